What follows belongs to an exercise in optimizing a design on an open flow for small area; a production flow would make more cautious choices. Where RTL was checked, it was by simulation tests only, not by an equivalence proof against the original. The runs stand in the order in which they began. Some may have run side by side, so a run need not build on the results above it, and the first need not be the original design. Some runs may be left out. An edit can pass the tests and still lose a function that they never use. Only the layout flow was run in runs 3 to 6; the RTL was not checked for function there.

--- flow/design.v ---
`default_nettype none
module wb_slave #(
	parameter ADDR_WIDTH = 16,
	parameter DATA_WIDTH = 32,
	parameter GRANULE = 8,
	parameter REGISTER_NUM = 16,
	localparam SEL_WIDTH = DATA_WIDTH / GRANULE
	) (
	input  wire rst_i,
	input  wire clk_i,
	input  wire [ADDR_WIDTH-1:0] adr_i,
	input  wire [DATA_WIDTH-1:0] dat_i,
	output reg  [DATA_WIDTH-1:0] dat_o,
	input  wire [SEL_WIDTH-1:0]  sel_i,
	input  wire we_i,
	input  wire stb_i,
	output wire ack_o,
	output wire err_o,
	output wire stall_o,
	input  wire cyc_i
	);
	localparam [1:0] STATE_IDLE = 2'd0;
	localparam [1:0] STATE_PROCESS = 2'd1;
	localparam [1:0] STATE_STALL = 2'd2;
	localparam [1:0] STATE_WAIT_FOR_PHASE_END = 2'd3;
	reg [DATA_WIDTH-1:0] register_value [0:REGISTER_NUM-1];
	reg [ADDR_WIDTH-1:0] r_adr_i;
	reg [DATA_WIDTH-1:0] r_dat_i;
	reg [SEL_WIDTH-1:0]  r_sel_i;
	reg r_we_i;
	reg ack;
	reg err;
	reg stall;
	reg [1:0] state;
	integer i;
	always @(posedge clk_i) begin
		if (rst_i) begin
			state <= STATE_IDLE;
			ack <= 1'h0;
			err <= 1'h0;
			stall <= 1'h0;
			for (i = 0; i < REGISTER_NUM; i = i + 1) begin
				register_value[i] <= {DATA_WIDTH{1'h0}};
			end
		end
		else begin
			case (state)
				STATE_IDLE: begin
					if (stb_i) begin
						state <= STATE_PROCESS;
						r_sel_i <= sel_i;
						r_adr_i <= adr_i;
						r_we_i <= we_i;
						ack <= 1'h0;
						err <= 1'h0;
						stall <= 1'h0;
						if (we_i) begin
							r_dat_i <= dat_i;
						end
					end
				end
				STATE_PROCESS: begin
					if (r_adr_i >= REGISTER_NUM) begin
						err <= 1'h1;
						ack <= 1'h0;
						stall <= 1'h0;
					end else begin
						for (i = 0; i < SEL_WIDTH; i = i + 1) begin
							if (r_sel_i[i]) begin
								if (r_we_i && r_adr_i != 16'h0008) begin
									register_value[r_adr_i][i*GRANULE+:GRANULE] <= r_dat_i[i*GRANULE+:GRANULE];
								end else if (!r_we_i && r_adr_i != 16'h0009) begin
									dat_o[i*GRANULE+:GRANULE] <= register_value[r_adr_i][i*GRANULE+:GRANULE];
								end
							end
						end
						ack <= 1'h1;
						err <= 1'h0;
					end
					if (stb_i) begin
						stall <= 1'h1;
						state <= STATE_STALL;
					end else begin
						state <= STATE_WAIT_FOR_PHASE_END;
					end
				end
				STATE_STALL: begin 
					stall <= 1'h0;
					ack   <= 1'h0;
					err   <= 1'h0;
					state <= STATE_PROCESS;
				end
				STATE_WAIT_FOR_PHASE_END: begin
					if (~stb_i) begin
						state <= STATE_IDLE;
						ack <= 1'h0;
						err <= 1'h0;
					end
				end
			endcase
		end
	end
	assign   ack_o = ack;
	assign   err_o = err;
	assign stall_o = stall;
endmodule
`default_nettype wire
--- flow/run.sh ---
#!/bin/bash
# synth_recipe.tcl (not shown) runs the flow's synth.tcl, then flattens the netlist and writes it again
# the make line also repeats each setting of config.mk as NAME=value (left out here)
make -C /OpenROAD-flow-scripts/flow DESIGN_CONFIG=/design/flow/config.mk WORK_HOME=/design/flow/orfs CLKGATE_MAP_FILE= SYNTH_SCRIPT=/design/flow/synth_recipe.tcl finish
--- flow/config.mk ---
export PLATFORM = sky130hd
export DESIGN_NAME = wb_slave
export DESIGN_NICKNAME = wb_slave
export VERILOG_FILES = /design/flow/design.v
export SDC_FILE = /design/flow/constraint.sdc
export NUM_CORES = 4
export LEC_CHECK = 0
export CAP_MARGIN = 20
export CORE_MARGIN = 2
export CORE_UTILIZATION = 40
export SLEW_MARGIN = 20
--- flow/constraint.sdc ---
create_clock -name core_clock -period 5.0 [get_ports {clk_i}]
set_input_delay 1.0000 -clock core_clock [delete_from_list [all_inputs] [get_ports {clk_i}]]
set_output_delay 1.0000 -clock core_clock [all_outputs]
set_load 0.01 [all_outputs]
==> results.cfg, run 1 <==
[sta]
post-route-period-util_pct = 69.4
maxSlewHeadroom_pct = 23.3
worst_clock_skew_ns = 0.0238
clock.fmax_mhz = 288
setup_viol = 0
period_needed_ns = 3.47
rsz0062_at_grt = false
finalHoldViolations = 0
tns_ns = 0
maxSlewViolCount = 0
worst_pin_slew_ns = 1.15

[global_route]
gr-total-overflow = 0
antenna_found_initial = 0
grt_pass1_wl_um = 112000
grt_usage_pct = 20.4
grt_max_degree = 104
grt_pass1_vias = 17600

[floorplan]
die_x_um = 270
design.die.area_um2 = 73000
start_util_pct = 40.5
die_h_um = 270
io_pins = 92
num_rows = 97
coreArea_um2 = 70000

[worst_setup_path]
crit_start = r_adr_i[14]
worstPathRequired_ns = 5.30
path_delay_family = buffers and inverters
crit_type = flop to flop
path_cells = nor4_2 > buf_4 > nand2_4 > buf_4 > buf_4 > buf_4 > nor4_1
worstPathMaxFanout = 54
worst-path-buf-inv = 4
endpoint_kind = flop
cp.arrival_ns = 3.77
slowest_stage = buf_4
critical-path-max-stage-delay_ns = 0.67
critPathLaunchType = flop
reg2reg_depth = 7
r2r_start = r_adr_i[14]
r2r_slack_ns = 1.53
r2r-end = register_value[0][13]
crit_top_cell = buf_4

[clock_network]
cts_tree = done
cts_root_buf = clkbuf_16
clk_pin_slew_ns = 0.06
postCtsHoldBufs = 0
htreeDepth = 3
clock_latency_ns = 0.61
cts_inserted_buffers = 66
cts_setup_buffers = 0
clock_sinks = 606
cts_buffer_depth = 3
cts.repair.resized = 0

[run_status]
status = no timing/DRC/antenna violations

[synth]
synth_ff_type = edfxtp_1
yosysSeqAreaShare_pct = 63.9
syn_area_um2 = 28300
ys_ff_latch = 606
syn_inst = 1744
synthArstFlopShare_pct = 0
syn_avg_cell_area_um2 = 16.2
synth_area_leader_cell = edfxtp_1
ys_types = 37
synth_edf_count = 597
synth.area.top_cells = edfxtp_1 (63%), mux4_2 (10%), nor4_2 (8.9%)
synth_common_cells = edfxtp_1 (597), nor4_1 (248), nor4_2 (202)
synth_top_area_share_pct = 63.3
yosysMostFrequentCell = edfxtp_1
yosys_warnings = 1

[drt]
drt_iter0_drc = 1856
drtAntennaViolNets = 0
drc = 0
wirelength_um = 75000
viasPerCell = 6.18
vias = 17100
firstDrtPassIters = 5
post_drt_wl_per_cell_um = 27.2

[min_path]
whs_endpoint = ack
hold_depth = 2
hp-class = flop to flop
hold_start = ack

[place]
gp_routability_congestion = 0.779
place_hpwl_um = 44000
io_buffers = 90
place_inst = 2645

[final_layout]
seq_area_um2 = 18100
diodes = 0
n_fill_cell = 6058
multi_input_area_um2 = 9490
final_nets = 1831
drive_gt1_share_pct = 32.4
synthToLayoutAreaGrowth_pct = 15.1
stdcell_count = 2760

[flow_run]
drv_cap = 0
## how the worst max path moves through the flow
stage	endpoint	cells after the start	slack, ns
after floorplan	r_dat_i[0]	3	0.93
after global placement	register_value[15][12]	4	1.53
after detailed placement	register_value[14][16]	4	1.43
after CTS	register_value[0][13]	7	1.60
after global routing	register_value[0][14]	7	1.41
final	register_value[0][13]	7	1.53
## cells in the final DEF, fill, tap and decap left out, types with 3 or more instances in the layout
cell type        netlist  routed
edfxtp_1             597     597
nor4_1               248     248
nor4_2               202     202
mux4_2               128     128
buf_4                  0      96
clkdlybuf4s50_1        0      89
nand2_1               78      71
clkbuf_16              0      69
a22oi_1               64      64
nor3_1                34      34
conb_1                 1      32
o41ai_2                0      21
o41ai_1               56      21
clkbuf_1             158      15
o41ai_4                0      14
clkinv_1               1      12
nor2b_1               12      10
clkinv_2               0      10
dfxtp_1                9       7
nand4_1                6       6
nand3_2                0       6
nand2_2                0       6
buf_12                 0       6
inv_1                  5       5
bufinv_16              0       5
mux2_2                 4       4
nor4b_2                1       3
## final cells by class
type	instances	share of cell area, %
clock buffer	84	5.47
clock inverter	30	0.829
inverter	6	0.0691
multi-input combinational	901	29.1
sequential	606	55.6
tap	940	3.61
timing repair buffer	193	5.37
## tightest hold or removal path: stages (launching register included)
cell	delay [ns]
dfxtp_1	0.31
o21ai_0	0.07
a21oi_1	0.06
## per-stage QoR
stage / util (%) / setup slack (ns) / cell area, µm² / hold slack, ns
floorplan: - / 0.935 / 28500 / 0.498
global placement: 43.3 / 1.53 / 30300 / 0.485
detailed placement: 43.5 / 1.43 / 30500 / 0.482
CTS: 46.4 / 1.60 / 32500 / 0.490
global route: 46.6 / 1.41 / 32600 / 0.519
finish: 46.6 / 1.53 / 32600 / 0.486
## layer usage
metal,part of all wire (%),global-route usage (%),up-vias
li1,-,-,7414
met1,40,26.2,8837
met2,51,35.3,676
met3,6.1,3.33,131
met4,3.1,7.05,0
met5,0,0,-
## logic make-up (layout without fill, tap and decap cells)
| kind of cell | count (synthesis) | in the layout | synth area share (%) |
|---|---|---|---|
| DFF | 606 | 606 | 63.9 |
| and+or+nand+nor | 604 | 604 | 17.1 |
| buffers and inverters | 268 | 313 | 4.96 |
| AOI/OAI and AO/OA | 132 | 132 | 3.71 |
| muxes | 132 | 132 | 10.3 |
| other | 1 | 32 | 0.0132 |
| xor gates and xnor gates | 1 | 1 | 0.0309 |
## flip-flops by register name (all words and copies together) (netlist names), named ones only
signal	flops
dat_o	32
register_value	512
r_adr_i	16
stall	1
err	1
r_dat_i	32
r_we_i	1
state	2
r_sel_i	4
ack	1
Power of run 1 is not shown: the default activity estimate is doubtful for this run.
==> inputs of run 2 (changes only) <==
==> flow/design.v (replaced) <==
`default_nettype none
module wb_slave #(
	parameter ADDR_WIDTH = 16,
	parameter DATA_WIDTH = 32,
	parameter GRANULE = 8,
	parameter REGISTER_NUM = 16,
	localparam SEL_WIDTH = DATA_WIDTH / GRANULE
	) (
	input  wire rst_i,
	input  wire clk_i,
	input  wire [ADDR_WIDTH-1:0] adr_i,
	input  wire [DATA_WIDTH-1:0] dat_i,
	output reg  [DATA_WIDTH-1:0] dat_o,
	input  wire [SEL_WIDTH-1:0]  sel_i,
	input  wire we_i,
	input  wire stb_i,
	output wire ack_o,
	output wire err_o,
	output wire stall_o,
	input  wire cyc_i
	);
	localparam [1:0] STATE_IDLE = 2'd0;
	localparam [1:0] STATE_PROCESS = 2'd1;
	localparam [1:0] STATE_WAIT_FOR_PHASE_END = 2'd2;
	localparam [1:0] STATE_STALL = 2'd3;
	reg [DATA_WIDTH-1:0] register_value [0:REGISTER_NUM-1];
	reg [3:0] r_adr;
	reg r_oor;
	reg [1:0] state;
	integer i, b;
	wire idle = (state == STATE_IDLE);
	wire capture = idle & stb_i;
	wire in_range = (adr_i[ADDR_WIDTH-1:4] == 0);
	always @(posedge clk_i) begin
		if (idle) begin
			r_adr <= adr_i[3:0];
			r_oor <= ~in_range;
		end
	end
	always @(posedge clk_i) begin
		if (rst_i) begin
			state <= STATE_IDLE;
		end else begin
			case (state)
				STATE_IDLE:               if (stb_i) state <= STATE_PROCESS;
				STATE_PROCESS:            state <= stb_i ? STATE_STALL : STATE_WAIT_FOR_PHASE_END;
				STATE_STALL:              state <= STATE_PROCESS;
				STATE_WAIT_FOR_PHASE_END: if (~stb_i) state <= STATE_IDLE;
			endcase
		end
	end
	wire [DATA_WIDTH-1:0] wdata = dat_i & {DATA_WIDTH{~rst_i}};
	wire wr = capture & we_i & in_range;
	always @(posedge clk_i) begin
		for (i = 0; i < REGISTER_NUM; i = i + 1) begin
			if (i != 8 && i != 9) begin
				for (b = 0; b < SEL_WIDTH; b = b + 1) begin
					if (rst_i | (wr & (adr_i[3:0] == i) & sel_i[b]))
						register_value[i][b*GRANULE+:GRANULE] <= wdata[b*GRANULE+:GRANULE];
				end
			end
		end
	end
	always @(*) begin
		dat_o = {DATA_WIDTH{1'b0}};
		for (i = 0; i < REGISTER_NUM; i = i + 1)
			if (i != 8 && i != 9 && r_adr == i)
				dat_o = dat_o | register_value[i];
	end
	wire phase = state[1];
	assign   ack_o = phase & ~r_oor;
	assign   err_o = phase & r_oor;
	assign stall_o = (state == STATE_STALL);
endmodule
`default_nettype wire
==> results.cfg, run 2 <==
[place]
gp_routability_congestion = 0.768
io_buffers = 90
place_hpwl_um = 26800

[sta]
worst_pin_slew_ns = 1.13
maxSlewViolCount = 0
finalHoldViolations = 0
period_needed_ns = 4.56
clock.fmax_mhz = 219
maxSlewHeadroom_pct = 24.3
worst_clock_skew_ns = 0.0120
rsz0062_at_grt = false
post-route-period-util_pct = 91.2
setup_viol = 0
tns_ns = 0

[synth]
syn_inst = 1075
synth_common_cells = edfxtp_1 (453), a22oi_1 (160), nor2b_1 (70)
synth_area_leader_cell = edfxtp_1
yosys_warnings = 2
synth.area.top_cells = edfxtp_1 (76%), a22oi_1 (6.7%), nor2b_1 (2.5%)
yosysMostFrequentCell = edfxtp_1
ys_ff_latch = 455
synth_top_area_share_pct = 76.3
ys_types = 33
syn_avg_cell_area_um2 = 16.6
synth_ff_type = edfxtp_1
yosysSeqAreaShare_pct = 76.6
syn_area_um2 = 17800
synth_edf_count = 453
synthArstFlopShare_pct = 0

[final_layout]
final_common_cell = edfxtp_1
n_fill_cell = 3807
multi_input_area_um2 = 3860
drive_gt1_share_pct = 10.2
largest_reg_flops = 448
final_nets = 1232
diodes = 0
seq_area_um2 = 13600
final_cell_mix = edfxtp_1 (453), a22oi_1 (160), clkdlybuf4s50_1 (89)
largestRegisters = register_value: 448 flops, r_adr: 4 flops, state: 2 flops
top_register = register_value
synthToLayoutAreaGrowth_pct = 17.2

[drt]
viasPerCell = 5.59
wirelength_um = 43000
drt_iter0_drc = 930
post_drt_wl_per_cell_um = 23.9
drc = 0
firstDrtPassIters = 5
drtAntennaViolNets = 0
vias = 10000

[worst_setup_path]
worstPathRequired_ns = 4.00
cp.arrival_ns = 3.56
worstPathMaxFanout = 17
critPathLaunchType = flop
slowest_stage = or4_1
critical-path-max-stage-delay_ns = 0.55
crit_type = flop to output pin
endpoint_kind = output pin
path_cells = nor2b_4 > and3b_1 > buf_4 > a221o_1 > or4_1 > clkdlybuf4s50_1

[global_route]
gr-total-overflow = 0
use_met2_pct = 29.5
antenna_found_initial = 0
grt_util_met3_pct = 3.61
grt_usage_pct = 18.3
grt_pass1_wl_um = 63700
top_usage_layer = met2
grt.met1_usage_pct = 25.7
grt_max_degree = 65
grt_pass1_vias = 10000

[run_status]
status = no timing/DRC/antenna violations

[floorplan]
coreArea_um2 = 44100
start_util_pct = 40.4
die_h_um = 215
num_rows = 77
design.die.area_um2 = 46300
die_x_um = 215
io_pins = 92

[clock_network]
cts_tree = done
cts_buffer_depth = 3
clock_latency_ns = 0.55
clock_sinks = 455
htreeDepth = 2
postCtsHoldBufs = 0
cts_setup_buffers = 0
cts_inserted_buffers = 46
cts.repair.resized = 0
cts_root_buf = clkbuf_16
clk_pin_slew_ns = 0.06

[flow_run]
drv_cap = 0

[min_path]
hp-class = flop to flop
run 2: cell count changes after synthesis, moves of 92 or more:
cell      change
edfxtp_1    -144
clkbuf_1     -92
nor4_2      -201
mux4_2      -128
a22oi_1      +96
nor4_1      -248
run 2: path summary, 6_finish.rpt:
path	from	endpoint	slack, ns	cells past startpoint
max	r_adr[1]	dat_o[2]	0.44	6
max reg2reg	state[1]	register_value[12][28]	1.96	7
min	state[0]	state[0]	0.54	2
min reg2reg	state[0]	state[0]	0.54	2
run 2: kinds of logic after synthesis:
kind of cell / after synthesis / synth area share (%)
AOI/OAI and AO/OA: 316 / 13.3
adders and majority gates: 4 / 0.281
buffers and inverters: 87 / 2.02
DFF: 455 / 76.6
muxes: 33 / 1.85
and+or+nand+nor: 180 / 6.02
run 2: cell type report:
cell class / count / area share [%]
Multi-Input combinational cell: 533 / 18.5
Tap cell: 592 / 3.55
Clock inverter: 15 / 0.371
Timing Repair Buffer: 132 / 5.86
Clock buffer: 67 / 6.34
Inverter: 3 / 0.0539
Sequential cell: 455 / 65.3
run 2: worst max-delay path, delay by kind of cell, from the launching register on:
family	cells	cell delay, ns
AND/OR/NAND/NOR	3	1.21
buffers and inverters	2	0.89
flip-flops	1	0.53
AO/OA/AOI/OAI	1	0.36
run 2: metrics by stage:
| stage | area, µm² | hold slack [ns] | setup slack (ns) | instances | utilization [%] |
|---|---|---|---|---|---|
| after detailed placement | 19500 | 0.528 | 0.894 | 1715 | 44.1 |
| final | 20900 | 0.544 | 0.441 | 1797 | 47.3 |
| after CTS | 20900 | 0.545 | 0.418 | 1797 | 47.3 |
| after global placement | 19500 | 0.520 | 1.02 | 1715 | 44.1 |
| after global routing | 20900 | 0.562 | 0.333 | 1797 | 47.3 |
| after floorplan | 17800 | 0.488 | 1.91 | 1075 | - |
run 2: layer usage:
metal | vias up | routed length [µm]
li1 | 4570 | -
met1 | 5069 | 18900
met2 | 353 | 20500
met3 | 54 | 2920
met4 | 0 | 722
met5 | - | 0
Power of run 2 is not shown: the default activity estimate is doubtful for this run.
==> inputs of run 3 (changes only) <==
==> flow/design.v (replaced) <==
`default_nettype none
module wb_slave #(
	parameter ADDR_WIDTH = 16,
	parameter DATA_WIDTH = 32,
	parameter GRANULE = 8,
	parameter REGISTER_NUM = 16,
	localparam SEL_WIDTH = DATA_WIDTH / GRANULE
	) (
	input  wire rst_i,
	input  wire clk_i,
	input  wire [ADDR_WIDTH-1:0] adr_i,
	input  wire [DATA_WIDTH-1:0] dat_i,
	output reg  [DATA_WIDTH-1:0] dat_o,
	input  wire [SEL_WIDTH-1:0]  sel_i,
	input  wire we_i,
	input  wire stb_i,
	output wire ack_o,
	output wire err_o,
	output wire stall_o,
	input  wire cyc_i
	);
	reg [1:0] state;
	reg [3:0] r_adr;
	reg r_oor;
	wire idle = ~state[1] & ~state[0];
	wire in_range = ~|adr_i[ADDR_WIDTH-1:4];
	always @(posedge clk_i) begin
		if (idle) begin
			r_adr <= adr_i[3:0];
			r_oor <= ~in_range;
		end
	end
	always @(posedge clk_i) begin
		state[1] <= ~rst_i & ((state[0] & ~state[1]) | (state[1] & ~state[0] & stb_i));
		state[0] <= ~rst_i & ((~state[1] & stb_i) | (state[1] & state[0]));
	end
	assign   ack_o = state[1] & ~r_oor;
	assign   err_o = state[1] & r_oor;
	assign stall_o = state[1] & state[0];
	wire wr = ~rst_i & idle & stb_i & we_i & in_range;
	wire [REGISTER_NUM-1:0] wdec, rdec, wrk;
	genvar gi, gb, gk;
	generate
		for (gi = 0; gi < REGISTER_NUM; gi = gi + 1) begin : g_dec
			assign wdec[gi] = (adr_i[3:0] == gi);
			assign rdec[gi] = (r_adr == gi);
			assign wrk[gi] = wr & wdec[gi];
		end
	endgenerate
	reg [DATA_WIDTH-1:0] register_value [0:REGISTER_NUM-1];
	wire [DATA_WIDTH-1:0] rd_v [0:13];
	wire [13:0] rd_s;
	generate
		for (gi = 0; gi < REGISTER_NUM; gi = gi + 1) begin : g_reg
			if (gi != 8 && gi != 9) begin : g_st
				localparam integer RI = (gi < 8) ? gi : gi - 2;
				assign rd_v[RI] = register_value[gi];
				assign rd_s[RI] = rdec[gi];
				for (gb = 0; gb < SEL_WIDTH; gb = gb + 1) begin : g_byte
					wire w, h;
					wb_byte_en u_en (.wrk(wrk[gi]), .sel(sel_i[gb]), .rst(rst_i), .w(w), .h(h));
					for (gk = 0; gk < GRANULE; gk = gk + 1) begin : g_bit
						wire nxt;
						wb_hold u_hold (
							.q(register_value[gi][gb*GRANULE+gk]),
							.d(dat_i[gb*GRANULE+gk]),
							.w(w), .h(h), .nxt(nxt));
						always @(posedge clk_i)
							register_value[gi][gb*GRANULE+gk] <= nxt;
					end
				end
			end
		end
		for (gk = 0; gk < DATA_WIDTH; gk = gk + 1) begin : g_rd
			wire o;
			wb_rdmux u_rd (
				.v({rd_v[13][gk], rd_v[12][gk], rd_v[11][gk], rd_v[10][gk],
				    rd_v[9][gk], rd_v[8][gk], rd_v[7][gk], rd_v[6][gk],
				    rd_v[5][gk], rd_v[4][gk], rd_v[3][gk], rd_v[2][gk],
				    rd_v[1][gk], rd_v[0][gk]}),
				.s(rd_s), .o(o));
			always @(*) dat_o[gk] = o;
		end
	endgenerate
endmodule
module wb_hold (
	input  wire q,
	input  wire d,
	input  wire w,
	input  wire h,
	output wire nxt
	);
	assign nxt = (q & h) | (d & w);
endmodule
module wb_byte_en (
	input  wire wrk,
	input  wire sel,
	input  wire rst,
	output wire w,
	output wire h
	);
	assign w = wrk & sel;
	assign h = ~(rst | w);
endmodule
module wb_rdmux (
	input  wire [13:0] v,
	input  wire [13:0] s,
	output wire o
	);
	wire [3:0] y;
	genvar g;
	generate
		for (g = 0; g < 4; g = g + 1) begin : g_aoi
			wb_aoi222 u_aoi (
				.a1(v[3*g]), .a2(s[3*g]), .b1(v[3*g+1]), .b2(s[3*g+1]),
				.c1(v[3*g+2]), .c2(s[3*g+2]), .y(y[g]));
		end
	endgenerate
	wb_rdout u_out (.y(y), .a1(v[12]), .a2(s[12]), .b1(v[13]), .b2(s[13]), .o(o));
endmodule
module wb_aoi222 (
	input  wire a1, a2, b1, b2, c1, c2,
	output wire y
	);
	assign y = ~((a1 & a2) | (b1 & b2) | (c1 & c2));
endmodule
module wb_rdout (
	input  wire [3:0] y,
	input  wire a1, a2, b1, b2,
	output wire o
	);
	assign o = ~&y | (a1 & a2) | (b1 & b2);
endmodule
`default_nettype wire
--- a/flow/config.mk
+++ b/flow/config.mk
@@ -8,4 +8,7 @@
 export CAP_MARGIN = 20
 export CORE_MARGIN = 2
 export CORE_UTILIZATION = 40
+export CTS_BUF_LIST = sky130_fd_sc_hd__clkbuf_4
+export CTS_CLUSTER_SIZE = 50
 export SLEW_MARGIN = 20
+export SYNTH_HIERARCHICAL = 1
==> results.cfg, run 3 <==
[floorplan]
num_rows = 73
die_h_um = 205
die_x_um = 205
design.die.area_um2 = 41900
coreArea_um2 = 39700
start_util_pct = 40.6
io_pins = 92

[clock_network]
cts_buffer_depth = 3
postCtsHoldBufs = 0
clock_latency_ns = 0.79
htreeDepth = 3
clock_sinks = 455
cts_inserted_buffers = 113
clk_pin_slew_ns = 0.06
cts_tree = done
cts_root_buf = clkbuf_4

[sta]
setup_viol = 0
tns_ns = 0
finalHoldViolations = 0
rsz0062_at_grt = false
worst_clock_skew_ns = 0.0209
post-route-period-util_pct = 96.6
maxSlewHeadroom_pct = 23.9
worst_pin_slew_ns = 1.14
period_needed_ns = 4.83
maxSlewViolCount = 0
clock.fmax_mhz = 207

[global_route]
antenna_found_initial = 2
grt_max_degree = 59
grt_pass1_vias = 13200
gr-total-overflow = 0
grt_usage_pct = 25.1
grt_pass1_wl_um = 80300

[worst_setup_path]
worstPathRequired_ns = 4.00
reg2reg_depth = 6
cp.arrival_ns = 3.83
r2r_start = state[0]
r2r-end = register_value[15][19]
critPathLaunchType = flop
crit_type = flop to output pin
worstPathMaxFanout = 19
r2r_slack_ns = 2.20
endpoint_kind = output pin

[flow_run]
drv_cap = 0

[drt]
wirelength_um = 53400
drtAntennaViolNets = 0
drc = 0
viasPerCell = 6.42
post_drt_wl_per_cell_um = 25.1
drt_iter0_drc = 1836
vias = 13700
firstDrtPassIters = 9

[synth]
synth-simple-area-share_pct = 5.48
yosysMostFrequentCell = dfxtp_1
ys_types = 23
synthArstFlopShare_pct = 0
synth.area.mux_share_pct = 0
synth_fa_ha_area_share_pct = 0
synth_common_cells = dfxtp_1 (450), a22o_1 (448), a222oi_1 (128)
synth_top_area_share_pct = 55.9
synth_ff_type = dfxtp_1
syn_avg_cell_area_um2 = 12.4
syn_inst = 1300
synthXorXnorAreaFrac_pct = 0
syn_area_um2 = 16100
ys_ff_latch = 455
synth_edf_count = 5
synth.area.top_cells = dfxtp_1 (56%), a22o_1 (24%), a222oi_1 (7.9%)
yosysSeqAreaShare_pct = 56.8
yosys_warnings = 9
synth_compound_area_share_pct = 36.1
synth_top_family_by_area = compound AO/OA/AOI/OAI gates
synth_area_leader_cell = dfxtp_1

[final_layout]
final_nets = 1576
largest_reg_flops = 448
final_cell_mix = dfxtp_1 (450), a22o_1 (448), clkbuf_4 (155)
synthToLayoutAreaGrowth_pct = 19.2
top_register = register_value
final_common_cell = dfxtp_1
largestRegisters = register_value: 448 flops, r_adr: 4 flops, state: 2 flops
drive_gt1_share_pct = 14.6

[min_path]
hp-class = flop to flop
hold_start = register_value[1][14]
hold_depth = 1
whs_endpoint = register_value[1][14]

[place]
place_hpwl_um = 34000
io_buffers = 90
gp_routability_congestion = 0.833

[run_status]
status = no timing/DRC/antenna violations
==> run 3: cell count changes after synthesis, sizes merged, moves of 33 or more <==
cell | previous run | this run
a21oi | 2 | 58
a222oi | 0 | 128
a22o | 0 | 448
a22oi | 160 | 0
and2 | 2 | 58
clkbuf | 66 | 1
dfxtp | 2 | 450
edfxtp | 453 | 5
mux2i | 33 | 0
nor2b | 70 | 0
o21bai | 49 | 0
o22ai | 64 | 0
or4 | 36 | 1
==> run 3: what timing repair did <==
item,in CTS,in global routing
buffers inserted,0,0
gates resized for setup,0,1
setup endpoints to repair,0,1
==> run 3: per-module statistics from Yosys (local to each module, per instance), excerpt <==
module,copies in the design,cells inside,flops+latches,cell area [µm²]
wb_aoi222,128,1,0,10.0
wb_byte_en,56,2,0,11.3
wb_hold,448,1,0,8.76
wb_rdout,32,2,0,16.3
wb_slave,1,548,455,9760
==> run 3: area by class of cell <==
| class | instances | area [µm²] |
|---|---|---|
| multi-input cells | 810 | 6780 |
| flip-flops and latches | 455 | 9160 |
| clock buffers | 155 | 1160 |
| fillers | 3694 | 20500 |
| well taps | 525 | 657 |
| repair buffers | 138 | 1250 |
| clock inverters | 43 | 196 |
| diodes | 3 | 7.51 |
| inverters | 1 | 3.75 |
==> run 3: cells by family (layout without fill, tap and decap cells) <==
logic type / after synthesis / after routing
buf+inv: 35 / 337
simple gates: 144 / 144
flops: 455 / 455
compound gates: 666 / 666
other cells: 0 / 3
==> run 3: per-stage QoR <==
step | util [%] | std cells | hold slack [ns] | area [µm²] | setup slack [ns]
after floorplan | - | 1300 | 0.455 | 16100 | 0.581
after global placement | 44.9 | 1928 | 0.466 | 17800 | 0.747
after detailed placement | 44.9 | 1929 | 0.470 | 17800 | 0.753
after CTS | 48.3 | 2127 | 0.488 | 19200 | 0.129
after global routing | 48.4 | 2129 | 0.495 | 19200 | 0.0276
final | 48.4 | 2130 | 0.484 | 19200 | 0.172
==> run 3: per-layer routing <==
| layer | share of wire (%) | track usage [%] |
|---|---|---|
| met4 | 2.1 | 9.29 |
| met2 | 46 | 38.0 |
| met3 | 8.3 | 5.42 |
| met5 | 0 | 0 |
| met1 | 44 | 35.0 |
==> run 3: how the worst max path moves through the flow <==
stage / startpoint / endpoint / slack (ns) / cells after the start
finish: r_adr[3] / dat_o[29] / 0.17 / 7
global route: r_adr[0] / dat_o[29] / 0.03 / 7
floorplan: r_adr[0] / dat_o[0] / 0.58 / 5
detailed placement: adr_i[10] / register_value[15][28] / 0.75 / 7
CTS: r_adr[0] / dat_o[24] / 0.13 / 7
global placement: adr_i[10] / register_value[15][24] / 0.75 / 7
==> run 3: worst max-delay path, cell delays in order (launching register included) <==
cell and delay (ns):
edfxtp_1 0.51, nand2b_1 0.32, nor2_2 0.91, buf_4 0.30, a222oi_1 0.11, nand4_1 0.14, a221o_1 0.19, clkdlybuf4s50_1 0.56
Power of run 3 is not shown: the default activity estimate is doubtful for this run.
==> inputs of run 4 (changes only) <==
--- a/flow/config.mk
+++ b/flow/config.mk
@@ -8,7 +8,5 @@
 export CAP_MARGIN = 20
 export CORE_MARGIN = 2
 export CORE_UTILIZATION = 40
-export CTS_BUF_LIST = sky130_fd_sc_hd__clkbuf_4
-export CTS_CLUSTER_SIZE = 50
 export SLEW_MARGIN = 20
 export SYNTH_HIERARCHICAL = 1
==> results.cfg, run 4 <==
[final_layout]
final_cell_mix = dfxtp_1 (450), a22o_1 (448), a222oi_1 (128)
synthToLayoutAreaGrowth_pct = 20.3
top_register = register_value
largest_reg_flops = 448
largestRegisters = register_value: 448 flops, r_adr: 4 flops, state: 2 flops
utilization_pct = 48.8
diodes = 0
n_fill_cell = 3559
drive_gt1_share_pct = 9.87
final_common_cell = dfxtp_1
final_nets = 1510

[clock_network]
cts_inserted_buffers = 47
clock_latency_ns = 0.58
htreeDepth = 2
cts_root_buf = clkbuf_16
clock_sinks = 455
cts.repair.resized = 0
clk_pin_slew_ns = 0.06
cts_tree = done
cts_buffer_depth = 3
cts_setup_buffers = 0
postCtsHoldBufs = 0

[synth]
synthArstFlopShare_pct = 0
synth.area.top_cells = dfxtp_1 (56%), a22o_1 (24%), a222oi_1 (7.9%)
synth_top_area_share_pct = 55.9
ys_ff_latch = 455
syn_area_um2 = 16100
synth_area_leader_cell = dfxtp_1
yosys_warnings = 9
yosysMostFrequentCell = dfxtp_1
synth_ff_type = dfxtp_1
synth_common_cells = dfxtp_1 (450), a22o_1 (448), a222oi_1 (128)
yosysSeqAreaShare_pct = 56.8
synth_edf_count = 5
ys_types = 23
syn_avg_cell_area_um2 = 12.4
syn_inst = 1300

[worst_setup_path]
worstPathMaxFanout = 18
path_cells = nand2b_1 > nor2_2 > buf_4 > a222oi_1 > nand4_1 > a221o_1 > clkdlybuf4s50_1
cp.arrival_ns = 3.66
worstPathRequired_ns = 4.00
crit_type = flop to output pin
endpoint_kind = output pin
critPathLaunchType = flop
critical-path-max-stage-delay_ns = 0.83
slowest_stage = nor2_2

[floorplan]
num_rows = 73
design.die.area_um2 = 41900
coreArea_um2 = 39700
start_util_pct = 40.6
die_h_um = 205
io_pins = 92
die_x_um = 205

[place]
io_buffers = 90
gp_routability_congestion = 0.833
place_hpwl_um = 34000

[sta]
tns_ns = 0
period_needed_ns = 4.66
worst_pin_slew_ns = 1.11
rsz0062_at_grt = false
worst_clock_skew_ns = 0.00564
clock.fmax_mhz = 215
maxSlewViolCount = 0
maxSlewHeadroom_pct = 25.6
whs_ns = 0.485
finalHoldViolations = 0
post-route-period-util_pct = 93.1
setup_viol = 0

[drt]
drtAntennaViolNets = 0
viasPerCell = 6.61
drt_iter0_drc = 1967
wirelength_um = 52800
firstDrtPassIters = 9
vias = 13300
drc = 0
post_drt_wl_per_cell_um = 26.2

[global_route]
grt_pass1_vias = 12600
grt_max_degree = 59
antenna_found_initial = 1
grt_usage_pct = 24.8
gr-total-overflow = 0
grt_pass1_wl_um = 79300

[min_path]
hp-class = flop to flop

[run_status]
status = no timing/DRC/antenna violations

[flow_run]
drv_cap = 0
==> run 4: cell counts after synthesis <==
Identical to the previous run, type by type.
==> run 4: per-module statistics from Yosys (local to each module, per instance), a selection <==
module	copies in the design	flops+latches	area [µm²]	cells
wb_slave	1	455	9760	548
wb_rdout	32	0	16.3	2
wb_byte_en	56	0	11.3	2
wb_aoi222	128	0	10.0	1
wb_hold	448	0	8.76	1
==> run 4: worst paths after layout <==
kind / to / startpoint / depth (start not counted) / slack, ns
worst max-delay path: dat_o[24] / r_adr[0] / 7 / 0.34
worst min-delay path: register_value[1][15] / register_value[1][15] / 1 / 0.48
worst max register to register: register_value[15][28] / state[0] / 6 / 2.16
worst min register to register: register_value[1][15] / register_value[1][15] / 1 / 0.48
==> run 4: worst max-delay path: cells and delay by family (launching register included) <==
| family | cells | cell delay [ns] |
|---|---|---|
| DFF | 1 | 0.49 |
| and+or+nand+nor | 3 | 1.37 |
| buffers and inverters | 2 | 0.87 |
| AOI/OAI and AO/OA | 2 | 0.32 |
==> run 4: logic make-up (layout without fill, tap and decap cells) <==
kind of cell    after synthesis  after routing  synth area share, %
compound gates              666            666                 36.1
buf+inv                      35            225                 1.61
flops                       455            455                 56.8
simple gates                144            144                 5.48
==> run 4: routing by layer <==
metal  GRT usage [%]  up-vias  wire (µm)
li1                -     5933          -
met1            35.8     6745      23700
met2            38.1      550      24100
met3            3.83       82       3780
met4            7.17        2       1130
met5               0        -         17
==> run 4: final cells by class <==
type / count / area, µm² / share of cell area [%]
Multi-Input combinational cell: 810 / 6770 / 34.9
Tap cell: 525 / 657 / 3.39
Inverter: 1 / 3.75 / 0.0194
Timing Repair Buffer: 138 / 1250 / 6.47
Clock inverter: 18 / 146 / 0.755
Clock buffer: 68 / 1400 / 7.21
Sequential cell: 455 / 9160 / 47.2
==> run 4: metrics by stage <==
step           std cells  setup WS (ns)  cell area [µm²]
2_1_floorplan       1300          0.581            16100
3_3_place_gp        1928          0.747            17800
3_5_place_dp        1929          0.753            17800
4_1_cts             2015          0.357            19400
5_1_grt             2015          0.197            19400
6_report            2015          0.345            19400
Power of run 4 is not shown: the default activity estimate is doubtful for this run.
==> inputs of run 5 (changes only) <==
--- a/flow/config.mk
+++ b/flow/config.mk
@@ -8,5 +8,8 @@
 export CAP_MARGIN = 20
 export CORE_MARGIN = 2
 export CORE_UTILIZATION = 40
+export CTS_BUF_LIST = sky130_fd_sc_hd__clkbuf_16
+export CTS_CLUSTER_DIAMETER = 100
+export CTS_CLUSTER_SIZE = 30
 export SLEW_MARGIN = 20
 export SYNTH_HIERARCHICAL = 1
==> results.cfg, run 5 <==
[synth]
yosys_warnings = 9
synth_top_area_share_pct = 55.9
synth_ff_type = dfxtp_1
synth_common_cells = dfxtp_1 (450), a22o_1 (448), a222oi_1 (128)
synth_edf_count = 5
synth.area.top_cells = dfxtp_1 (56%), a22o_1 (24%), a222oi_1 (7.9%)
yosysMostFrequentCell = dfxtp_1
synth_area_leader_cell = dfxtp_1
syn_avg_cell_area_um2 = 12.4
ys_types = 23
ys_ff_latch = 455
syn_inst = 1300
syn_area_um2 = 16100
synthArstFlopShare_pct = 0
yosysSeqAreaShare_pct = 56.8

[clock_network]
cts_buffer_depth = 3
clock_latency_ns = 0.54
htreeDepth = 1
cts_tree = done
cts_root_buf = clkbuf_16
cts.repair.resized = 0
clk_pin_slew_ns = 0.11
clock_sinks = 455
cts_inserted_buffers = 19
cts_setup_buffers = 0
postCtsHoldBufs = 0

[final_layout]
final_common_cell = dfxtp_1
largest_reg_flops = 448
final_cell_mix = dfxtp_1 (450), a22o_1 (448), a222oi_1 (128)
diodes = 0
largestRegisters = register_value: 448 flops, r_adr: 4 flops, state: 2 flops
top_register = register_value
synthToLayoutAreaGrowth_pct = 14.2
utilization_pct = 46.3
final_nets = 1482
drive_gt1_share_pct = 6.44

[sta]
maxSlewHeadroom_pct = 25.3
finalHoldViolations = 0
worst_clock_skew_ns = 0.0131
setup_viol = 0
period_needed_ns = 4.66
maxSlewViolCount = 0
worst_pin_slew_ns = 1.12
tns_ns = 0
rsz0062_at_grt = false
post-route-period-util_pct = 93.2
clock.fmax_mhz = 215

[global_route]
grt_pass1_wl_um = 77700
grt_max_degree = 59
grt_pass1_vias = 12300
gr-total-overflow = 0
antenna_found_initial = 1
grt_usage_pct = 24.0

[floorplan]
die_x_um = 205
num_rows = 73
die_h_um = 205
io_pins = 92
design.die.area_um2 = 41900
coreArea_um2 = 39700
start_util_pct = 40.6

[run_status]
status = no timing/DRC/antenna violations

[drt]
post_drt_wl_per_cell_um = 26.6
wirelength_um = 52000
viasPerCell = 6.66
drtAntennaViolNets = 0
vias = 13000
firstDrtPassIters = 7
drc = 0
drt_iter0_drc = 1888

[worst_setup_path]
r2r_start = state[0]
endpoint_kind = output pin
worstPathRequired_ns = 4.00
worstPathMaxFanout = 18
critPathLaunchType = flop
crit_type = flop to output pin
crit_start = r_adr[0]
cp.arrival_ns = 3.66

[min_path]
hold_start = register_value[15][25]
hp-class = flop to flop

[flow_run]
drv_cap = 0

[place]
gp_routability_congestion = 0.833
place_hpwl_um = 34000
io_buffers = 90
[run 5: worst max-delay path: stages (launching register included)]
cell,delay (ns)
edfxtp_1,0.51
nand2b_1,0.31
nor2_2,0.85
buf_4,0.30
a222oi_1,0.14
nand4_1,0.24
a221o_1,0.19
clkdlybuf4s50_1,0.57
[run 5: layout make-up]
type                            count  area (µm²)
Clock buffer                       19         475
Clock inverter                      5        87.6
Fill cell                        3644       21300
Inverter                            1        3.75
Multi-Input combinational cell    810        6770
Sequential cell                   455        9160
Tap cell                          525         657
Timing Repair Buffer              138        1250
[run 5: metal layers]
metal | GRT usage [%] | routed length [µm] | vias up
met4 | 3.34 | 557 | 2
met2 | 37.9 | 24100 | 527
met1 | 35.8 | 23500 | 6594
li1 | - | - | 5842
met5 | 0 | 13 | -
met3 | 2.82 | 3740 | 44
[run 5: worst paths after layout]
check / slack (ns) / end / depth (start not counted)
setup / recovery: 0.34 / dat_o[24] / 7
hold reg to reg: 0.50 / register_value[15][25] / 1
setup reg to reg: 2.20 / register_value[15][22] / 6
hold / removal: 0.50 / register_value[15][25] / 1
[run 5: modules after synthesis (local to each module, per instance), excerpt]
module,flops+latches,area (µm²),copies in the design
wb_byte_en,0,11.3,56
wb_hold,0,8.76,448
wb_aoi222,0,10.0,128
wb_rdout,0,16.3,32
wb_slave,455,9760,1
[run 5: logic make-up (layout without fill, tap and decap cells)]
group | count (synthesis) | after routing | synth area share, %
buffers and inverters | 35 | 163 | 1.61
and+or+nand+nor | 144 | 144 | 5.48
AOI/OAI and AO/OA | 666 | 666 | 36.1
DFF | 455 | 455 | 56.8
[run 5: metrics by stage]
step           cell area, µm²  worst slack (ns)  instances  hold slack, ns
2_1_floorplan           16100             0.581       1300           0.455
6_report                18400             0.342       1953           0.497
3_3_place_gp            17800             0.747       1928           0.466
4_1_cts                 18400             0.377       1953           0.496
3_5_place_dp            17800             0.753       1929           0.470
5_1_grt                 18400             0.190       1953           0.507
Power of run 5 is not shown: the default activity estimate is doubtful for this run.
==> inputs of run 6 (changes only) <==
==> flow/flow/run.sh (new file) <==
#!/bin/bash
# The standard layout (standard.sh, with its standard synthesis), with two
# changes passed to ORFS through its own variables:
#  - port buffers use the smallest buffer cell instead of the resizer's pick;
#  - clock tree: larger sink clusters of clkbuf_16 and no dummy loads.
# The full output of the run goes to layout.log in this folder; ORFS's per-step
# logs stay under orfs/logs/.
set -euo pipefail
export BUFFER_PORTS_ARGS="-buffer_cell sky130_fd_sc_hd__buf_1"
export CTS_ARGS="-sink_clustering_enable -repair_clock_nets -sink_clustering_size 30 -sink_clustering_max_diameter 100 -buf_list sky130_fd_sc_hd__clkbuf_16 -dont_use_dummy_load"
bash standard.sh > layout.log 2>&1
==> flow/standard.sh (new file) <==
#!/bin/bash
# synth_recipe.tcl (not shown) runs the flow's synth.tcl, then flattens the netlist and writes it again
# the make line also repeats each setting of config.mk as NAME=value (left out here)
make -C /OpenROAD-flow-scripts/flow DESIGN_CONFIG=/design/flow/config.mk WORK_HOME=/design/flow/orfs CLKGATE_MAP_FILE= SYNTH_SCRIPT=/design/flow/synth_recipe.tcl "${@:-finish}"
removed: flow/run.sh
==> results.cfg, run 6 <==
[global_route]
antenna_found_initial = 3
gr-total-overflow = 0
grt_pass1_vias = 12300
grt_max_degree = 59
grt_pass1_wl_um = 77500
grt_usage_pct = 24.1

[synth]
yosys_warnings = 9
synth_top_area_share_pct = 55.9
ys_ff_latch = 455
syn_inst = 1300
synth_edf_count = 5
yosysSeqAreaShare_pct = 56.8
synthArstFlopShare_pct = 0
synth.area.top_cells = dfxtp_1 (56%), a22o_1 (24%), a222oi_1 (7.9%)
syn_area_um2 = 16100
synth_area_leader_cell = dfxtp_1
ys_types = 23
synth_ff_type = dfxtp_1
syn_avg_cell_area_um2 = 12.4
yosysMostFrequentCell = dfxtp_1
synth_common_cells = dfxtp_1 (450), a22o_1 (448), a222oi_1 (128)

[place]
place_hpwl_um = 33500
gp_routability_congestion = 0.817
io_buffers = 90

[run_status]
status = no timing/DRC/antenna violations

[drt]
viasPerCell = 6.72
drc = 0
wirelength_um = 52100
drtAntennaViolNets = 0
vias = 13000
firstDrtPassIters = 10
post_drt_wl_per_cell_um = 26.9
drt_iter0_drc = 1828

[sta]
maxSlewHeadroom_pct = 21.6
maxSlewViolCount = 0
worst_pin_slew_ns = 1.17
finalHoldViolations = 0
setup_viol = 0
rsz0062_at_grt = false
period_needed_ns = 4.25
tns_ns = 0
post-route-period-util_pct = 85.0
clock.fmax_mhz = 235
worst_clock_skew_ns = 0.0635

[final_layout]
top_register = register_value
n_fill_cell = 3675
largestRegisters = register_value: 448 flops, r_adr: 4 flops, state: 2 flops
final_cell_mix = dfxtp_1 (450), a22o_1 (448), a222oi_1 (128)
final_common_cell = dfxtp_1
largest_reg_flops = 448
synthToLayoutAreaGrowth_pct = 10.0
final_nets = 1473
seq_area_um2 = 9160
diodes = 0
drive_gt1_share_pct = 6.01
multi_input_area_um2 = 6790

[flow_run]
drv_cap = 0

[floorplan]
num_rows = 73
start_util_pct = 40.6
die_h_um = 205
io_pins = 92
coreArea_um2 = 39700
design.die.area_um2 = 41900
die_x_um = 205

[worst_setup_path]
critical-path-max-stage-delay_ns = 0.76
slowest_stage = nor2_2
critPathLaunchType = flop
worstPathRequired_ns = 4.00
path_delay_family = simple AND/OR/NAND/NOR gates
cp.arrival_ns = 3.25
worst-path-buf-inv = 2
path_cells = nand2_1 > nor2_2 > buf_4 > a222oi_1 > nand4_1 > a221o_1 > buf_1
crit_type = flop to output pin
endpoint_kind = output pin
worstPathMaxFanout = 17

[clock_network]
postCtsHoldBufs = 0
cts_setup_buffers = 0
clock_latency_ns = 0.54
htreeDepth = 1
clk_pin_slew_ns = 0.11
cts_inserted_buffers = 19
clock_sinks = 455
cts.repair.resized = 0
cts_tree = done
cts_buffer_depth = 3
cts_root_buf = clkbuf_16

[min_path]
hp-class = flop to flop
-- run 6: layout make-up --
| cell class | count | share of cell area [%] |
|---|---|---|
| flip-flops and latches | 455 | 51.6 |
| multi-input cells | 810 | 38.3 |
| well taps | 525 | 3.70 |
| repair buffers | 129 | 3.65 |
| clock buffers | 19 | 2.68 |
| inverters | 1 | 0.0212 |
-- run 6: path summary, 6_finish.rpt --
kind                            end                    from  slack (ns)  cells after the start
max                        dat_o[2]                r_adr[2]        0.75                      7
min          register_value[12][21]  register_value[12][21]        0.48                      1
max reg2reg   register_value[5][25]                state[0]        2.24                      6
min reg2reg  register_value[12][21]  register_value[12][21]        0.48                      1
-- run 6: layer usage --
metal | vias up | wire [µm] | share of wire, % | track usage [%]
met5 | - | 34 | 0.065 | 0
met4 | 6 | 1150 | 2.2 | 6.26
met3 | 75 | 4130 | 7.9 | 4.09
met2 | 515 | 23300 | 45 | 36.1
met1 | 6620 | 23500 | 45 | 35.6
li1 | 5813 | - | - | -
-- run 6: cell families (layout without fill, tap and decap cells) --
| kind of cell | after synthesis | after routing | share of synthesized area, % |
|---|---|---|---|
| and+or+nand+nor | 144 | 144 | 5.48 |
| AOI/OAI and AO/OA | 666 | 666 | 36.1 |
| DFF | 455 | 455 | 56.8 |
| buffers and inverters | 35 | 149 | 1.61 |
-- run 6: per-module statistics from Yosys (local to each module, per instance), a selection --
module      cells  times used  area (µm²)  flip-flops and latches
wb_aoi222       1         128        10.0                       0
wb_byte_en      2          56        11.3                       0
wb_hold         1         448        8.76                       0
wb_rdout        2          32        16.3                       0
wb_slave      548           1        9760                     455
-- run 6: through the flow --
| stage | hold WS (ns) | setup WS, ns | cell area, µm² | utilization [%] | cells |
|---|---|---|---|---|---|
| after global routing | 0.505 | 0.591 | 17700 | 44.6 | 1939 |
| after global placement | 0.465 | 1.04 | 17200 | 43.3 | 1919 |
| after detailed placement | 0.470 | 1.10 | 17200 | 43.4 | 1919 |
| after floorplan | 0.455 | 0.581 | 16100 | - | 1300 |
| final | 0.481 | 0.751 | 17700 | 44.6 | 1939 |
| after CTS | 0.482 | 0.778 | 17700 | 44.6 | 1938 |
Power of run 6 is not shown: the default activity estimate is doubtful for this run.
==> inputs of run 7 (changes only) <==
--- a/flow/design.v
+++ b/flow/design.v
@@ -38,13 +38,14 @@
 	assign   err_o = state[1] & r_oor;
 	assign stall_o = state[1] & state[0];
 	wire wr = ~rst_i & idle & stb_i & we_i & in_range;
-	wire [REGISTER_NUM-1:0] wdec, rdec, wrk;
+	wire [REGISTER_NUM-1:0] wdec, rdec, wrk_n;
+	wire [SEL_WIDTH-1:0] sel_n = ~sel_i;
 	genvar gi, gb, gk;
 	generate
 		for (gi = 0; gi < REGISTER_NUM; gi = gi + 1) begin : g_dec
 			assign wdec[gi] = (adr_i[3:0] == gi);
 			assign rdec[gi] = (r_adr == gi);
-			assign wrk[gi] = wr & wdec[gi];
+			assign wrk_n[gi] = ~(wr & wdec[gi]);
 		end
 	endgenerate
 	reg [DATA_WIDTH-1:0] register_value [0:REGISTER_NUM-1];
@@ -58,7 +59,7 @@
 				assign rd_s[RI] = rdec[gi];
 				for (gb = 0; gb < SEL_WIDTH; gb = gb + 1) begin : g_byte
 					wire w, h;
-					wb_byte_en u_en (.wrk(wrk[gi]), .sel(sel_i[gb]), .rst(rst_i), .w(w), .h(h));
+					wb_byte_en u_en (.wrk_n(wrk_n[gi]), .sel_n(sel_n[gb]), .rst(rst_i), .w(w), .h(h));
 					for (gk = 0; gk < GRANULE; gk = gk + 1) begin : g_bit
 						wire nxt;
 						wb_hold u_hold (
@@ -93,14 +94,21 @@
 	assign nxt = (q & h) | (d & w);
 endmodule
 module wb_byte_en (
-	input  wire wrk,
-	input  wire sel,
+	input  wire wrk_n,
+	input  wire sel_n,
 	input  wire rst,
 	output wire w,
 	output wire h
 	);
-	assign w = wrk & sel;
-	assign h = ~(rst | w);
+	wb_nor2 u_w (.a(wrk_n), .b(sel_n), .y(w));
+	wb_nor2 u_h (.a(rst), .b(w), .y(h));
+endmodule
+module wb_nor2 (
+	input  wire a,
+	input  wire b,
+	output wire y
+	);
+	assign y = ~(a | b);
 endmodule
 module wb_rdmux (
 	input  wire [13:0] v,
==> results.cfg, run 7 <==
[worst_setup_path]
endpoint_kind = output pin
critical-path-max-stage-delay_ns = 0.76
worstPathRequired_ns = 4.00
cp.arrival_ns = 3.20
worst-path-buf-inv = 2
path_delay_family = simple AND/OR/NAND/NOR gates
crit_type = flop to output pin
critPathLaunchType = flop
path_cells = nand2b_1 > nor2_2 > buf_4 > a222oi_1 > nand4_1 > a221o_1 > buf_1
slowest_stage = nor2_2
worstPathMaxFanout = 17

[global_route]
antenna_found_initial = 3
grt_max_degree = 59
gr-total-overflow = 0
grt_usage_pct = 23.7
grt_pass1_vias = 12400
grt_pass1_wl_um = 76200

[clock_network]
htreeDepth = 1
cts_buffer_depth = 3
postCtsHoldBufs = 0
cts_setup_buffers = 0
clock_sinks = 455
cts_inserted_buffers = 19
clk_pin_slew_ns = 0.11
cts_tree = done
cts_root_buf = clkbuf_16
cts.repair.resized = 0
clock_latency_ns = 0.55

[floorplan]
start_util_pct = 40.2
die_x_um = 203
coreArea_um2 = 39500
io_pins = 92
die_h_um = 203
num_rows = 73
design.die.area_um2 = 41400

[final_layout]
final_nets = 1515
drive_gt1_share_pct = 7.83
largest_reg_flops = 448
synthToLayoutAreaGrowth_pct = 11.6
top_register = register_value
final_cell_mix = dfxtp_1 (450), a22o_1 (448), a222oi_1 (128)
largestRegisters = register_value: 448 flops, r_adr: 4 flops, state: 2 flops
final_common_cell = dfxtp_1

[drt]
drc = 0
post_drt_wl_per_cell_um = 25.6
drtAntennaViolNets = 0
firstDrtPassIters = 9
drt_iter0_drc = 1639
wirelength_um = 50800
vias = 12900
viasPerCell = 6.53

[sta]
setup_viol = 0
clock.fmax_mhz = 238
period_needed_ns = 4.20
worst_pin_slew_ns = 1.00
maxSlewHeadroom_pct = 32.9
tns_ns = 0
post-route-period-util_pct = 84.0
worst_clock_skew_ns = 0.0588
maxSlewViolCount = 0
finalHoldViolations = 0
rsz0062_at_grt = false

[synth]
synth_common_cells = dfxtp_1 (450), a22o_1 (448), a222oi_1 (128)
yosysMostFrequentCell = dfxtp_1
syn_inst = 1305
synth_area_leader_cell = dfxtp_1
ys_ff_latch = 455
ys_types = 23
synthArstFlopShare_pct = 0
syn_area_um2 = 15900
synth_top_area_share_pct = 56.6
synth.area.top_cells = dfxtp_1 (57%), a22o_1 (25%), a222oi_1 (8.0%)
synth_edf_count = 5
syn_avg_cell_area_um2 = 12.2
yosysSeqAreaShare_pct = 57.5
synth_ff_type = dfxtp_1
yosys_warnings = 9

[min_path]
hp-class = flop to flop

[place]
place_hpwl_um = 32800
io_buffers = 90
gp_routability_congestion = 0.802

[flow_run]
drv_cap = 0

[run_status]
status = no timing/DRC/antenna violations
[run 7: logic make-up after synthesis]
kind of cell	Yosys count	share of synthesized area [%]
flops	455	57.5
buf+inv	40	1.78
simple gates	200	5.91
compound gates	610	34.8
[run 7: final cells by class]
cell class,instances,area [µm²]
clock buffers,19,475
repair buffers,167,917
diodes,3,7.51
multi-input cells,810,6530
well taps,525,657
inverters,5,18.8
flip-flops and latches,455,9160
fillers,3657,21800
[run 7: per-module statistics from Yosys (local to each module, per instance), excerpt]
module | flip-flops and latches | area (µm²) | cells inside | copies in the design
wb_aoi222 | 0 | 10.0 | 1 | 128
wb_hold | 0 | 8.76 | 1 | 448
wb_nor2 | 0 | 3.75 | 1 | 112
wb_slave | 455 | 9770 | 553 | 1
wb_rdout | 0 | 16.3 | 2 | 32
[run 7: layer usage]
metal  track usage [%]  share of wire (%)
met5                 0                  0
met4              6.20                2.5
met3              2.48                6.5
met2              37.9                 46
met1              34.1                 45
[run 7: path summary, 6_finish.rpt]
check,slack [ns],to,from,depth (start not counted)
hold / removal,0.49,register_value[12][27],register_value[12][27],1
setup reg to reg,2.00,register_value[1][23],state[1],6
setup / recovery,0.80,dat_o[18],r_adr[3],7
hold reg to reg,0.49,register_value[12][27],register_value[12][27],1
[run 7: through the flow]
step / cell area, µm² / worst slack, ns / hold slack (ns) / util (%) / instances
2_1_floorplan: 15900 / 0.581 / 0.455 / - / 1305
3_3_place_gp: 17300 / 1.23 / 0.465 / 43.7 / 1962
3_5_place_dp: 17300 / 1.20 / 0.470 / 43.7 / 1962
4_1_cts: 17800 / 0.800 / 0.483 / 44.9 / 1981
5_1_grt: 17800 / 0.667 / 0.506 / 44.9 / 1983
6_report: 17800 / 0.802 / 0.486 / 44.9 / 1984
Power of run 7 is not shown: the default activity estimate is doubtful for this run.
==> inputs of run 8 (changes only) <==
--- a/flow/flow/run.sh
+++ b/flow/flow/run.sh
@@ -7,5 +7,5 @@
 # logs stay under orfs/logs/.
 set -euo pipefail
 export BUFFER_PORTS_ARGS="-buffer_cell sky130_fd_sc_hd__buf_1"
-export CTS_ARGS="-sink_clustering_enable -repair_clock_nets -sink_clustering_size 30 -sink_clustering_max_diameter 100 -buf_list sky130_fd_sc_hd__clkbuf_16 -dont_use_dummy_load"
+export CTS_ARGS="-sink_clustering_enable -repair_clock_nets -sink_clustering_size 25 -sink_clustering_max_diameter 150 -buf_list sky130_fd_sc_hd__clkbuf_16 -dont_use_dummy_load"
 bash standard.sh > layout.log 2>&1
==> results.cfg, run 8 <==
[run_status]
status = no timing/DRC/antenna violations

[worst_setup_path]
critical-path-max-stage-delay_ns = 0.75
crit_type = flop to output pin
worstPathMaxFanout = 17
critPathLaunchType = flop
slowest_stage = nor2_2
endpoint_kind = output pin
reg2reg_depth = 6
r2r_start = state[1]
worstPathRequired_ns = 4.00
r2r-end = register_value[1][22]
path_cells = nand2_1 > nor2_2 > buf_4 > a222oi_1 > nand4_1 > a221o_1 > buf_1
r2r_slack_ns = 2.02
cp.arrival_ns = 3.22

[global_route]
grt_max_degree = 59
gr-total-overflow = 0
antenna_found_initial = 3
grt_pass1_vias = 12400
grt_usage_pct = 23.7
grt_pass1_wl_um = 76100

[place]
io_buffers = 90
dpl_worst_slack_ns = 1.20
place_hpwl_um = 32800
place_inst = 1962
gp_routability_congestion = 0.802

[drt]
post_drt_wl_per_cell_um = 25.6
drt_iter0_drc = 1611
drc = 0
wirelength_um = 50900
vias = 12900
viasPerCell = 6.51
firstDrtPassIters = 10
drtAntennaViolNets = 0

[synth]
synth_common_cells = dfxtp_1 (450), a22o_1 (448), a222oi_1 (128)
syn_avg_cell_area_um2 = 12.2
ys_types = 23
yosys_warnings = 9
synth_ff_type = dfxtp_1
synth.area.top_cells = dfxtp_1 (57%), a22o_1 (25%), a222oi_1 (8.0%)
synthArstFlopShare_pct = 0
yosysSeqAreaShare_pct = 57.5
synth_edf_count = 5
yosysMostFrequentCell = dfxtp_1
synth_top_area_share_pct = 56.6
syn_area_um2 = 15900
syn_inst = 1305
synth_area_leader_cell = dfxtp_1
ys_ff_latch = 455

[floorplan]
die_h_um = 203
die_x_um = 203
io_pins = 92
start_util_pct = 40.2
design.die.area_um2 = 41400
coreArea_um2 = 39500
num_rows = 73

[flow_run]
drv_cap = 0

[final_layout]
final_common_cell = dfxtp_1
utilization_pct = 45.1
stdcell_count = 1987
synthToLayoutAreaGrowth_pct = 12.1
final_cell_mix = dfxtp_1 (450), a22o_1 (448), a222oi_1 (128)
multi_input_area_um2 = 6530
largest_reg_flops = 448
largestRegisters = register_value: 448 flops, r_adr: 4 flops, state: 2 flops
drive_gt1_share_pct = 8.02
n_fill_cell = 3662
top_register = register_value
seq_area_um2 = 9160
final_nets = 1518

[sta]
rsz0062_at_grt = false
finalHoldViolations = 0
period_needed_ns = 4.22
post-route-period-util_pct = 84.4
worst_clock_skew_ns = 0.0501
setup_viol = 0
worst_pin_slew_ns = 1.01
clock.fmax_mhz = 237
tns_ns = 0
setup_slack_ns = 0.780
maxSlewViolCount = 0
maxSlewHeadroom_pct = 32.2

[clock_network]
postCtsHoldBufs = 0
cts_setup_buffers = 0
clk_pin_slew_ns = 0.10
cts_inserted_buffers = 22
htreeDepth = 1
cts.repair.resized = 0
cts_tree = done
clock_latency_ns = 0.54
clock_sinks = 455
cts_root_buf = clkbuf_16
cts_buffer_depth = 3

[min_path]
hold_depth = 1
whs_endpoint = register_value[13][26]
hp-class = flop to flop
hold_start = register_value[13][26]
run 8: cell types whose count changed in the layout (fill, tap and decap cells not counted):
cell	before	now
clkbuf_16	19	22
run 8: worst max-delay path by stage:
stage	end	slack, ns	from
global placement	register_value[1][21]	1.23	adr_i[10]
finish	dat_o[25]	0.78	r_adr[0]
detailed placement	register_value[1][18]	1.20	adr_i[10]
global route	dat_o[19]	0.65	r_adr[3]
CTS	dat_o[25]	0.80	r_adr[0]
floorplan	dat_o[0]	0.58	r_adr[0]
run 8: cell type report:
| cell class | count | area share (%) |
|---|---|---|
| sequential | 455 | 51.3 |
| multi-input combinational | 810 | 36.6 |
| timing repair buffer | 167 | 5.14 |
| tap | 525 | 3.68 |
| clock buffer | 22 | 3.09 |
| inverter | 5 | 0.105 |
| antenna | 3 | 0.0421 |
run 8: kinds of logic after synthesis:
family	count (synthesis)	synth area share (%)
flops	455	57.5
buf+inv	40	1.78
compound gates	610	34.8
simple gates	200	5.91
run 8: stage by stage:
stage	hold WS, ns	cell area [µm²]
after floorplan	0.455	15900
after global placement	0.465	17300
after detailed placement	0.470	17300
after CTS	0.483	17800
after global routing	0.504	17800
final	0.483	17800
run 8: Yosys stat by module, one instance, submodules excluded, excerpt:
module | cells inside | times used | cell area [µm²] | flip-flops and latches
wb_hold | 1 | 448 | 8.76 | 0
wb_aoi222 | 1 | 128 | 10.0 | 0
wb_rdout | 2 | 32 | 16.3 | 0
wb_nor2 | 1 | 112 | 3.75 | 0
wb_slave | 553 | 1 | 9770 | 455
run 8: layer usage:
metal | GRT usage, % | wire length (µm) | vias to the layer above | share of wire (%)
met5 | 0 | 0 | - | 0
met4 | 5.63 | 1110 | 0 | 2.2
met3 | 2.81 | 3540 | 65 | 7.0
met2 | 38.0 | 23300 | 489 | 46
met1 | 34.1 | 22900 | 6522 | 45
li1 | - | - | 5866 | -
run 8: worst max-delay path: cells and delay by family (launching register included):
family                 cells  cell delay (ns)
AOI/OAI and AO/OA          2             0.45
buffers and inverters      2             0.58
DFF                        1             0.50
and+or+nand+nor            3             1.14
Power of run 8 is not shown: the default activity estimate is doubtful for this run.
==> inputs of run 9 (changes only) <==
--- a/flow/flow/run.sh
+++ b/flow/flow/run.sh
@@ -7,5 +7,6 @@
 # logs stay under orfs/logs/.
 set -euo pipefail
 export BUFFER_PORTS_ARGS="-buffer_cell sky130_fd_sc_hd__buf_1"
-export CTS_ARGS="-sink_clustering_enable -repair_clock_nets -sink_clustering_size 25 -sink_clustering_max_diameter 150 -buf_list sky130_fd_sc_hd__clkbuf_16 -dont_use_dummy_load"
+export GPL_KEEP_OVERFLOW=0
+export CTS_ARGS="-sink_clustering_enable -repair_clock_nets -sink_clustering_size 30 -sink_clustering_max_diameter 100 -buf_list sky130_fd_sc_hd__clkbuf_16 -dont_use_dummy_load"
 bash standard.sh > layout.log 2>&1
--- a/flow/config.mk
+++ b/flow/config.mk
@@ -7,7 +7,7 @@
 export LEC_CHECK = 0
 export CAP_MARGIN = 20
 export CORE_MARGIN = 2
-export CORE_UTILIZATION = 40
+export CORE_UTILIZATION = 65
 export CTS_BUF_LIST = sky130_fd_sc_hd__clkbuf_16
 export CTS_CLUSTER_DIAMETER = 100
 export CTS_CLUSTER_SIZE = 30
==> results.cfg, run 9 <==
[floorplan]
coreArea_um2 = 24200
design.die.area_um2 = 25800
die_h_um = 160
num_rows = 57
die_x_um = 160
io_pins = 92
start_util_pct = 65.8

[place]
place_hpwl_um = 30900
io_buffers = 90
gp_routability_congestion = 0.825

[drt]
post_drt_wl_per_cell_um = 27.4
drtAntennaViolNets = 0
wirelength_um = 47500
viasPerCell = 7.49
firstDrtPassIters = 10
vias = 13000
drc = 0
drt_iter0_drc = 2187

[global_route]
grt_pass1_wl_um = 72000
gr-total-overflow = 0
antenna_found_initial = 2
grt_max_degree = 32
grt_usage_pct = 35.3
grt_pass1_vias = 12400

[clock_network]
cts_buffer_depth = 3
clock_sinks = 455
cts.repair.resized = 0
cts_setup_buffers = 0
cts_tree = done
cts_root_buf = clkbuf_16
postCtsHoldBufs = 0
htreeDepth = 1
clk_pin_slew_ns = 0.11
cts_inserted_buffers = 19
clock_latency_ns = 0.53

[sta]
maxSlewHeadroom_pct = 39.5
worst_clock_skew_ns = 0.0614
setup_viol = 0
worst_pin_slew_ns = 0.907
finalHoldViolations = 0
maxSlewViolCount = 0
whs_ns = 0.482
clock.fmax_mhz = 238
post-route-period-util_pct = 84.2
period_needed_ns = 4.21
rsz0062_at_grt = false

[final_layout]
final_cell_mix = dfxtp_1 (450), a22o_1 (448), a222oi_1 (128)
synthToLayoutAreaGrowth_pct = 9.24
largest_reg_flops = 448
drive_gt1_share_pct = 4.62
utilization_pct = 71.9
n_fill_cell = 1828
largestRegisters = register_value: 448 flops, r_adr: 4 flops, state: 2 flops
final_common_cell = dfxtp_1
final_nets = 1466
seq_area_um2 = 9160
multi_input_area_um2 = 6570
top_register = register_value

[min_path]
hold_depth = 1
hp-class = flop to flop

[synth]
ys_ff_latch = 455
syn_avg_cell_area_um2 = 12.2
yosysSeqAreaShare_pct = 57.5
ys_types = 23
yosysMostFrequentCell = dfxtp_1
synth_area_leader_cell = dfxtp_1
synth_edf_count = 5
synth_top_area_share_pct = 56.6
synthArstFlopShare_pct = 0
synth.area.top_cells = dfxtp_1 (57%), a22o_1 (25%), a222oi_1 (8.0%)
synth_ff_type = dfxtp_1
syn_inst = 1305
yosys_warnings = 9
synth_common_cells = dfxtp_1 (450), a22o_1 (448), a222oi_1 (128)
syn_area_um2 = 15900

[worst_setup_path]
critPathLaunchType = flop
cp.arrival_ns = 3.21
worstPathRequired_ns = 4.00
endpoint_kind = output pin
crit_type = flop to output pin
reg2reg_depth = 6
worstPathMaxFanout = 10

[run_status]
status = no timing/DRC/antenna violations

[flow_run]
drv_cap = 0
==> run 9: changes by cell type in the layout (fill, tap and decap cells not counted), moves of 3 or more <==
cell	delta
nor2_2	-7
clkbuf_16	-3
buf_6	+12
buf_16	+8
nor2_4	+7
buf_4	-74
buf_2	+5
==> run 9: logic make-up (layout without fill, tap and decap cells) <==
logic type | count (synthesis) | in the layout | share of synthesized area (%)
AO/OA/AOI/OAI | 610 | 610 | 34.8
flip-flops | 455 | 455 | 57.5
AND/OR/NAND/NOR | 200 | 200 | 5.91
other | 0 | 2 | 0
buffers and inverters | 40 | 142 | 1.78
==> run 9: final timing paths <==
path                                from                endpoint  slack, ns
hold reg to reg   register_value[12][19]  register_value[12][19]       0.48
hold / removal    register_value[12][19]  register_value[12][19]       0.48
setup reg to reg                state[1]  register_value[15][23]       1.68
setup / recovery                r_adr[0]               dat_o[18]       0.79
==> run 9: through the flow <==
stage | setup slack [ns] | instances | area [µm²] | setup TNS (ns)
2_1_floorplan | 0.581 | 1305 | 15900 | 0
3_3_place_gp | -2.60 | 1684 | 16400 | -158.61
3_5_place_dp | 0.752 | 1712 | 16900 | 0
4_1_cts | 0.876 | 1731 | 17400 | 0
5_1_grt | 0.717 | 1733 | 17400 | 0
6_report | 0.792 | 1733 | 17400 | 0
==> run 9: layout make-up <==
| type | count | area share (%) |
|---|---|---|
| diodes | 2 | 0.0288 |
| clock buffers | 19 | 2.73 |
| flip-flops and latches | 455 | 52.7 |
| inverters | 5 | 0.108 |
| well taps | 324 | 2.33 |
| multi-input cells | 810 | 37.8 |
| repair buffers | 118 | 4.35 |
==> run 9: critical path, stage by stage (launching register included) <==
cell and delay (ns):
edfxtp_1 0.50, nand2b_1 0.39, nor3_2 0.22, buf_6 0.20, buf_6 0.14, a222oi_1 0.49, nand4_1 0.25, a221o_1 0.33
buf_1 0.13
==> run 9: modules after synthesis (local to each module, per instance), excerpt <==
module | times used | cells inside
wb_slave | 1 | 553
wb_nor2 | 112 | 1
wb_hold | 448 | 1
wb_rdout | 32 | 2
wb_aoi222 | 128 | 1
==> run 9: metal layers <==
metal / share of wire (%) / global-route usage (%) / vias up
li1: - / - / 5751
met1: 42 / 50.1 / 6496
met2: 46 / 56.3 / 649
met3: 9.1 / 5.17 / 81
met4: 2.8 / 10.7 / 0
met5: 0 / 0 / -
Power of run 9 is not shown: the default activity estimate is doubtful for this run.
==> inputs of run 10 (changes only) <==
--- a/flow/config.mk
+++ b/flow/config.mk
@@ -7,7 +7,7 @@
 export LEC_CHECK = 0
 export CAP_MARGIN = 20
 export CORE_MARGIN = 2
-export CORE_UTILIZATION = 65
+export CORE_UTILIZATION = 40
 export CTS_BUF_LIST = sky130_fd_sc_hd__clkbuf_16
 export CTS_CLUSTER_DIAMETER = 100
 export CTS_CLUSTER_SIZE = 30
==> results.cfg, run 10 <==
[place]
place_hpwl_um = 33400
gp_routability_congestion = 0.794
dpl_worst_slack_ns = 0.616
io_buffers = 90

[synth]
synth_area_leader_cell = dfxtp_1
yosysMostFrequentCell = dfxtp_1
synth_top_area_share_pct = 56.6
syn_avg_cell_area_um2 = 12.2
synth_edf_count = 5
synthArstFlopShare_pct = 0
syn_area_um2 = 15900
ys_ff_latch = 455
syn_inst = 1305
yosysSeqAreaShare_pct = 57.5
synth_common_cells = dfxtp_1 (450), a22o_1 (448), a222oi_1 (128)
synth.area.top_cells = dfxtp_1 (57%), a22o_1 (25%), a222oi_1 (8.0%)
ys_types = 23
synth_ff_type = dfxtp_1
yosys_warnings = 9

[worst_setup_path]
worstPathMaxFanout = 10
cp.arrival_ns = 3.22
path_delay_family = simple AND/OR/NAND/NOR gates
slowest_stage = nor3_2
reg2reg_depth = 6
crit_type = flop to output pin
endpoint_kind = output pin
critPathLaunchType = flop
worst-path-buf-inv = 3
r2r_start = state[1]
critical-path-max-stage-delay_ns = 0.75
worstPathRequired_ns = 4.00
r2r_slack_ns = 1.59
path_cells = nand2b_1 > nor3_2 > buf_6 > buf_6 > a222oi_1 > nand4_1 > a221o_1 > buf_1
r2r-end = register_value[15][6]
crit_top_cell = buf_6

[clock_network]
clock_sinks = 455
cts_buffer_depth = 3
postCtsHoldBufs = 0
cts_tree = done
htreeDepth = 1
clock_latency_ns = 0.54
cts_setup_buffers = 0
cts_root_buf = clkbuf_16
cts_inserted_buffers = 19
clk_pin_slew_ns = 0.11
cts.repair.resized = 0

[floorplan]
num_rows = 73
die_h_um = 203
coreArea_um2 = 39500
io_pins = 92
design.die.area_um2 = 41400
start_util_pct = 40.2
die_x_um = 203

[final_layout]
largestRegisters = register_value: 448 flops, r_adr: 4 flops, state: 2 flops
top_register = register_value
final_common_cell = dfxtp_1
diodes = 0
synthToLayoutAreaGrowth_pct = 10.9
final_nets = 1467
final_cell_mix = dfxtp_1 (450), a22o_1 (448), a222oi_1 (128)
drive_gt1_share_pct = 4.69
largest_reg_flops = 448

[flow_run]
drv_cap = 0

[sta]
maxSlewViolCount = 0
worst_clock_skew_ns = 0.0573
worst_pin_slew_ns = 0.982
clock.fmax_mhz = 237
post-route-period-util_pct = 84.5
setup_slack_ns = 0.776
rsz0062_at_grt = false
finalHoldViolations = 0
maxSlewHeadroom_pct = 34.5
period_needed_ns = 4.22
setup_viol = 0

[global_route]
gr-total-overflow = 0
grt_usage_pct = 24.1
grt_pass1_wl_um = 77500
antenna_found_initial = 0
grt_pass1_vias = 12400
grt_max_degree = 31

[drt]
drt_iter0_drc = 1711
firstDrtPassIters = 9
viasPerCell = 6.65
wirelength_um = 51500
post_drt_wl_per_cell_um = 26.6
vias = 12900
drtAntennaViolNets = 0
drc = 0

[run_status]
status = no timing/DRC/antenna violations

[min_path]
whs_endpoint = register_value[12][29]
hold_start = register_value[12][29]
hp-class = flop to flop
hold_depth = 1
run 10: per-layer routing:
layer  vias up  GRT usage, %  wire [µm]
li1       5748             -          -
met4         0          5.97       1200
met3        69          3.13       3510
met5         -             0          0
met1      6541          34.5      23000
met2       500          38.5      23800
run 10: how the worst max path moves through the flow:
stage                             to  depth (start not counted)  startpoint
3_5_place_dp   register_value[15][6]                          7       rst_i
6_report                   dat_o[25]                          8    r_adr[0]
5_1_grt                    dat_o[25]                          8    r_adr[0]
3_3_place_gp                dat_o[5]                          5    r_adr[1]
4_1_cts                    dat_o[25]                          8    r_adr[3]
2_1_floorplan               dat_o[0]                          5    r_adr[0]
run 10: logic make-up (layout without fill, tap and decap cells):
group,Yosys count,after routing,share of synthesized area (%)
AO/OA/AOI/OAI,610,610,34.8
flip-flops,455,455,57.5
AND/OR/NAND/NOR,200,200,5.91
buffers and inverters,40,143,1.78
run 10: stage by stage:
stage	setup TNS (ns)	hold WS (ns)	util (%)	instances	instance area, µm²
final	0	0.486	44.6	1933	17600
after global routing	0	0.509	44.6	1933	17600
after CTS	0	0.489	44.6	1933	17600
after detailed placement	0	0.470	43.4	1914	17200
after global placement	-322.02	0.466	42.1	1885	16600
after floorplan	0	0.455	-	1305	15900
run 10: Yosys stat by module, one instance, submodules excluded, a selection:
| module | cells inside | times used | area (µm²) | flops+latches |
|---|---|---|---|---|
| wb_hold | 1 | 448 | 8.76 | 0 |
| wb_slave | 553 | 1 | 9770 | 455 |
| wb_rdout | 2 | 32 | 16.3 | 0 |
| wb_aoi222 | 1 | 128 | 10.0 | 0 |
| wb_nor2 | 1 | 112 | 3.75 | 0 |
run 10: layout make-up:
cell class	count	area [µm²]
Tap cell	525	657
Fill cell	3650	21900
Inverter	5	18.8
Clock buffer	19	475
Multi-Input combinational cell	810	6570
Timing Repair Buffer	119	771
Sequential cell	455	9160
Power of run 10 is not shown: the default activity estimate is doubtful for this run.
==> inputs of run 11 (changes only) <==
--- a/flow/design.v
+++ b/flow/design.v
@@ -38,25 +38,23 @@
 	assign   err_o = state[1] & r_oor;
 	assign stall_o = state[1] & state[0];
 	wire wr = ~rst_i & idle & stb_i & we_i & in_range;
-	wire [REGISTER_NUM-1:0] wdec, rdec, wrk_n;
+	wire [REGISTER_NUM-1:0] wdec, wrk_n;
 	wire [SEL_WIDTH-1:0] sel_n = ~sel_i;
 	genvar gi, gb, gk;
 	generate
 		for (gi = 0; gi < REGISTER_NUM; gi = gi + 1) begin : g_dec
 			assign wdec[gi] = (adr_i[3:0] == gi);
-			assign rdec[gi] = (r_adr == gi);
 			assign wrk_n[gi] = ~(wr & wdec[gi]);
 		end
 	endgenerate
 	reg [DATA_WIDTH-1:0] register_value [0:REGISTER_NUM-1];
 	wire [DATA_WIDTH-1:0] rd_v [0:13];
-	wire [13:0] rd_s;
+	wire [13:0] rd_s [0:SEL_WIDTH-1];
 	generate
 		for (gi = 0; gi < REGISTER_NUM; gi = gi + 1) begin : g_reg
 			if (gi != 8 && gi != 9) begin : g_st
 				localparam integer RI = (gi < 8) ? gi : gi - 2;
 				assign rd_v[RI] = register_value[gi];
-				assign rd_s[RI] = rdec[gi];
 				for (gb = 0; gb < SEL_WIDTH; gb = gb + 1) begin : g_byte
 					wire w, h;
 					wb_byte_en u_en (.wrk_n(wrk_n[gi]), .sel_n(sel_n[gb]), .rst(rst_i), .w(w), .h(h));
@@ -72,6 +70,12 @@
 				end
 			end
 		end
+		wire [3:0] lo_n, hi_n;
+		wb_predec u_plo (.a(r_adr[1:0]), .y_n(lo_n));
+		wb_predec u_phi (.a(r_adr[3:2]), .y_n(hi_n));
+		for (gb = 0; gb < SEL_WIDTH; gb = gb + 1) begin : g_rdec
+			wb_rdec u_dec (.lo_n(lo_n), .hi_n(hi_n), .s(rd_s[gb]));
+		end
 		for (gk = 0; gk < DATA_WIDTH; gk = gk + 1) begin : g_rd
 			wire o;
 			wb_rdmux u_rd (
@@ -79,7 +83,7 @@
 				    rd_v[9][gk], rd_v[8][gk], rd_v[7][gk], rd_v[6][gk],
 				    rd_v[5][gk], rd_v[4][gk], rd_v[3][gk], rd_v[2][gk],
 				    rd_v[1][gk], rd_v[0][gk]}),
-				.s(rd_s), .o(o));
+				.s(rd_s[gk/GRANULE]), .o(o));
 			always @(*) dat_o[gk] = o;
 		end
 	endgenerate
@@ -109,6 +113,26 @@
 	output wire y
 	);
 	assign y = ~(a | b);
+endmodule
+module wb_rdec (
+	input  wire [3:0] lo_n,
+	input  wire [3:0] hi_n,
+	output wire [13:0] s
+	);
+	genvar g;
+	generate
+		for (g = 0; g < 16; g = g + 1) begin : g_s
+			if (g < 8 || g >= 10) begin : g_st
+				wb_nor2 u_s (.a(lo_n[g % 4]), .b(hi_n[g / 4]), .y(s[g < 8 ? g : g - 2]));
+			end
+		end
+	endgenerate
+endmodule
+module wb_predec (
+	input  wire [1:0] a,
+	output wire [3:0] y_n
+	);
+	assign y_n = ~(4'b0001 << a);
 endmodule
 module wb_rdmux (
 	input  wire [13:0] v,
==> results.cfg, run 11 <==
[run_status]
status = no timing/DRC/antenna violations

[clock_network]
htreeDepth = 1
cts_setup_buffers = 0
cts.repair.resized = 0
cts_buffer_depth = 3
clock_latency_ns = 0.54
cts_tree = done
cts_root_buf = clkbuf_16
clk_pin_slew_ns = 0.11
clock_sinks = 455
cts_inserted_buffers = 19
postCtsHoldBufs = 0

[global_route]
grt_pass1_wl_um = 75100
grt_pass1_vias = 12000
grt_usage_pct = 23.1
antenna_found_initial = 3
grt_max_degree = 33
gr-total-overflow = 0

[synth]
syn_area_um2 = 16100
ys_ff_latch = 455
synth.area.top_cells = dfxtp_1 (56%), a22o_1 (24%), a222oi_1 (8.0%)
syn_inst = 1349
synth_ff_type = dfxtp_1
yosys_warnings = 9
synth_edf_count = 5
synth_area_leader_cell = dfxtp_1
syn_avg_cell_area_um2 = 11.9
synth_top_area_share_pct = 56.0
synth_common_cells = dfxtp_1 (450), a22o_1 (448), nor2_1 (173)
yosysSeqAreaShare_pct = 57.0
ys_types = 23
synthArstFlopShare_pct = 0
yosysMostFrequentCell = dfxtp_1

[worst_setup_path]
critPathLaunchType = flop
slowest_stage = nand2b_1
worstPathMaxFanout = 16
worstPathRequired_ns = 4.00
endpoint_kind = output pin
crit_type = flop to output pin
critical-path-max-stage-delay_ns = 0.94
path_delay_family = simple AND/OR/NAND/NOR gates
cp.arrival_ns = 3.63
path_cells = nand2b_1 > nor2_1 > a222oi_1 > nand4_1 > a221o_1 > buf_1
worst-path-buf-inv = 1

[sta]
maxSlewViolCount = 0
setup_viol = 0
post-route-period-util_pct = 92.7
period_needed_ns = 4.63
worst_pin_slew_ns = 1.22
clock.fmax_mhz = 216
maxSlewHeadroom_pct = 18.5
rsz0062_at_grt = false
worst_clock_skew_ns = 0.0675
finalHoldViolations = 0
setup_slack_ns = 0.367

[place]
io_buffers = 90
dpl_worst_slack_ns = 0.337
gp_routability_congestion = 0.834
place_hpwl_um = 32400

[drt]
drt_iter0_drc = 1609
firstDrtPassIters = 7
viasPerCell = 6.57
wirelength_um = 50200
drtAntennaViolNets = 0
drc = 0
post_drt_wl_per_cell_um = 25.7
vias = 12800

[floorplan]
io_pins = 92
num_rows = 73
start_util_pct = 40.5
die_x_um = 204
design.die.area_um2 = 41800
die_h_um = 204
coreArea_um2 = 39700

[final_layout]
final_nets = 1483
final_common_cell = dfxtp_1
drive_gt1_share_pct = 1.69
top_register = register_value
largestRegisters = register_value: 448 flops, r_adr: 4 flops, state: 2 flops
utilization_pct = 43.6
final_cell_mix = dfxtp_1 (450), a22o_1 (448), nor2_1 (173)
largest_reg_flops = 448
synthToLayoutAreaGrowth_pct = 7.68

[flow_run]
drv_cap = 0

[min_path]
hp-class = flop to flop
-- run 11: cell count changes in the layout (fill, tap and decap cells not counted) --
| cell | delta |
|---|---|
| buf_6 | -13 |
| buf_4 | -4 |
| nor3_2 | -5 |
| nor2_4 | -8 |
| buf_16 | -8 |
| or2_1 | +2 |
| nor2_1 | +56 |
| nor4_2 | -1 |
| diode_2 | +3 |
| buf_2 | -3 |
-- run 11: final cells by class --
| type | instances | area (µm²) |
|---|---|---|
| Inverter | 5 | 18.8 |
| Multi-Input combinational cell | 854 | 6640 |
| Sequential cell | 455 | 9160 |
| Tap cell | 525 | 657 |
| Fill cell | 3751 | 22400 |
| Antenna cell | 3 | 7.51 |
| Clock buffer | 19 | 475 |
| Timing Repair Buffer | 91 | 359 |
-- run 11: per-stage QoR --
| stage | hold WS [ns] | TNS [ns] | cells | instance area (µm²) |
|---|---|---|---|---|
| finish | 0.490 | 0 | 1952 | 17300 |
| global route | 0.507 | 0 | 1951 | 17300 |
| CTS | 0.487 | 0 | 1949 | 17300 |
| detailed placement | 0.470 | 0 | 1930 | 16800 |
| global placement | 0.466 | -248.87 | 1929 | 16800 |
| floorplan | 0.455 | 0 | 1349 | 16100 |
-- run 11: worst reg2reg max path, stage by stage, from the launching register on --
cell	delay, ns
dfxtp_1	0.37
nor4b_1	0.27
and3_1	0.53
nand4_1	0.65
nor2_1	0.84
nor2_1	0.35
a22o_1	0.29
-- run 11: modules after synthesis, one instance, submodules excluded, a selection --
module     flip-flops and latches  cells inside  copies in the design  area (µm²)
wb_aoi222                       0             1                   128        10.0
wb_slave                      455           533                     1        9680
wb_hold                         0             1                   448        8.76
wb_rdout                        0             2                    32        16.3
wb_nor2                         0             1                   168        3.75
wb_predec                       0             4                     2        22.5
-- run 11: final timing paths --
check / start / to / slack, ns / depth (start not counted)
setup reg to reg: state[1] / register_value[14][19] / 1.59 / 6
setup / recovery: r_adr[0] / dat_o[18] / 0.37 / 6
hold / removal: register_value[6][7] / register_value[6][7] / 0.49 / 1
hold reg to reg: register_value[6][7] / register_value[6][7] / 0.49 / 1
-- run 11: logic make-up after synthesis --
logic type,count (synthesis),synth area share (%)
AOI/OAI and AO/OA,610,34.4
buffers and inverters,40,1.76
DFF,455,57.0
and+or+nand+nor,244,6.86
-- run 11: per-layer routing --
| metal | part of all wire [%] | global-route usage (%) | vias to the layer above |
|---|---|---|---|
| li1 | - | - | 5837 |
| met1 | 45 | 33.2 | 6407 |
| met2 | 46 | 36.5 | 504 |
| met3 | 6.6 | 2.59 | 76 |
| met4 | 2.7 | 7.01 | 0 |
| met5 | 0 | 0 | - |
Power of run 11 is not shown: the default activity estimate is doubtful for this run.
==> inputs of run 12 (changes only) <==
==> flow/flow/run.sh (replaced) <==
#!/bin/bash
# The standard layout (standard.sh, with its standard synthesis), with two
# changes passed to ORFS through its own variables:
#  - port buffers use the smallest buffer cell instead of the resizer's pick;
#  - clock tree: sink clusters of ten under clkbuf_4 and no dummy loads.
# The full output of the run goes to layout.log in this folder; ORFS's per-step
# logs stay under orfs/logs/.
set -euo pipefail
export BUFFER_PORTS_ARGS="-buffer_cell sky130_fd_sc_hd__buf_1"
export GPL_KEEP_OVERFLOW=0
export CTS_ARGS="-sink_clustering_enable -repair_clock_nets -sink_clustering_size 10 -sink_clustering_max_diameter 100 -buf_list sky130_fd_sc_hd__clkbuf_4 -dont_use_dummy_load"
bash standard.sh > layout.log 2>&1
==> results.cfg, run 12 <==
[drt]
wirelength_um = 51000
drc = 0
post_drt_wl_per_cell_um = 25.7
firstDrtPassIters = 9
viasPerCell = 6.52
drt_iter0_drc = 1561
vias = 12900
drtAntennaViolNets = 0

[place]
place_area_um2 = 16800
place_hpwl_um = 32400
dpl_worst_slack_ns = 0.337
gp_routability_congestion = 0.834
io_buffers = 90

[sta]
clock.fmax_mhz = 208
finalHoldViolations = 0
whs_ns = 0.465
post-route-period-util_pct = 96.1
maxSlewViolCount = 0
period_needed_ns = 4.81
setup_viol = 0
worst_pin_slew_ns = 1.15
rsz0062_at_grt = false
setup_slack_ns = 0.194
maxSlewHeadroom_pct = 23.4
worst_clock_skew_ns = 0.0451

[run_status]
status = no timing/DRC/antenna violations

[clock_network]
cts_tree = done
htreeDepth = 2
clock_sinks = 455
cts_root_buf = clkbuf_4
cts_buffer_depth = 3
clk_pin_slew_ns = 0.11
cts_inserted_buffers = 51
clock_latency_ns = 0.79

[synth]
ys_types = 23
yosysSeqAreaShare_pct = 57.0
yosys_warnings = 9
synth.area.top_cells = dfxtp_1 (56%), a22o_1 (24%), a222oi_1 (8.0%)
synth_ff_type = dfxtp_1
synth_area_leader_cell = dfxtp_1
synth_edf_count = 5
synth_top_area_share_pct = 56.0
synthArstFlopShare_pct = 0
syn_area_um2 = 16100
ys_ff_latch = 455
syn_avg_cell_area_um2 = 11.9
synth_common_cells = dfxtp_1 (450), a22o_1 (448), nor2_1 (173)
yosysMostFrequentCell = dfxtp_1
syn_inst = 1349

[floorplan]
start_util_pct = 40.5
die_x_um = 204
io_pins = 92
design.die.area_um2 = 41800
num_rows = 73
coreArea_um2 = 39700
die_h_um = 204

[worst_setup_path]
crit_start = r_adr[1]
worstPathRequired_ns = 4.00
path_delay_family = simple AND/OR/NAND/NOR gates
critPathLaunchType = flop
worst-path-buf-inv = 1
slowest_stage = nand2_1
critical-path-max-stage-delay_ns = 0.86
worstPathMaxFanout = 16
cp.arrival_ns = 3.81
endpoint_kind = output pin
path_cells = nand2_1 > nor2_1 > a222oi_1 > nand4_1 > a221o_1 > buf_1
r2r_start = state[1]
crit_type = flop to output pin

[global_route]
grt_pass1_wl_um = 75900
antenna_found_initial = 4
gr-total-overflow = 0
grt_usage_pct = 23.6
grt_max_degree = 33
grt_pass1_vias = 12300

[final_layout]
drive_gt1_share_pct = 3.91
final_cell_mix = dfxtp_1 (450), a22o_1 (448), nor2_1 (173)
largestRegisters = register_value: 448 flops, r_adr: 4 flops, state: 2 flops
design_area_um2 = 17200
multi_input_area_um2 = 6640
top_register = register_value
final_nets = 1515
synthToLayoutAreaGrowth_pct = 7.14
seq_area_um2 = 9160
final_common_cell = dfxtp_1
largest_reg_flops = 448
n_fill_cell = 3782

[flow_run]
drv_cap = 0

[min_path]
hold_start = adr_i[15]
hp-class = input pin to flop
-- run 12: cell count changes in the layout (fill, tap and decap cells not counted), sizes merged --
cell	before	now
diode	3	4
clkbuf	19	51
-- run 12: per-module statistics from Yosys (local to each module, per instance), a selection --
| module | flops+latches | area (µm²) |
|---|---|---|
| wb_slave | 455 | 9680 |
| wb_nor2 | 0 | 3.75 |
| wb_hold | 0 | 8.76 |
| wb_rdout | 0 | 16.3 |
| wb_predec | 0 | 22.5 |
| wb_aoi222 | 0 | 10.0 |
-- run 12: per-layer routing --
layer | wire length [µm] | vias to the layer above | GRT usage, %
met4 | 1640 | 0 | 9.29
met3 | 3700 | 101 | 3.69
li1 | - | 5910 | -
met1 | 22700 | 6409 | 32.9
met5 | 0 | - | 0
met2 | 23000 | 528 | 36.8
-- run 12: final cells by class --
class / instances / share of cell area, %
inverter: 5 / 0.109
antenna: 4 / 0.0581
clock buffer: 51 / 2.22
multi-input combinational: 854 / 38.5
sequential: 455 / 53.2
tap: 525 / 3.81
timing repair buffer: 91 / 2.08
-- run 12: kinds of logic after synthesis --
logic type             after synthesis  share of synthesized area [%]
AOI/OAI and AO/OA                  610                           34.4
DFF                                455                           57.0
and+or+nand+nor                    244                           6.86
buffers and inverters               40                           1.76
-- run 12: timing repair --
action	4_1_cts	5_1_grt
resized for setup	0	1
setup endpoints to repair	0	1
hold buffers	0	0
buffers inserted	0	0
-- run 12: final timing paths --
| path | to | slack, ns | cells after the start |
|---|---|---|---|
| min | r_oor | 0.47 | 3 |
| min reg2reg | register_value[7][19] | 0.50 | 1 |
| max reg2reg | register_value[15][0] | 1.49 | 6 |
| max | dat_o[28] | 0.19 | 6 |
-- run 12: per-stage QoR --
| step | std cells | util (%) | setup TNS [ns] |
|---|---|---|---|
| final | 1985 | 43.4 | 0 |
| after global routing | 1984 | 43.4 | 0 |
| after CTS | 1981 | 43.3 | 0 |
| after detailed placement | 1930 | 42.4 | 0 |
| after global placement | 1929 | 42.3 | -248.87 |
| after floorplan | 1349 | - | 0 |
-- run 12: worst min-delay path: cells and delay by family --
| kind | cells | cell delay [ns] |
|---|---|---|
| buf+inv | 1 | 0.06 |
| simple gates | 2 | 0.10 |
Power of run 12 is not shown: the default activity estimate is doubtful for this run.

## separate check: timing with driven ports
Ports are ideal in the flow. The routed layouts listed here were re-timed in OpenROAD. Step 1, drivers: a clkbuf_16 drives clk_i and a buf_2 each remaining input, both assumed. Step 2 times the ports against the registers' clock, not the clock port: input delays grow and output delays shrink by t, the midpoint of the rising clock arrivals with the driver on. Three values: no drivers, after step 1, after step 2; two values: the first two.
| run | t (ns) | setup slack, ns | hold slack, ns |
|---|---|---|---|
| run 1 | 0.655 | 1.528 / 1.528 / 1.395 | 0.486 / 0.486 / 0.486 |
| run 2 | 0.605 | 0.441 / 0.386 / 0.930 | 0.544 / 0.544 / 0.544 |
| run 3 | 0.833 | 0.172 / 0.125 / 0.763 | 0.484 / 0.484 / 0.484 |
| run 4 | 0.631 | 0.345 / 0.287 / 0.716 | 0.485 / 0.485 / 0.485 |
| run 5 | 0.587 | 0.342 / 0.288 / 0.770 | 0.497 / 0.497 / 0.497 |
| run 6 | 0.568 | 0.751 / 0.694 / 1.180 | 0.481 / 0.481 / 0.481 |
| run 7 | 0.577 | 0.802 / 0.747 / 1.109 | 0.486 / 0.486 / 0.486 |
| run 8 | 0.576 | 0.780 / 0.724 / 1.140 | 0.483 / 0.483 / 0.483 |
| run 9 | 0.560 | 0.792 / 0.738 / 0.676 | 0.482 / 0.482 / 0.482 |
| run 10 | 0.568 | 0.776 / 0.720 / 0.574 | 0.486 / 0.486 / 0.486 |
| run 11 | 0.564 | 0.367 / 0.314 / 0.382 | 0.490 / 0.490 / 0.490 |
| run 12 | 0.831 | 0.194 / 0.145 / 0.238 | 0.465 / 0.442 / 0.495 |
After both steps setup and hold are still met in every run listed. The setup slack of run 10, which loses most, moves by -0.056 ns with the drivers and by -0.202 ns with both steps.
